This design comes from an exercise in tuning for small area, a short achievable clock period and few clock cycles on the open sky130 flow, not from production work.
At most, simulation tests tie the RTL to the original design; equivalence was not proved.
The runs stand in the order in which they began. Some may have run side by side, so a run need not build on the results above it, and the first need not be the original design.
Some runs may be left out. An edit can pass the tests and still lose a function that they never use.
Function not checked in run 3: the RTL went through the layout flow alone.
No activity file was given, so power comes from the tool's default toggle rates.

[flow/design.v]
module rv32i_cpu(
    input clk,
    input reset,
    input  [31:0] program_data_bus,
    output [31:0] program_addr_bus,
    input  [31:0] mem_read_data_bus,
    output reg [31:0] mem_write_data_bus,
    output reg mem_write_signal,
    output reg [31:0] mem_addr_bus
);
    reg  [31:0] regs [31:1];
    reg  [31:0] pc;
    reg         load_wait;  
    assign program_addr_bus = pc;
    wire [31:0] instruction = program_data_bus;
    wire [6:0]  opcode = instruction[6:0];
    wire [4:0]  rd     = instruction[11:7];                            
    wire [2:0]  funct3 = instruction[14:12];                           
    wire [4:0]  rs1    = instruction[19:15];                           
    wire [4:0]  rs2    = instruction[24:20];                           
    wire [6:0]  funct7 = instruction[31:25];                           
    wire [31:0] i_imm  = $signed(instruction[31:20]);                  
    wire [31:0] u_imm  = {instruction[31:12], 12'b0};                  
    wire [31:0] j_imm  = $signed({instruction[31], instruction[19:12], instruction[20], instruction[30:21], 1'b0 });  
    wire [31:0] b_imm  = $signed({instruction[31], instruction[7],  instruction[30:25], instruction[11:8] , 1'b0 });  
    wire [31:0] s_imm  = $signed({instruction[31:25], instruction[11:7]});      
    logic [31:0] result;
    logic writeResult;
    logic [31:0] pcResult;
    wire [31:0] rs1Val = (rs1 == 5'd0) ? 32'd0 : regs[rs1];
    wire [31:0] rs2Val = (rs2 == 5'd0) ? 32'd0 : regs[rs2];
    function jumpCond();
        case (funct3)
            3'b000:  jumpCond = rs1Val == rs2Val;
            3'b001:  jumpCond = rs1Val != rs2Val;
            3'b100:  jumpCond = $signed(rs1Val) < $signed(rs2Val);
            3'b101:  jumpCond = $signed(rs1Val) >= $signed(rs2Val);
            3'b110: jumpCond = rs1Val < rs2Val;
            3'b111: jumpCond = rs1Val >= rs2Val;
            default:  jumpCond = 0;
        endcase
    endfunction
    function [31:0] immMath();
        case (funct3)
            3'b000:  immMath = rs1Val + i_imm;
            3'b010:  immMath = $signed(rs1Val) < $signed(i_imm);
            3'b011: immMath = rs1Val < i_imm;
            3'b100:  immMath = rs1Val ^ i_imm;
            3'b110:   immMath = rs1Val | i_imm;
            3'b111:  immMath = rs1Val & i_imm;
            3'b001:  immMath = rs1Val << i_imm[4:0];
            3'b101: begin
                if (i_imm[10]) immMath = $signed(rs1Val) >>> i_imm[4:0];
                else           immMath = rs1Val >> i_imm[4:0];
            end
            default: immMath = 0;
        endcase
    endfunction
    function [31:0] opMath();
        case({funct7, funct3})
            {7'b0000000, 3'b000}:  opMath = rs1Val + rs2Val;
            {7'b0000000, 3'b010}:  opMath = $signed(rs1Val) < $signed(rs2Val);
            {7'b0000000, 3'b011}: opMath = rs1Val < rs2Val;
            {7'b0000000, 3'b100}:  opMath = rs1Val ^ rs2Val;
            {7'b0000000, 3'b110}:   opMath = rs1Val | rs2Val;
            {7'b0000000, 3'b111}:  opMath = rs1Val & rs2Val;
            {7'b0000000, 3'b001}:  opMath = rs1Val << rs2Val[4:0];
            {7'b0000000, 3'b101}:  opMath = rs1Val >> rs2Val[4:0];
            {7'b0100000, 3'b000}:  opMath = $signed(rs1Val) - $signed(rs2Val);
            {7'b0100000, 3'b101}:  opMath = $signed(rs1Val) >>> rs2Val[4:0];
            default:              opMath = 0;
        endcase
    endfunction
    always @(posedge(clk)) begin
        if (reset == 0) begin
            pc <= 0;
            load_wait <= 0;
            mem_write_signal <= 0;
        end else begin
            result = 0;
            writeResult = 0;
            pcResult = pc + 4;
            mem_write_signal <= 0;
            case (opcode)
                7'b0000011: begin
                    mem_addr_bus <= rs1Val + i_imm;
                    if (load_wait) begin
                        result = funct3 == 3'b010 ? mem_read_data_bus : 0;
                        writeResult = 1;
                        load_wait <= 0;
                    end else begin
                        pcResult = pc;
                        load_wait <= 1;
                    end
                end
                7'b0100011: begin
                    mem_addr_bus <= rs1Val + $signed(s_imm);
                    mem_write_data_bus <= rs2Val;
                    if (funct3 == 3'b010) mem_write_signal <= 1;
                end
                7'b0010011: begin
                    result = immMath();
                    writeResult = 1;
                end  
                7'b0110111: begin
                    result = u_imm; 
                    writeResult = 1;
                end 
                7'b0010111: begin
                    result = u_imm + pc;
                    writeResult = 1;
                end
                7'b0110011: begin
                    result = opMath();
                    writeResult = 1;
                end
                7'b1101111: begin
                    result = pc + 4;
                    writeResult = 1;
                    pcResult = pc + j_imm;
                end
                7'b1100111: begin
                    result = pc + 4; 
                    writeResult = 1;
                    pcResult = (rs1Val + i_imm) & 32'b11111111111111111111111111111110;
                end
                7'b1100011: if(jumpCond()) pcResult = pc + b_imm;
            endcase
            pc <= pcResult;
            if (writeResult && rd != 5'd0) regs[rd] <= result; 
        end
    end
endmodule
[flow/constraint.sdc]
create_clock -name core_clock -period 9.0 [get_ports {clk}]
set_input_delay 1.8000 -clock core_clock [delete_from_list [all_inputs] [get_ports {clk}]]
set_output_delay 1.8000 -clock core_clock [all_outputs]
set_load 0.01 [all_outputs]
[flow/run.sh]
#!/bin/bash
# synth_recipe.tcl (not shown) runs the flow's synth.tcl, then flattens the netlist and writes it again
# the make line also repeats each setting of config.mk as NAME=value (left out here)
make -C /OpenROAD-flow-scripts/flow DESIGN_CONFIG=/design/flow/config.mk WORK_HOME=/design/flow/orfs CLKGATE_MAP_FILE= SYNTH_SCRIPT=/design/flow/synth_recipe.tcl finish
[flow/config.mk]
export PLATFORM = sky130hd
export DESIGN_NAME = rv32i_cpu
export DESIGN_NICKNAME = rv32i_cpu
export VERILOG_FILES = /design/flow/design.v
export SDC_FILE = /design/flow/constraint.sdc
export NUM_CORES = 4
export LEC_CHECK = 0
export CAP_MARGIN = 20
export CORE_MARGIN = 2
export CORE_UTILIZATION = 35
export PLACE_DENSITY = 0.55
export SLEW_MARGIN = 20
==> notes.md, run 1 <==
final cycle utilization of the critical path a little over nine tenths; max-cap viol count 0; pwr/cell area approximately 170 nW/um^2; Worst-Skew Late Latency between 0.7 and 0.8 ns; Core Area between 200,000 and 250,000 sq um; Max Buffers Root-to-Sink 3; gr usage total between 30% and 40%; Post-synth top cells edfxtp_1 (1,056), nand2_1 (471), mux4_2 (414); worst clock skew around 0.052 ns; I/O Buffers 161; CP max stage cell a211oi_2; hpwl dp 260,000 um; initial antenna violation count 21; achievable clock frequency 118 MHz; Rel. slew slack around 22%; Yosys cell types between 100 and 150; vias per inst about 6.7; Ys Warns 1; P&R area growth vs syn 15.1%; pin count of the biggest net entering global routing approximately 120; Pre-antenna DRT Iters 7; ANT nets after route 0; final hold viol count 0; root buffer cell clkbuf_16; post-synth top area share about 43%; num rows 168; Synth Flop Type edfxtp_1; #FFs+latches synth 1,089; RSZ-0062 raised after global routing false; setup repair bufs after CTS 0; Layout Nets roughly 6.8k; Worst-Margin Slew between 1 and 1.5 ns; Final Setup Violations 0; placed inst area about 80,000 sq um; most frequent CP cell buf_4; Design Area, Final around 84,000 sq um; worst endpoint required time 9.48 ns; first-pass GRT wire length 496,000 um; DRT iter0 DRCs about 9.7k; P_leak 30.7 nW; dominant cell type by area after synthesis edfxtp_1; Pins Over Slew Limit 0; Synth async-reset ratio 0%; Peak VDD IR approximately 0.00017 V; routed via count about 63k; share of cells above drive strength 1 between 20 and 25%; Setup CP Type in -> reg; top-count cell post-synth edfxtp_1; Clk pin slew, worst setup/hold paths approximately 0.06 ns; Hold/Removal Path Class reg -> reg; Tmin final 8.46 ns; Post-CTS Hold Buffers 0; Die Width roughly 460 um; DR WL/cell a little under 40 um; Num CTS Buffers 117; Post-Syn Area about 73,000 sq um; Starting Density between 30% and 40%; Fin Hold WS ~0.53 ns; EDFF count, synth approximately 1.1k; # IOs 163; worst path cell trace clkbuf_8 > buf_4 > nand3b_1 > o22a_1 > o2111ai_1 > o21ai_0 > nor2_2 > ha_1 > nor2b_1 > or3_1 > a31oi_1 > or3_1 > a2111oi_0 > buf_4 > o41ai_1 > buf_4 > o41ai_1 > a211oi_1 > xnor2_1 > a211oi_2 > buf_4 > o211ai_1 > buf_4; Post-Route WL roughly 360,000 um; CP arrival around 9.0 ns; sequential area share after synthesis 44.1%; H-tree depth 3; Synth Area per Inst between 10 and 15 sq um; CTS tree built; Worst Setup Start Kind primary input; Worst setup EP type flop; Die Area 213,000 sq um; vias in the first global route between 50k and 60k; CTS sink cnt around 1.1k; Post-Syn Instances approximately 6k; Die Y 462 um; Final GP Congestion 1.08; Post-CTS Resized 0; total gr overflow 0; top cells by area, synth edfxtp_1 (43%), mux4_2 (13%), ha_1 (4.3%); Crit Path Max Fanout 42; status finished clean; residual DRC count 0; worst stage delay on the critical path roughly 0.7 ns
==> final cells by class <==
type	instances	area (sq um)
diodes	12	30.0
clock buffers	135	3040
clock inverters	85	937
fillers	19800	124000
inverters	178	683
multi-input cells	4438	38400
flip-flops and latches	1089	32400
well taps	2805	3510
repair buffers	618	5490
==> sequential cells by signal, summed over array words and instances (netlist names) <==
signal and cells:
regs 992, mem_write_data_bus 32, mem_write_signal 1, pc 31, load_wait 1, mem_addr_bus 32
==> cell usage in the layout, fill, tap and decap left out, drive strengths merged, types with 55 or more instances in the layout <==
cell and count:
edfxtp 1056, buf 469, a211oi 91, mux2i 309
mux4 443, a21o 82, o22ai 55, inv 171
a22oi 63, clkinv 65, o21ai 334, o211ai 62
ha 254, nor2 413, a221oi 91, nand3 103
nand2 471, nor3 95, clkbuf 137, xnor2 124
mux2 159, clkdlybuf4s50 147, a21oi 411
==> report_power, final <==
part / internal [mW] / switching, mW
combinational: 1.17 / 2.43
clock: 2.90 / 2.16
sequential: 5.52 / 0.0267
==> cell families after synthesis <==
| logic type | synth area share, % |
|---|---|
| AO/OA/AOI/OAI | 16.0 |
| AND/OR/NAND/NOR | 8.74 |
| flip-flops | 44.1 |
| multiplexers | 20.4 |
| buffers and inverters | 4.32 |
| adder cells (fa/ha/maj) | 4.52 |
| XOR/XNOR | 1.87 |
| other | 0.00511 |
==> stage by stage <==
stage                     setup WS, ns  setup TNS (ns)  utilization, %  std cells  total power, mW
after floorplan                 0.0326               0               -       6178             7.58
after global placement          -0.488          -15.06            38.5       9124             9.12
after detailed placement        0.0191               0            38.5       9128             9.09
after CTS                        0.795               0            40.4       9348             14.1
after global routing             0.411               0            40.4       9350             14.5
final                            0.537               0            40.4       9360             14.2
==> worst max-delay path, delay by kind of cell <==
| family | cells | cell delay [ns] |
|---|---|---|
| AOI/OAI and AO/OA | 10 | 2.81 |
| xor gates and xnor gates | 1 | 0.20 |
| adders and majority gates | 1 | 0.31 |
| buffers and inverters | 6 | 1.88 |
| and+or+nand+nor | 5 | 1.80 |
==> metal layers <==
layer  vias to the layer above  track usage [%]  part of all wire [%]
met5                         -                0                 0.027
met4                        12             21.7                   7.9
met3                      1014             7.24                    11
met2                      4424             50.3                    43
met1                     32100             43.1                    38
li1                      25200                -                     -
==> worst paths after layout <==
path | endpoint | cells past startpoint | slack [ns] | from
hold reg to reg | load_wait | 2 | 0.53 | load_wait
setup reg to reg | regs[3][26] | 21 | 2.02 | regs[30][0]
setup / recovery | regs[3][26] | 23 | 0.54 | program_data_bus[16]
hold / removal | load_wait | 2 | 0.53 | load_wait
Testbench counts, summed over its fixed seeds: cycles 27,000.
==> inputs of run 2 (changes only) <==
==> flow/design.v (replaced) <==
module rv32i_cpu(
    input clk,
    input reset,
    input  [31:0] program_data_bus,
    output [31:0] program_addr_bus,
    input  [31:0] mem_read_data_bus,
    output reg [31:0] mem_write_data_bus,
    output reg mem_write_signal,
    output reg [31:0] mem_addr_bus
);
    localparam [6:0] OP_LOAD   = 7'b0000011,
                     OP_STORE  = 7'b0100011,
                     OP_IMM    = 7'b0010011,
                     OP_LUI    = 7'b0110111,
                     OP_AUIPC  = 7'b0010111,
                     OP_OP     = 7'b0110011,
                     OP_JAL    = 7'b1101111,
                     OP_JALR   = 7'b1100111,
                     OP_BRANCH = 7'b1100011;
    reg [31:0] regs [31:1];
    reg [31:2] pc;
    assign program_addr_bus = {pc, 2'b00};
    reg [31:0] ir;
    reg [31:2] pcD;
    reg        vD;
    reg        vE;
    reg [31:0] opA, opB, aux;
    reg [4:0]  rdE;
    reg        wE;           
    reg        ldE;          
    reg        lwE;          
    reg        stE;          
    reg        swE;          
    reg        stFwdE;       
    reg        brE;          
    reg        predE;        
    reg        jalrE;
    reg [2:0]  f3E;
    reg        subE;
    reg        sAdd, sSlt, sSltu, sXor, sOr, sAnd, sSll, sSrl, sSra, sAux;
    reg        wW;
    reg        lwW;
    reg [4:0]  rdW;
    reg [31:0] resW;
    wire [6:0] opcode = ir[6:0];
    wire [4:0] rd     = ir[11:7];
    wire [2:0] funct3 = ir[14:12];
    wire [4:0] rs1    = ir[19:15];
    wire [4:0] rs2    = ir[24:20];
    wire [6:0] funct7 = ir[31:25];
    wire [31:0] i_imm = {{20{ir[31]}}, ir[31:20]};
    wire [31:0] s_imm = {{20{ir[31]}}, ir[31:25], ir[11:7]};
    wire [31:0] u_imm = {ir[31:12], 12'b0};
    wire [31:0] b_imm = {{19{ir[31]}}, ir[31], ir[7], ir[30:25], ir[11:8], 1'b0};
    wire [31:0] j_imm = {{11{ir[31]}}, ir[31], ir[19:12], ir[20], ir[30:21], 1'b0};
    wire isLoad   = opcode == OP_LOAD;
    wire isStore  = opcode == OP_STORE;
    wire isImm    = opcode == OP_IMM;
    wire isLui    = opcode == OP_LUI;
    wire isAuipc  = opcode == OP_AUIPC;
    wire isOp     = opcode == OP_OP;
    wire isJal    = opcode == OP_JAL;
    wire isJalr   = opcode == OP_JALR;
    wire isBranch = opcode == OP_BRANCH;
    wire use1 = isOp | isBranch | isStore | isImm | isLoad | isJalr;
    wire use2 = isOp | isBranch;             
    wire writes = isLoad | isImm | isLui | isAuipc | isOp | isJal | isJalr;
    wire [31:0] exRes;
    wire [31:0] wbVal = lwW ? mem_read_data_bus : resW;
    wire fE1 = wE && rdE == rs1;
    wire fE2 = wE && rdE == rs2;
    wire fW1 = wW && rdW == rs1;
    wire fW2 = wW && rdW == rs2;
    wire [31:0] rf1 = (rs1 == 5'd0) ? 32'd0 : regs[rs1];
    wire [31:0] rf2 = (rs2 == 5'd0) ? 32'd0 : regs[rs2];
    wire [31:0] r1W = fW1 ? wbVal : rf1;
    wire [31:0] r2W = fW2 ? wbVal : rf2;
    wire [31:0] rs1Val = fE1 ? exRes : r1W;
    wire [31:0] rs2Val = fE2 ? exRes : r2W;
    wire ldHaz = vE && lwE && wE;
    wire stall = vD && ldHaz && ((use1 && fE1) || (use2 && fE2));
    wire stFwd = ldHaz && isStore && fE2;
    wire [31:2] tgt  = pcD + (isJal ? j_imm[31:2] : b_imm[31:2]);
    wire predT = isJal | (isBranch & ir[31]);
    wire exRedirect;
    wire [31:2] exTarget;
    wire idGo = vD && !stall && !exRedirect;      
    wire idRedirect = idGo && predT;
    wire [31:0] bOp  = subE ? ~opB : opB;
    wire [32:0] sum  = {1'b0, opA} + {1'b0, bOp} + {32'd0, subE};
    wire [31:0] add  = sum[31:0];
    wire ltu = ~sum[32];
    wire lt  = (opA[31] ^ opB[31]) ? opA[31] : add[31];
    wire eq  = opA == opB;
    wire [4:0]  sh = opB[4:0];
    reg  [31:0] shIn, shOut;
    integer k;
    always @* begin
        for (k = 0; k < 32; k = k + 1) shIn[k] = sSll ? opA[31 - k] : opA[k];
    end
    wire        shFill = sSra & opA[31];
    wire [63:0] shExt  = {{32{shFill}}, shIn} >> sh;
    always @* begin
        for (k = 0; k < 32; k = k + 1) shOut[k] = sSll ? shExt[31 - k] : shExt[k];
    end
    assign exRes = ({32{sAdd}} & add)
                 | {31'd0, (sSlt & lt) | (sSltu & ltu)}
                 | ({32{sXor}} & (opA ^ opB))
                 | ({32{sOr}}  & (opA | opB))
                 | ({32{sAnd}} & (opA & opB))
                 | ({32{sSll | sSrl | sSra}} & shOut)
                 | ({32{sAux}} & aux);
    reg taken;
    always @* begin
        case (f3E)
            3'b000: taken = eq;
            3'b001: taken = ~eq;
            3'b100: taken = lt;
            3'b101: taken = ~lt;
            3'b110: taken = ltu;
            3'b111: taken = ~ltu;
            default: taken = 1'b0;
        endcase
    end
    assign exRedirect = vE && (jalrE || (brE && (taken != predE)));
    assign exTarget   = jalrE ? add[31:2] : aux[31:2];
    always @(posedge clk) begin
        if (reset == 1'b0) begin
            pc <= 30'd0;
            vD <= 1'b0;
            vE <= 1'b0;
            wE <= 1'b0;
            ldE <= 1'b0;
            lwE <= 1'b0;
            stE <= 1'b0;
            swE <= 1'b0;
            brE <= 1'b0;
            jalrE <= 1'b0;
            wW <= 1'b0;
            lwW <= 1'b0;
            mem_write_signal <= 1'b0;
        end else begin
            if (exRedirect)      pc <= exTarget;
            else if (stall)      pc <= pc;
            else if (idRedirect) pc <= tgt;
            else                 pc <= pc + 30'd1;
            if (!stall || exRedirect) begin
                ir  <= program_data_bus;
                pcD <= pc;
                vD  <= !exRedirect && !idRedirect;
            end
            vE    <= idGo;
            wE    <= idGo && writes && rd != 5'd0;
            ldE   <= idGo && isLoad;
            lwE   <= idGo && isLoad && funct3 == 3'b010;
            stE   <= idGo && isStore;
            swE   <= idGo && isStore && funct3 == 3'b010;
            brE   <= idGo && isBranch;
            jalrE <= idGo && isJalr;
            predE <= predT;
            stFwdE <= stFwd;
            f3E   <= funct3;
            rdE   <= rd;
            opA <= isLui ? 32'd0 : isAuipc ? {pcD, 2'b00} : rs1Val;
            opB <= (isOp | isBranch) ? rs2Val :
                   isStore ? s_imm :
                   (isLui | isAuipc) ? u_imm : i_imm;
            aux <= isStore ? rs2Val :
                   (isBranch & ~ir[31]) ? {tgt, 2'b00} : {pc, 2'b00};
            subE <= isBranch | (isOp & funct7[5]) | ((isOp | isImm) & funct3[2:1] == 2'b01);
            sAdd <= isLui | isAuipc |
                    (isImm & funct3 == 3'b000) | (isOp & funct3 == 3'b000 & (funct7 == 7'b0000000 | funct7 == 7'b0100000));
            sSlt  <= (isImm & funct3 == 3'b010) | (isOp & funct3 == 3'b010 & funct7 == 7'b0000000);
            sSltu <= (isImm & funct3 == 3'b011) | (isOp & funct3 == 3'b011 & funct7 == 7'b0000000);
            sXor  <= (isImm & funct3 == 3'b100) | (isOp & funct3 == 3'b100 & funct7 == 7'b0000000);
            sOr   <= (isImm & funct3 == 3'b110) | (isOp & funct3 == 3'b110 & funct7 == 7'b0000000);
            sAnd  <= (isImm & funct3 == 3'b111) | (isOp & funct3 == 3'b111 & funct7 == 7'b0000000);
            sSll  <= (isImm & funct3 == 3'b001) | (isOp & funct3 == 3'b001 & funct7 == 7'b0000000);
            sSrl  <= (isImm & funct3 == 3'b101 & ~ir[30]) | (isOp & funct3 == 3'b101 & funct7 == 7'b0000000);
            sSra  <= (isImm & funct3 == 3'b101 &  ir[30]) | (isOp & funct3 == 3'b101 & funct7 == 7'b0100000);
            sAux  <= isJal | isJalr;
            if (ldE || stE) mem_addr_bus <= add;
            if (stE) mem_write_data_bus <= stFwdE ? mem_read_data_bus : aux;
            mem_write_signal <= vE && swE;
            wW   <= wE;
            lwW  <= lwE;
            rdW  <= rdE;
            resW <= exRes;
            if (wW) regs[rdW] <= wbVal;
        end
    end
endmodule
==> run 2 against run 1 <==
First-iteration DRC count shrank 37%. Sequential cell count grew 235. Die area shrank 5.3%. Worst setup slack gained 2.3 ns. Non-clock buffer count shrank 333. Hold slack lost 0.050 ns. Global-route usage shrank 8.5 points. Register-to-register slack gained 0.80 ns.
==> notes.md, run 2 <==
fin cells approximately 7.4k; Synth Area per Inst around 15 sq um; sequential area share after synthesis a little under three fifths; Power, Total approximately 16 mW; final worst slack 2.82 ns; achievable clock frequency ~160 MHz; worst stage delay on the critical path between 0.7 and 0.8 ns; hpwl dp approximately 170,000 um; CTS sink cnt 1,324; gr usage total between 20% and 30%; worst endpoint required time 9.51 ns; Post-Syn Instances roughly 4.6k; Worst setup EP type flop; critical path's top delay family compound AO/OA/AOI/OAI gates; post-synth top area share between 50% and 60%; DRT iter0 DRCs approximately 6.1k; Starting Density between 30% and 40%; Post-synth top cells edfxtp_1 (1,272), mux4_2 (575), clkbuf_1 (257); worst clock skew between 0.04 and 0.05 ns; top cells by area, synth edfxtp_1 (55%), mux4_2 (19%), mux2i_1 (2.8%); Worst-Margin Slew 1.14 ns; Layout Nets 4,871; reg2reg setup slack approximately 2.8 ns; Pins Over Slew Limit 0; Max Buffers Root-to-Sink 3; Crit Path Max Fanout 25; vias in the first global route 44.8k; hold path start swE; Rel. slew slack between 20% and 30%; I/O Buffers 160; Tmin final approximately 6 ns; first-pass GRT wire length about 360,000 um; DR WL/cell between 30 and 40 um; root buffer cell clkbuf_16; Synth Flop Type edfxtp_1; Post-CTS Hold Buffers 0; DP Cell Count ~7k; CP arrival around 6.7 ns; Bufs and invs on worst path 1; status finished clean; initial antenna violation count 22; max reg flops between 900 and 1k; r2r startpoint ir[5]; Worst-Skew Late Latency between 0.8 and 0.9 ns; Post-CTS Resized 0; setup repair bufs after CTS 0; pwr/cell area around 200 nW/um^2; # IOs approximately 160; Hold/Removal Path Class reg -> reg; Core Area 197,000 sq um; Final Setup Violations 0; dominant cell type by area after synthesis edfxtp_1; final hold viol count 0; RSZ-0062 raised after global routing false; Die Width between 400 and 500 um; Final GP Congestion approximately 1.0; Clk pin slew, worst setup/hold paths about 0.060 ns; Setup Slack @ Placement a little under 3 ns; H-tree depth 4; most common library cell in the layout ignoring fill and taps edfxtp_1; P&R area growth vs syn 13.8%; Num CTS Buffers 148; most frequent CP cell o21ai_0; #FFs+latches synth ~1.3k; share of cells above drive strength 1 between 20% and 30%; num rows about 160; Synth async-reset ratio 0%; Die Y about 450 um; ANT nets after route 0; Final Util between 40% and 50%; final cycle utilization of the critical path 68.6%; Setup CP Type reg -> reg; R2R Path End aux[22]; worst path cell trace nor2b_1 > nand3_1 > inv_1 > and2_1 > mux2_2 > ha_1 > fa_1 > a21o_1 > a21oi_1 > o21ai_0 > a311oi_1 > o21ai_0 > a211oi_1 > o21bai_1 > mux2i_1 > o21ai_0 > a22oi_1; Post-Syn Area 69,500 sq um; EDFF count, synth roughly 1.3k; top-count cell post-synth edfxtp_1; Ys Warns 1; Yosys cell types just under 90; Die Area between 200,000 and 250,000 sq um; Peak VDD IR around 0.00020 V; total gr overflow 0; max-cap viol count 0; residual DRC count 0; hold path cells 1; CTS tree built; vias per inst around 6; setup total negative slack 0 ns; P_leak roughly 26 nW; commonest non-fill, non-tap cells in the layout edfxtp_1 (1,272), mux4_2 (575), a21oi_1 (255), nand2_1 (223), nor2_1 (203); routed via count between 40k and 50k; Top reg by flops regs; reg2reg path depth 17; CP max stage cell edfxtp_1; pin count of the biggest net entering global routing around 110; Worst Setup Start Kind flop; Post-Route WL between 200,000 and 300,000 um; hold worst-path end mem_write_signal; Pre-antenna DRT Iters 6
-- run 2: how the worst max path moves through the flow --
stage / from / cells past startpoint / end / slack, ns
4_1_cts: ir[5] / 17 / aux[22] / 2.88
2_1_floorplan: ir[5] / 19 / aux[22] / 4.22
3_3_place_gp: ir[5] / 17 / aux[22] / 3.01
6_report: ir[5] / 17 / aux[22] / 2.82
5_1_grt: ir[5] / 17 / aux[22] / 2.33
3_5_place_dp: ir[5] / 17 / aux[22] / 2.95
-- run 2: final cells by class --
class | count | area, sq um
antenna | 8 | 20.0
clock buffer | 186 | 3970
clock inverter | 79 | 724
fill | 18000 | 118000
inverter | 119 | 447
multi-input combinational | 2800 | 28700
sequential | 1324 | 39300
tap | 2640 | 3300
timing repair buffer | 285 | 2640
-- run 2: power by group --
group          total [mW]  internal, mW  switching (mW)
sequential           7.26          7.01           0.250
clock                5.98          3.37            2.61
combinational        2.91          1.05            1.86
total                16.2          11.4            4.72
-- run 2: worst register-to-register path, stage by stage, from the launching register on --
cell and delay, ns:
edfxtp_1 0.76, nor2b_1 0.36, nand3_1 0.18, inv_1 0.13, and2_1 0.59, mux2_2 0.42
ha_1 0.22, fa_1 0.44, a21o_1 0.19, a21oi_1 0.29, o21ai_0 0.24, a311oi_1 0.73
o21ai_0 0.33, a211oi_1 0.45, o21bai_1 0.15, mux2i_1 0.13, o21ai_0 0.19, a22oi_1 0.09
-- run 2: kinds of logic after synthesis --
group                      after synthesis  synth area share, %
DFF                                   1324                 56.5
AOI/OAI and AO/OA                      961                 9.14
muxes                                  876                 23.2
and+or+nand+nor                        726                 4.89
buffers and inverters                  468                 2.65
adders and majority gates              127                 2.31
xor gates and xnor gates               108                 1.36
other                                    1              0.00540
-- run 2: per-layer routing --
layer  wire (um)  track usage [%]  share of wire [%]
met5          51                0              0.020
met4       13700             11.7                5.4
met3       22500             5.42                8.8
met2      118000             38.8                 46
met1      101000             32.7                 39
-- run 2: metrics by stage --
stage,area [sq um],hold WS [ns]
after floorplan,69500,0.424
after global placement,74300,0.454
after detailed placement,74300,0.459
after CTS,79000,0.472
after global routing,79100,0.489
final,79100,0.477
Testbench counts for the RTL of run 2, summed over its fixed seeds: cycles 29,722.
==> inputs of run 3 (changes only) <==
--- a/flow/design.v
+++ b/flow/design.v
@@ -4,7 +4,7 @@
     input  [31:0] program_data_bus,
     output [31:0] program_addr_bus,
     input  [31:0] mem_read_data_bus,
-    output reg [31:0] mem_write_data_bus,
+    output [31:0] mem_write_data_bus,
     output reg mem_write_signal,
     output reg [31:0] mem_addr_bus
 );
@@ -42,6 +42,7 @@
     reg        lwW;
     reg [4:0]  rdW;
     reg [31:0] resW;
+    assign mem_write_data_bus = resW;
     wire [6:0] opcode = ir[6:0];
     wire [4:0] rd     = ir[11:7];
     wire [2:0] funct3 = ir[14:12];
@@ -71,16 +72,22 @@
     wire fE2 = wE && rdE == rs2;
     wire fW1 = wW && rdW == rs1;
     wire fW2 = wW && rdW == rs2;
-    wire [31:0] rf1 = (rs1 == 5'd0) ? 32'd0 : regs[rs1];
-    wire [31:0] rf2 = (rs2 == 5'd0) ? 32'd0 : regs[rs2];
+    reg [31:0] rf1, rf2;
+    integer r;
+    always @* begin
+        rf1 = 32'd0;
+        rf2 = 32'd0;
+        for (r = 1; r < 32; r = r + 1) begin
+            rf1 = rf1 | ({32{rs1 == r}} & regs[r]);
+            rf2 = rf2 | ({32{rs2 == r}} & regs[r]);
+        end
+    end
     wire [31:0] r1W = fW1 ? wbVal : rf1;
     wire [31:0] r2W = fW2 ? wbVal : rf2;
-    wire [31:0] rs1Val = fE1 ? exRes : r1W;
-    wire [31:0] rs2Val = fE2 ? exRes : r2W;
     wire ldHaz = vE && lwE && wE;
     wire stall = vD && ldHaz && ((use1 && fE1) || (use2 && fE2));
     wire stFwd = ldHaz && isStore && fE2;
-    wire [31:2] tgt  = pcD + (isJal ? j_imm[31:2] : b_imm[31:2]);
+    wire [31:2] tgt  = pcD + (ir[3] ? j_imm[31:2] : b_imm[31:2]);
     wire predT = isJal | (isBranch & ir[31]);
     wire exRedirect;
     wire [31:2] exTarget;
@@ -141,14 +148,10 @@
             mem_write_signal <= 1'b0;
         end else begin
             if (exRedirect)      pc <= exTarget;
-            else if (stall)      pc <= pc;
+            else if (stall)      pc <= pcD;
             else if (idRedirect) pc <= tgt;
             else                 pc <= pc + 30'd1;
-            if (!stall || exRedirect) begin
-                ir  <= program_data_bus;
-                pcD <= pc;
-                vD  <= !exRedirect && !idRedirect;
-            end
+            vD <= !exRedirect && !idRedirect && !stall;
             vE    <= idGo;
             wE    <= idGo && writes && rd != 5'd0;
             ldE   <= idGo && isLoad;
@@ -157,36 +160,40 @@
             swE   <= idGo && isStore && funct3 == 3'b010;
             brE   <= idGo && isBranch;
             jalrE <= idGo && isJalr;
-            predE <= predT;
-            stFwdE <= stFwd;
-            f3E   <= funct3;
-            rdE   <= rd;
-            opA <= isLui ? 32'd0 : isAuipc ? {pcD, 2'b00} : rs1Val;
-            opB <= (isOp | isBranch) ? rs2Val :
-                   isStore ? s_imm :
-                   (isLui | isAuipc) ? u_imm : i_imm;
-            aux <= isStore ? rs2Val :
-                   (isBranch & ~ir[31]) ? {tgt, 2'b00} : {pc, 2'b00};
-            subE <= isBranch | (isOp & funct7[5]) | ((isOp | isImm) & funct3[2:1] == 2'b01);
-            sAdd <= isLui | isAuipc |
-                    (isImm & funct3 == 3'b000) | (isOp & funct3 == 3'b000 & (funct7 == 7'b0000000 | funct7 == 7'b0100000));
-            sSlt  <= (isImm & funct3 == 3'b010) | (isOp & funct3 == 3'b010 & funct7 == 7'b0000000);
-            sSltu <= (isImm & funct3 == 3'b011) | (isOp & funct3 == 3'b011 & funct7 == 7'b0000000);
-            sXor  <= (isImm & funct3 == 3'b100) | (isOp & funct3 == 3'b100 & funct7 == 7'b0000000);
-            sOr   <= (isImm & funct3 == 3'b110) | (isOp & funct3 == 3'b110 & funct7 == 7'b0000000);
-            sAnd  <= (isImm & funct3 == 3'b111) | (isOp & funct3 == 3'b111 & funct7 == 7'b0000000);
-            sSll  <= (isImm & funct3 == 3'b001) | (isOp & funct3 == 3'b001 & funct7 == 7'b0000000);
-            sSrl  <= (isImm & funct3 == 3'b101 & ~ir[30]) | (isOp & funct3 == 3'b101 & funct7 == 7'b0000000);
-            sSra  <= (isImm & funct3 == 3'b101 &  ir[30]) | (isOp & funct3 == 3'b101 & funct7 == 7'b0100000);
-            sAux  <= isJal | isJalr;
-            if (ldE || stE) mem_addr_bus <= add;
-            if (stE) mem_write_data_bus <= stFwdE ? mem_read_data_bus : aux;
             mem_write_signal <= vE && swE;
             wW   <= wE;
             lwW  <= lwE;
-            rdW  <= rdE;
-            resW <= exRes;
-            if (wW) regs[rdW] <= wbVal;
         end
+        ir  <= program_data_bus;
+        pcD <= pc;
+        predE  <= predT;
+        stFwdE <= stFwd;
+        f3E    <= funct3;
+        rdE    <= rd;
+        opA <= (fE1 & ~isLui & ~isAuipc) ? exRes :
+               isLui ? 32'd0 : isAuipc ? {pcD, 2'b00} : r1W;
+        opB <= (fE2 & (isOp | isBranch)) ? exRes :
+               (isOp | isBranch) ? r2W :
+               isStore ? s_imm :
+               (isLui | isAuipc) ? u_imm : i_imm;
+        aux <= (fE2 & isStore) ? exRes :
+               isStore ? r2W :
+               (isBranch & ~ir[31]) ? {tgt, 2'b00} : {pc, 2'b00};
+        subE  <= isBranch | (isOp & funct7[5]) | ((isOp | isImm) & funct3[2:1] == 2'b01);
+        sAdd  <= isLui | isAuipc |
+                 (isImm & funct3 == 3'b000) | (isOp & funct3 == 3'b000 & (funct7 == 7'b0000000 | funct7 == 7'b0100000));
+        sSlt  <= (isImm & funct3 == 3'b010) | (isOp & funct3 == 3'b010 & funct7 == 7'b0000000);
+        sSltu <= (isImm & funct3 == 3'b011) | (isOp & funct3 == 3'b011 & funct7 == 7'b0000000);
+        sXor  <= (isImm & funct3 == 3'b100) | (isOp & funct3 == 3'b100 & funct7 == 7'b0000000);
+        sOr   <= (isImm & funct3 == 3'b110) | (isOp & funct3 == 3'b110 & funct7 == 7'b0000000);
+        sAnd  <= (isImm & funct3 == 3'b111) | (isOp & funct3 == 3'b111 & funct7 == 7'b0000000);
+        sSll  <= (isImm & funct3 == 3'b001) | (isOp & funct3 == 3'b001 & funct7 == 7'b0000000);
+        sSrl  <= (isImm & funct3 == 3'b101 & ~ir[30]) | (isOp & funct3 == 3'b101 & funct7 == 7'b0000000);
+        sSra  <= (isImm & funct3 == 3'b101 &  ir[30]) | (isOp & funct3 == 3'b101 & funct7 == 7'b0100000);
+        sAux  <= isJal | isJalr | isStore;
+        mem_addr_bus       <= add;
+        rdW  <= rdE;
+        resW <= stFwdE ? mem_read_data_bus : exRes;
+        if (wW) regs[rdW] <= wbVal;
     end
 endmodule
--- a/flow/config.mk
+++ b/flow/config.mk
@@ -9,4 +9,5 @@
 export CORE_MARGIN = 2
 export CORE_UTILIZATION = 35
 export PLACE_DENSITY = 0.55
+export SETUP_SLACK_MARGIN = 5
 export SLEW_MARGIN = 20
==> run 3 against run 2 <==
Synthesized area is 13% lower. Still clean on timing, DRC and antenna. Critical path depth fell by 4. Combinational power decreased by 37%. Hold slack worse by 0.087 ns. Design area is 9.1% lower. Non-clock buffer count rose by 129. Clock skew increased by 0.010 ns.
==> notes.md, run 3 <==
sequential area share after synthesis between 50% and 60%; dominant cell type by area after synthesis edfxtp_1; Pins Over Slew Limit 0; Synth async-reset ratio 0%; Starting Density 35.3%; I/O Buffers between 150 and 200; Pre-antenna DRT Iters 17; Post-CTS Hold Buffers 0; ANT nets after route 0; CP arrival 4.66 ns; Final Setup Violations 0; Die Y between 400 and 500 um; top-count cell post-synth edfxtp_1; Hold/Removal Path Class reg -> reg; vias in the first global route 50.0k; Yosys cell types roughly 110; P_leak around 25 nW; Final Util between 40% and 50%; final cycle utilization of the critical path 46.4%; Tmin final 4.17 ns; DRT iter0 DRCs about 12k; P&R area growth vs syn 18.7%; Final GP Congestion 0.998; worst clock skew ~0.052 ns; share of cells above drive strength 1 approximately 16%; Ys Warns 1; Layout Nets roughly 5.4k; Synth Flop Type edfxtp_1; num rows 152; Clock Power Share between 40% and 50%; gr usage total between 30 and 40%; DR WL/cell between 40 and 50 um; vias per inst approximately 7.1; Pint just over 10 mW; Post-Syn Instances 4,978; Setup CP Type reg -> reg; Num CTS Buffers roughly 140; Rel. slew slack ~13%; hpwl dp between 150,000 and 200,000 um; H-tree depth 4; Worst-Skew Late Latency about 0.84 ns; Top reg by flops regs; max reg flops a little under 1k; residual DRC count 0; setup total negative slack 0 ns; final hold viol count 0; #FFs+latches synth 1,280; Crit Path Max Fanout 18; achievable clock frequency about 240 MHz; Post-Route WL 328,000 um; Worst setup EP type flop; pwr/cell area 198 nW/um^2; root buffer cell clkbuf_16; Worst-Margin Slew about 1.3 ns; first-pass GRT wire length 433,000 um; CTS sink cnt between 1k and 1.5k; Peak VDD IR approximately 0.0002 V; Max Buffers Root-to-Sink 3; CTS tree built; Clk pin slew, worst setup/hold paths about 0.060 ns; initial antenna violation count 26; sw power ~4 mW; post-synth top area share 49.2%; pin count of the biggest net entering global routing between 50 and 60; commonest non-fill, non-tap cells in the layout edfxtp_1 (992), a22oi_1 (598), nand2_1 (313), dfxtp_1 (264), buf_4 (226); final-layout fill cell count 15.9k; Core Area about 170,000 sq um; top cells by area, synth edfxtp_1 (49%), dfxtp_1 (9.5%), a22oi_1 (7.4%); Die Area 176,000 sq um; RSZ-0062 raised after global routing true; routed via count about 54k; EDFF count, synth 992; most common library cell in the layout ignoring fill and taps edfxtp_1; worst endpoint required time roughly 9.5 ns; Post-Syn Area between 60,000 and 70,000 sq um; Combinational Power Share ~13%; Synth Area per Inst ~12 sq um; Worst Setup Start Kind flop; Die Width about 420 um; total gr overflow 0; max-cap viol count 0; status finished clean; Reg power frac a little under half; Post-synth top cells edfxtp_1 (992), a22oi_1 (599), nand2_1 (317); # IOs between 150 and 200; switching share of power ~28%
run 3: per-layer routing:
metal  track usage [%]  wire [um]
met1              43.2     111000
met2              52.0     135000
met3              14.5      51400
met4              25.9      30600
met5             0.167        190
run 3: power groups by stage:
stage	registers [mW]	logic, mW	clock network (mW)
3_3_place_gp	6.72	1.62	0
5_1_grt	6.61	1.87	6.05
3_5_place_dp	6.72	1.62	0
4_1_cts	6.60	1.67	5.81
2_1_floorplan	6.65	0.819	0
6_report	6.61	1.82	5.81
run 3: per-stage QoR:
stage / total power [mW] / instance area [sq um] / cells / hold WS, ns / setup slack, ns
floorplan: 7.47 / 60600 / 4979 / 0.329 / 5.05
global placement: 8.34 / 65700 / 7261 / 0.383 / 3.71
detailed placement: 8.34 / 65700 / 7263 / 0.385 / 3.72
CTS: 14.1 / 71100 / 7557 / 0.391 / 4.97
global route: 14.5 / 71800 / 7592 / 0.404 / 4.85
finish: 14.2 / 71900 / 7606 / 0.389 / 4.83
run 3: worst paths after layout:
check	slack [ns]	end	startpoint	cells after the start
max	4.83	opA[4]	ir[17]	13
min	0.39	rdE[1]	ir[8]	0
max reg2reg	4.83	opA[4]	ir[17]	13
min reg2reg	0.39	rdE[1]	ir[8]	0
run 3: cell families (layout without fill, tap and decap cells):
logic type / Yosys count / in the layout / share of synthesized area [%]
AOI/OAI and AO/OA: 1648 / 1651 / 20.7
muxes: 194 / 194 / 4.06
buffers and inverters: 486 / 786 / 3.17
and+or+nand+nor: 1106 / 1106 / 8.67
xor gates and xnor gates: 136 / 136 / 2.00
other: 1 / 16 / 0.00619
DFF: 1280 / 1280 / 58.7
adders and majority gates: 127 / 127 / 2.65
run 3: what timing repair did:
action,CTS,global route
resized for setup,101,83
pin swaps,21,26
cloned,3,3
setup buffers,41,32
setup endpoints to repair,151,92
run 3: critical path, stage by stage, from the launching register on:
cell	delay, ns
dfxtp_2	0.59
nor2_1	0.09
nand2_1	0.31
nor2_4	0.05
buf_4	0.34
buf_4	0.40
a22o_1	0.24
a221oi_1	0.24
nand4_1	0.17
nor3_1	0.26
a221oi_1	0.11
buf_2	0.25
a21oi_1	0.30
o21ai_0	0.46
run 3: final cells by class:
type,instances,area [sq um],share of cell area (%)
clock buffers,166,3640,5.07
repair inverters,1,5.00,0.00696
repair buffers,414,3720,5.17
clock inverters,84,877,1.22
well taps,2310,2890,4.02
flip-flops and latches,1280,35600,49.5
multi-input cells,3216,24600,34.3
inverters,121,467,0.649
diodes,14,35.0,0.0487
==> inputs of run 4 (changes only) <==
--- a/flow/design.v
+++ b/flow/design.v
@@ -18,18 +18,13 @@
                      OP_JALR   = 7'b1100111,
                      OP_BRANCH = 7'b1100011;
     reg [31:0] regs [31:1];
-    reg [31:2] pc;
+    reg [31:2] pc;           
     assign program_addr_bus = {pc, 2'b00};
-    reg [31:0] ir;
-    reg [31:2] pcD;
-    reg        vD;
     reg        vE;
     reg [31:0] opA, opB, aux;
     reg [4:0]  rdE;
     reg        wE;           
-    reg        ldE;          
     reg        lwE;          
-    reg        stE;          
     reg        swE;          
     reg        stFwdE;       
     reg        brE;          
@@ -41,8 +36,9 @@
     reg        wW;
     reg        lwW;
     reg [4:0]  rdW;
-    reg [31:0] resW;
+    reg [31:0] resW;         
     assign mem_write_data_bus = resW;
+    wire [31:0] ir = program_data_bus;
     wire [6:0] opcode = ir[6:0];
     wire [4:0] rd     = ir[11:7];
     wire [2:0] funct3 = ir[14:12];
@@ -72,29 +68,32 @@
     wire fE2 = wE && rdE == rs2;
     wire fW1 = wW && rdW == rs1;
     wire fW2 = wW && rdW == rs2;
-    reg [31:0] rf1, rf2;
-    integer r;
-    always @* begin
-        rf1 = 32'd0;
-        rf2 = 32'd0;
-        for (r = 1; r < 32; r = r + 1) begin
-            rf1 = rf1 | ({32{rs1 == r}} & regs[r]);
-            rf2 = rf2 | ({32{rs2 == r}} & regs[r]);
+    wire [31:0] rf1, rf2;
+    wire [32*32-1:0] rfAll;
+    genvar gr;
+    assign rfAll[31:0] = 32'd0;
+    generate
+        for (gr = 1; gr < 32; gr = gr + 1) begin : g_rf
+            assign rfAll[gr*32 +: 32] = regs[gr];
         end
-    end
+    endgenerate
+    rv_rfread u_rf1 (.sel(rs1), .regs(rfAll), .q(rf1));
+    rv_rfread u_rf2 (.sel(rs2), .regs(rfAll), .q(rf2));
     wire [31:0] r1W = fW1 ? wbVal : rf1;
     wire [31:0] r2W = fW2 ? wbVal : rf2;
     wire ldHaz = vE && lwE && wE;
-    wire stall = vD && ldHaz && ((use1 && fE1) || (use2 && fE2));
+    wire stall = ldHaz && ((use1 && fE1) || (use2 && fE2));
     wire stFwd = ldHaz && isStore && fE2;
-    wire [31:2] tgt  = pcD + (ir[3] ? j_imm[31:2] : b_imm[31:2]);
+    wire [31:2] tgt;
+    rv_target u_tgt (.pc(pc), .ir(ir), .tgt(tgt));
+    wire [31:2] pc1 = pc + 30'd1;
     wire predT = isJal | (isBranch & ir[31]);
     wire exRedirect;
     wire [31:2] exTarget;
-    wire idGo = vD && !stall && !exRedirect;      
-    wire idRedirect = idGo && predT;
+    wire fGo = !stall && !exRedirect;        
     wire [31:0] bOp  = subE ? ~opB : opB;
-    wire [32:0] sum  = {1'b0, opA} + {1'b0, bOp} + {32'd0, subE};
+    wire [32:0] sum;
+    rv_add32 u_add (.a(opA), .b(bOp), .ci(subE), .s(sum[31:0]), .co(sum[32]));
     wire [31:0] add  = sum[31:0];
     wire ltu = ~sum[32];
     wire lt  = (opA[31] ^ opB[31]) ? opA[31] : add[31];
@@ -134,12 +133,9 @@
     always @(posedge clk) begin
         if (reset == 1'b0) begin
             pc <= 30'd0;
-            vD <= 1'b0;
             vE <= 1'b0;
             wE <= 1'b0;
-            ldE <= 1'b0;
             lwE <= 1'b0;
-            stE <= 1'b0;
             swE <= 1'b0;
             brE <= 1'b0;
             jalrE <= 1'b0;
@@ -147,38 +143,33 @@
             lwW <= 1'b0;
             mem_write_signal <= 1'b0;
         end else begin
-            if (exRedirect)      pc <= exTarget;
-            else if (stall)      pc <= pcD;
-            else if (idRedirect) pc <= tgt;
-            else                 pc <= pc + 30'd1;
-            vD <= !exRedirect && !idRedirect && !stall;
-            vE    <= idGo;
-            wE    <= idGo && writes && rd != 5'd0;
-            ldE   <= idGo && isLoad;
-            lwE   <= idGo && isLoad && funct3 == 3'b010;
-            stE   <= idGo && isStore;
-            swE   <= idGo && isStore && funct3 == 3'b010;
-            brE   <= idGo && isBranch;
-            jalrE <= idGo && isJalr;
+            if (exRedirect)  pc <= exTarget;
+            else if (stall)  pc <= pc;
+            else if (predT)  pc <= tgt;
+            else             pc <= pc1;
+            vE    <= fGo;
+            wE    <= fGo && writes && rd != 5'd0;
+            lwE   <= fGo && isLoad && funct3 == 3'b010;
+            swE   <= fGo && isStore && funct3 == 3'b010;
+            brE   <= fGo && isBranch;
+            jalrE <= fGo && isJalr;
             mem_write_signal <= vE && swE;
             wW   <= wE;
             lwW  <= lwE;
         end
-        ir  <= program_data_bus;
-        pcD <= pc;
         predE  <= predT;
         stFwdE <= stFwd;
         f3E    <= funct3;
         rdE    <= rd;
         opA <= (fE1 & ~isLui & ~isAuipc) ? exRes :
-               isLui ? 32'd0 : isAuipc ? {pcD, 2'b00} : r1W;
+               isLui ? 32'd0 : isAuipc ? {pc, 2'b00} : r1W;
         opB <= (fE2 & (isOp | isBranch)) ? exRes :
                (isOp | isBranch) ? r2W :
                isStore ? s_imm :
                (isLui | isAuipc) ? u_imm : i_imm;
         aux <= (fE2 & isStore) ? exRes :
                isStore ? r2W :
-               (isBranch & ~ir[31]) ? {tgt, 2'b00} : {pc, 2'b00};
+               (isBranch & ~ir[31]) ? {tgt, 2'b00} : {pc1, 2'b00};
         subE  <= isBranch | (isOp & funct7[5]) | ((isOp | isImm) & funct3[2:1] == 2'b01);
         sAdd  <= isLui | isAuipc |
                  (isImm & funct3 == 3'b000) | (isOp & funct3 == 3'b000 & (funct7 == 7'b0000000 | funct7 == 7'b0100000));
@@ -191,9 +182,67 @@
         sSrl  <= (isImm & funct3 == 3'b101 & ~ir[30]) | (isOp & funct3 == 3'b101 & funct7 == 7'b0000000);
         sSra  <= (isImm & funct3 == 3'b101 &  ir[30]) | (isOp & funct3 == 3'b101 & funct7 == 7'b0100000);
         sAux  <= isJal | isJalr | isStore;
-        mem_addr_bus       <= add;
+        mem_addr_bus <= add;
         rdW  <= rdE;
         resW <= stFwdE ? mem_read_data_bus : exRes;
         if (wW) regs[rdW] <= wbVal;
     end
 endmodule
+module rv_add32(
+    input  [31:0] a,
+    input  [31:0] b,
+    input         ci,
+    output [31:0] s,
+    output        co
+);
+    reg [31:0] g, p, G, P;
+    integer l, i, j;
+    always @* begin
+        g = a & b;
+        p = a ^ b;
+        G = g;
+        P = p;
+        G[0] = g[0] | (p[0] & ci);
+        for (l = 0; l < 5; l = l + 1)
+            for (i = 0; i < 32; i = i + 1)
+                if (((i >> l) & 1) == 1) begin
+                    j = ((i >> (l + 1)) << (l + 1)) + (1 << l) - 1;
+                    G[i] = G[i] | (P[i] & G[j]);
+                    P[i] = P[i] & P[j];
+                end
+    end
+    assign s  = p ^ {G[30:0], ci};
+    assign co = G[31];
+endmodule
+module rv_target(
+    input  [31:2] pc,
+    input  [31:0] ir,
+    output [31:2] tgt
+);
+    wire [20:2] jOff = {ir[31], ir[19:12], ir[20], ir[30:22]};
+    wire [20:2] bOff = {{8{ir[31]}}, ir[31], ir[7], ir[30:25], ir[11:9]};
+    wire [20:2] offLo = ir[3] ? jOff : bOff;
+    wire [31:0] sLo;
+    wire        cLo;
+    rv_add32 u_lo (.a({13'd0, pc[20:2]}), .b({13'd0, offLo}), .ci(1'b0), .s(sLo), .co(cLo));
+    wire c = sLo[19];
+    wire [31:21] pcHi1 = pc[31:21] + 11'd1;
+    wire [31:21] pcHiM = pc[31:21] - 11'd1;
+    wire hiSame = ir[31] == c;
+    wire hiInc  = c & ~ir[31];
+    wire hiDec  = ir[31] & ~c;
+    assign tgt = {({11{hiSame}} & pc[31:21]) | ({11{hiInc}} & pcHi1) | ({11{hiDec}} & pcHiM),
+                  sLo[18:0]};
+endmodule
+module rv_rfread(
+    input  [4:0]       sel,
+    input  [32*32-1:0] regs,
+    output reg [31:0]  q
+);
+    integer r;
+    always @* begin
+        q = 32'd0;
+        for (r = 1; r < 32; r = r + 1)
+            q = q | ({32{sel == r}} & regs[r*32 +: 32]);
+    end
+endmodule
==> run 4 against run 3 <==
Maximum frequency decreased by 8.9%. Power decreased by 3.0%. Routed wire length increased by 0.67%. Synthesized cell count decreased by 1.2%. Hold slack improved by 0.0056 ns.
==> notes.md, run 4 <==
status finished clean; Pint between 10 and 15 mW; Worst Setup Start Kind primary input; pwr/cell area ~190 nW/um^2; P&R area growth vs syn 23.3%; sequential area share after synthesis approximately three fifths; Clock Power Share 41.3%; Worst setup EP type flop; Starting Density 35.2%; Die Width roughly 410 um; Top reg by flops regs; switching share of power 27.1%; Combinational Power Share a little over an eighth; EDFF count, synth 992; Pins Over Slew Limit 0; Crit Path Max Fanout 7; Setup CP Type in -> reg; Die Y 414 um; Final GP Congestion approximately 0.98; vias in the first global route ~51k; achievable clock frequency approximately 220 MHz; r2r startpoint opB[0]; hold path start rdE[0]; Tmin final between 4 and 5 ns; first-pass GRT wire length ~440,000 um; Clk pin slew, worst setup/hold paths 0.06 ns; Ys Warns 3; Worst-Skew Late Latency roughly 0.82 ns; top-count cell post-synth edfxtp_1; CTS sink cnt 1,217; ANT nets after route 0; max-cap viol count 0; RSZ-0062 raised after global routing true; Hold/Removal Path Class reg -> reg; CP arrival between 5 and 6 ns; worst path cell trace buf_12 > buf_4 > mux2_2 > ha_1 > nand2_1 > o21ai_1 > a21oi_1 > o21ai_2 > a31o_2 > nand2_2 > a21oi_4 > a21o_1 > buf_4 > ha_4 > clkinv_4 > o22ai_2 > o21ai_1 > o21ai_1 > o22a_1 > o22ai_1 > nor3_1 > a31o_2; Setup Slack @ Placement approximately 2.3 ns; Synth async-reset ratio 0%; initial antenna violation count 26; worst stage delay on the critical path roughly 0.36 ns; Post-Syn Instances around 4.9k; share of cells above drive strength 1 about a fifth; most common library cell in the layout ignoring fill and taps edfxtp_1; Worst-Margin Slew 1.22 ns; Layout Nets 5,460; Yosys cell types 80; commonest non-fill, non-tap cells in the layout edfxtp_1 (992), a22oi_1 (627), nand2_1 (345), buf_4 (323), dfxtp_1 (196); routed via count 55.1k; root buffer cell clkbuf_16; hpwl dp about 190,000 um; H-tree depth 4; most frequent CP cell o21ai_1; total gr overflow 0; worst clock skew around 0.048 ns; Num CTS Buffers ~140; DR WL/cell between 40 and 50 um; final worst slack about 4.4 ns; critical path launch point program_data_bus[3]; Core Area 167,000 sq um; Max Buffers Root-to-Sink 3; Post-synth top cells edfxtp_1 (992), a22oi_1 (629), nand2_1 (352); P_leak 25.4 nW; setup total negative slack 0 ns; DRT iter0 DRCs about 13k; reg2reg setup slack approximately 4.8 ns; post-synth top area share 50.6%; Post-Route WL around 330,000 um; Rel. slew slack about 17%; final cycle utilization of the critical path roughly half; sw power 3.75 mW; Reg power frac a little under half; gr usage total 36.8%; final-layout fill cell count roughly 15k; Synth Area per Inst around 12 sq um; vias per inst around 7.2; I/O Buffers 160; dominant cell type by area after synthesis edfxtp_1; CP max stage cell ha_1; CTS tree built; Peak VDD IR roughly 0.00017 V; # IOs 163; residual DRC count 0; Die Area 172,000 sq um; Final Setup Violations 0; worst endpoint required time ~9.7 ns; num rows 150; Post-Syn Area slightly below 60,000 sq um; Pre-antenna DRT Iters 11; Synth Flop Type edfxtp_1; final hold viol count 0; top cells by area, synth edfxtp_1 (51%), a22oi_1 (8.0%), dfxtp_1 (7.6%); pin count of the biggest net entering global routing between 60 and 70; max reg flops ~990; #FFs+latches synth between 1k and 1.5k
run 4: changes by cell type in the layout (fill, tap and decap cells not counted), sizes merged, moves of 13 or more:
cell	previous run	this run
buf	252	430
dfxtp	288	225
a221oi	198	159
nand2	317	352
a22oi	599	629
clkdlybuf4s50	160	136
mux2i	88	64
xnor2	53	40
run 4: path summary, 6_finish.rpt:
| kind | endpoint | cells after the start |
|---|---|---|
| worst min-delay path | rdW[0] | 0 |
| worst min register to register | rdW[0] | 0 |
| worst max-delay path | pc[23] | 22 |
| worst max register to register | aux[12] | 13 |
run 4: stage by stage:
step	cell area, sq um	hold WS [ns]	power, mW	utilization [%]	std cells
final	72600	0.395	13.8	43.4	7601
after global routing	72600	0.407	14.0	43.4	7586
after CTS	71600	0.396	13.6	42.8	7537
after detailed placement	64000	0.387	7.91	38.3	7088
after global placement	64000	0.390	7.91	38.3	7087
after floorplan	59100	0.373	7.12	-	4920
run 4: logic make-up (layout without fill, tap and decap cells):
family | count (synthesis) | in the layout | share of synthesized area, %
AO/OA/AOI/OAI | 1624 | 1626 | 20.5
XOR/XNOR | 119 | 119 | 1.77
adder cells (fa/ha/maj) | 127 | 127 | 2.82
buffers and inverters | 516 | 971 | 3.37
flip-flops | 1217 | 1217 | 58.2
multiplexers | 192 | 192 | 4.41
other | 1 | 20 | 0.00637
AND/OR/NAND/NOR | 1123 | 1125 | 8.92
run 4: routing by layer:
metal	global-route usage [%]	routed length [um]	part of all wire [%]	vias up
met5	0.667	340	0.10	-
met3	16.5	54200	16	1936
li1	-	-	-	20500
met2	52.3	133000	40	6103
met1	42.9	108000	33	26600
met4	29.0	34600	10	34
run 4: area by class of cell:
class	instances	area, sq um	area share [%]
sequential	1217	34300	47.3
antenna	18	45.0	0.0620
timing repair buffer	584	5680	7.82
timing repair inverter	3	17.5	0.0241
tap	2204	2760	3.80
inverter	135	559	0.770
clock inverter	74	850	1.17
clock buffer	175	3620	4.99
multi-input combinational	3191	24800	34.1
run 4: critical path, delay by kind of cell:
kind            cells  cell delay, ns
compound gates     12            1.81
fa+ha+maj           2            0.54
buf+inv             4            0.47
mux                 1            0.35
simple gates        3            0.27
run 4: power by group through the flow:
stage | combinational, mW | sequential, mW | clock (mW)
floorplan | 0.765 | 6.35 | 0
global placement | 1.51 | 6.40 | 0
detailed placement | 1.51 | 6.40 | 0
CTS | 1.66 | 6.28 | 5.70
global route | 1.84 | 6.29 | 5.90
finish | 1.81 | 6.29 | 5.71
run 4: repair_timing:
action,4_1_cts,5_1_grt
hold endpoints to repair,0,0
cloned,10,3
resized for setup,363,151
setup endpoints to repair,163,121
hold buffers,0,0
buffers inserted,190,42
pin swaps,116,77
Testbench counts for the RTL of run 4, summed over its fixed seeds: cycles 26,504.
==> inputs of run 5 (changes only) <==
--- a/flow/design.v
+++ b/flow/design.v
@@ -21,6 +21,7 @@
     reg [31:2] pc;           
     assign program_addr_bus = {pc, 2'b00};
     reg        vE;
+    reg        killE;        
     reg [31:0] opA, opB, aux;
     reg [4:0]  rdE;
     reg        wE;           
@@ -31,7 +32,7 @@
     reg        predE;        
     reg        jalrE;
     reg [2:0]  f3E;
-    reg        subE;
+    reg        subE;         
     reg        sAdd, sSlt, sSltu, sXor, sOr, sAnd, sSll, sSrl, sSra, sAux;
     reg        wW;
     reg        lwW;
@@ -61,11 +62,14 @@
     wire isBranch = opcode == OP_BRANCH;
     wire use1 = isOp | isBranch | isStore | isImm | isLoad | isJalr;
     wire use2 = isOp | isBranch;             
+    wire subD = isBranch | (isOp & funct7[5] & funct3 == 3'b000) |
+                ((isOp | isImm) & funct3[2:1] == 2'b01);
     wire writes = isLoad | isImm | isLui | isAuipc | isOp | isJal | isJalr;
     wire [31:0] exRes;
     wire [31:0] wbVal = lwW ? mem_read_data_bus : resW;
-    wire fE1 = wE && rdE == rs1;
-    wire fE2 = wE && rdE == rs2;
+    wire wX  = wE && !killE;
+    wire fE1 = wX && rdE == rs1;
+    wire fE2 = wX && rdE == rs2;
     wire fW1 = wW && rdW == rs1;
     wire fW2 = wW && rdW == rs2;
     wire [31:0] rf1, rf2;
@@ -81,7 +85,7 @@
     rv_rfread u_rf2 (.sel(rs2), .regs(rfAll), .q(rf2));
     wire [31:0] r1W = fW1 ? wbVal : rf1;
     wire [31:0] r2W = fW2 ? wbVal : rf2;
-    wire ldHaz = vE && lwE && wE;
+    wire ldHaz = lwE && wE && !killE;
     wire stall = ldHaz && ((use1 && fE1) || (use2 && fE2));
     wire stFwd = ldHaz && isStore && fE2;
     wire [31:2] tgt;
@@ -90,14 +94,13 @@
     wire predT = isJal | (isBranch & ir[31]);
     wire exRedirect;
     wire [31:2] exTarget;
-    wire fGo = !stall && !exRedirect;        
-    wire [31:0] bOp  = subE ? ~opB : opB;
+    wire fGo = !stall;
     wire [32:0] sum;
-    rv_add32 u_add (.a(opA), .b(bOp), .ci(subE), .s(sum[31:0]), .co(sum[32]));
+    rv_add32 u_add (.a(opA), .b(opB), .ci(subE), .s(sum[31:0]), .co(sum[32]));
     wire [31:0] add  = sum[31:0];
     wire ltu = ~sum[32];
-    wire lt  = (opA[31] ^ opB[31]) ? opA[31] : add[31];
-    wire eq  = opA == opB;
+    wire lt  = (opA[31] == opB[31]) ? opA[31] : add[31];
+    wire eq  = &(opA ^ opB);
     wire [4:0]  sh = opB[4:0];
     reg  [31:0] shIn, shOut;
     integer k;
@@ -128,12 +131,13 @@
             default: taken = 1'b0;
         endcase
     end
-    assign exRedirect = vE && (jalrE || (brE && (taken != predE)));
+    assign exRedirect = vE && !killE && (jalrE || (brE && (taken != predE)));
     assign exTarget   = jalrE ? add[31:2] : aux[31:2];
     always @(posedge clk) begin
         if (reset == 1'b0) begin
             pc <= 30'd0;
             vE <= 1'b0;
+            killE <= 1'b0;
             wE <= 1'b0;
             lwE <= 1'b0;
             swE <= 1'b0;
@@ -148,14 +152,15 @@
             else if (predT)  pc <= tgt;
             else             pc <= pc1;
             vE    <= fGo;
+            killE <= exRedirect;
             wE    <= fGo && writes && rd != 5'd0;
             lwE   <= fGo && isLoad && funct3 == 3'b010;
             swE   <= fGo && isStore && funct3 == 3'b010;
             brE   <= fGo && isBranch;
             jalrE <= fGo && isJalr;
-            mem_write_signal <= vE && swE;
-            wW   <= wE;
-            lwW  <= lwE;
+            mem_write_signal <= swE && !killE;
+            wW   <= wX;
+            lwW  <= lwE && !killE;
         end
         predE  <= predT;
         stFwdE <= stFwd;
@@ -163,14 +168,14 @@
         rdE    <= rd;
         opA <= (fE1 & ~isLui & ~isAuipc) ? exRes :
                isLui ? 32'd0 : isAuipc ? {pc, 2'b00} : r1W;
-        opB <= (fE2 & (isOp | isBranch)) ? exRes :
+        opB <= {32{subD}} ^ ((fE2 & (isOp | isBranch)) ? exRes :
                (isOp | isBranch) ? r2W :
                isStore ? s_imm :
-               (isLui | isAuipc) ? u_imm : i_imm;
+               (isLui | isAuipc) ? u_imm : i_imm);
         aux <= (fE2 & isStore) ? exRes :
                isStore ? r2W :
                (isBranch & ~ir[31]) ? {tgt, 2'b00} : {pc1, 2'b00};
-        subE  <= isBranch | (isOp & funct7[5]) | ((isOp | isImm) & funct3[2:1] == 2'b01);
+        subE  <= subD;
         sAdd  <= isLui | isAuipc |
                  (isImm & funct3 == 3'b000) | (isOp & funct3 == 3'b000 & (funct7 == 7'b0000000 | funct7 == 7'b0100000));
         sSlt  <= (isImm & funct3 == 3'b010) | (isOp & funct3 == 3'b010 & funct7 == 7'b0000000);
--- a/flow/config.mk
+++ b/flow/config.mk
@@ -6,8 +6,10 @@
 export NUM_CORES = 4
 export LEC_CHECK = 0
 export CAP_MARGIN = 20
+export CELL_PAD_IN_SITES_DETAIL_PLACEMENT = 1
+export CELL_PAD_IN_SITES_GLOBAL_PLACEMENT = 1
 export CORE_MARGIN = 2
-export CORE_UTILIZATION = 35
+export CORE_UTILIZATION = 30
 export PLACE_DENSITY = 0.55
 export SETUP_SLACK_MARGIN = 5
 export SLEW_MARGIN = 20
==> run 5 against run 4 <==
Global-route usage down 1.0 points. Synthesized cell count grew 6.2%. Sequential cell count grew 1. Sequential power about the same. Register-to-register slack got worse by 0.17 ns. Die area increased by 19%. Non-clock buffer count grew 73. Critical path type unchanged.
==> notes.md, run 5 <==
Starting Density 30.2%; Worst-Margin Slew ~1.2 ns; CTS sink cnt about 1.2k; Pins Over Slew Limit 0; Num CTS Buffers around 140; Power, Total about 14 mW; Post-Route WL 380,000 um; worst endpoint required time around 9.7 ns; Synth Flop Type edfxtp_1; Clock Power Share 41.3%; pin count of the biggest net entering global routing 56; final-layout fill cell count approximately 21k; Worst-Skew Late Latency between 0.8 and 0.9 ns; #FFs+latches synth approximately 1.2k; Pint 10.2 mW; most common library cell in the layout ignoring fill and taps edfxtp_1; pwr/cell area 185 nW/um^2; RSZ-0062 raised after global routing true; Die Area roughly 200,000 sq um; hpwl dp ~230,000 um; share of cells above drive strength 1 roughly 24%; commonest non-fill, non-tap cells in the layout edfxtp_1 (992), a22oi_1 (749), nand2_1 (401), buf_4 (328), nand3_1 (236); Post-Syn Area around 60,000 sq um; Synth Area per Inst about 12 sq um; Crit Path Max Fanout 4; met1 usage between 40% and 50%; vias in the first global route between 50k and 60k; I/O Buffers 160; Die Y between 400 and 500 um; gr usage total 35.7%; Post-Syn Instances approximately 5.2k; ANT nets after route 0; total gr overflow 0; dominant cell type by area after synthesis edfxtp_1; switching share of power 28.6%; Pre-antenna DRT Iters 9; setup total negative slack 0 ns; Reg power frac 44.3%; Clk pin slew, worst setup/hold paths about 0.060 ns; DR WL/cell approximately 45 um; P_leak 27.5 nW; Top reg by flops regs; Design Area, Final 76,900 sq um; placed inst area between 60,000 and 70,000 sq um; Final Setup Violations 0; met3 global-route usage about an eighth; Worst setup EP type flop; DRT iter0 DRCs 10.8k; post-synth top area share approximately half; # IOs between 150 and 200; initial antenna violation count 24; H-tree depth 4; residual DRC count 0; first-pass GRT wire length 500,000 um; Synth async-reset ratio 0%; EDFF count, synth slightly below 1k; max reg flops between 900 and 1k; Hold/Removal Path Class reg -> reg; Peak VDD IR about 0.00021 V; top cells by area, synth edfxtp_1 (49%), a22oi_1 (9.6%), dfxtp_1 (7.5%); CP arrival ~5.5 ns; Max Buffers Root-to-Sink 3; Die Width 452 um; Core Area roughly 200,000 sq um; status finished clean; P&R area growth vs syn 27.6%; sequential area share after synthesis a little under three fifths; Layout Nets between 5k and 6k; max-cap viol count 0; top-count cell post-synth edfxtp_1; achievable clock frequency slightly above 200 MHz; Combinational Power Share between 10% and 20%; Setup CP Type in -> reg; final cycle utilization of the critical path a little over half; final hold viol count 0; Final GP Congestion 0.955; Worst Setup Start Kind primary input; vias per inst approximately 7; Ys Warns 3; CTS tree built; root buffer cell clkbuf_16; Rel. slew slack roughly 15%; Tmin final around 4.8 ns; num rows ~160; sw power 4.06 mW; M2 GR Usage between 50% and 60%; Post-synth top cells edfxtp_1 (992), a22oi_1 (768), nand2_1 (408); worst clock skew between 0.04 and 0.05 ns; routed via count between 50k and 60k; global route hottest layer met2; Yosys cell types 90
## run 5: cell types whose count changed after synthesis, sizes merged, moves of 52 or more
cell and delta:
a221oi -105, a22o -101, a22oi +139, and3 +78, nand2 +56, nand3 +131, o21ai -52
## run 5: per-stage QoR
step / util [%] / setup WS, ns / std cells / hold slack [ns]
after floorplan: - / 3.69 / 5223 / 0.373
after global routing: 38.5 / 4.08 / 8390 / 0.427
after global placement: 33.0 / 2.07 / 7841 / 0.396
final: 38.5 / 4.16 / 8402 / 0.414
after detailed placement: 33.1 / 1.99 / 7842 / 0.397
after CTS: 37.5 / 4.35 / 8312 / 0.407
## run 5: metal layers
layer	routed length, um	vias up
met4	34600	16
met5	127	-
met1	132000	29400
met3	50900	1577
li1	-	21500
met2	162000	5363
## run 5: kinds of logic after synthesis
group                    synth area share, %
AO/OA/AOI/OAI                           19.2
AND/OR/NAND/NOR                         11.9
flip-flops                              56.9
buffers and inverters                   3.59
multiplexers                            4.63
XOR/XNOR                                1.54
adder cells (fa/ha/maj)                 2.21
other                                0.00622
## run 5: final timing paths
path / slack [ns] / depth (start not counted) / start / to
setup / recovery: 4.16 / 20 / program_data_bus[22] / aux[19]
hold / removal: 0.41 / 0 / rdE[2] / rdW[2]
setup reg to reg: 4.66 / 22 / opB[4] / pc[15]
hold reg to reg: 0.41 / 0 / rdE[2] / rdW[2]
## run 5: layout make-up
cell class,instances,area (sq um),share of cell area (%)
well taps,2656,3320,4.32
repair inverters,3,15.0,0.0195
multi-input cells,3459,26900,35.0
flip-flops and latches,1218,34400,44.8
clock inverters,88,797,1.04
inverters,134,549,0.715
clock buffers,174,3820,4.96
diodes,13,32.5,0.0423
repair buffers,657,7010,9.12
## run 5: timing repair
action | in CTS | in global routing
hold buffers | 0 | 0
endpoints found under the setup margin | 171 | 146
gates resized for setup | 605 | 264
setup buffers | 186 | 70
gates cloned | 22 | 6
pin swaps | 130 | 130
## run 5: critical path, stage by stage
cell      delay [ns]
buf_8           0.10
buf_12          0.13
mux2_4          0.27
ha_4            0.16
inv_2           0.05
fa_2            0.20
nor2b_2         0.06
o31ai_4         0.28
a21oi_2         0.10
a221o_1         0.38
a221oi_2        0.31
buf_4           0.16
buf_4           0.09
buf_4           0.09
buf_4           0.08
inv_1           0.04
fa_2            0.37
xor2_4          0.18
a211oi_4        0.52
a31oi_1         0.09
## run 5: power groups by stage
stage / clock (mW) / sequential [mW] / combinational (mW)
6_report: 5.87 / 6.29 / 2.06
5_1_grt: 6.08 / 6.29 / 2.11
4_1_cts: 5.87 / 6.28 / 1.87
3_5_place_dp: 0 / 6.41 / 1.65
3_3_place_gp: 0 / 6.41 / 1.64
2_1_floorplan: 0 / 6.35 / 0.830
Testbench counts for the RTL of run 5, summed over its fixed seeds: cycles 26,504.
==> inputs of run 6 (changes only) <==
--- a/flow/design.v
+++ b/flow/design.v
@@ -31,9 +31,11 @@
     reg        brE;          
     reg        predE;        
     reg        jalrE;
+    reg        jalE;
+    reg [20:2] offE;         
     reg [2:0]  f3E;
     reg        subE;         
-    reg        sAdd, sSlt, sSltu, sXor, sOr, sAnd, sSll, sSrl, sSra, sAux;
+    reg        sAdd, sSlt, sSltu, sXor, sOr, sAnd, sSll, sSrl, sSra, sAux, sLink;
     reg        wW;
     reg        lwW;
     reg [4:0]  rdW;
@@ -72,26 +74,29 @@
     wire fE2 = wX && rdE == rs2;
     wire fW1 = wW && rdW == rs1;
     wire fW2 = wW && rdW == rs2;
-    wire [31:0] rf1, rf2;
-    wire [32*32-1:0] rfAll;
-    genvar gr;
-    assign rfAll[31:0] = 32'd0;
-    generate
-        for (gr = 1; gr < 32; gr = gr + 1) begin : g_rf
-            assign rfAll[gr*32 +: 32] = regs[gr];
+    reg [31:0] rf1, rf2;
+    integer r;
+    always @* begin
+        rf1 = 32'd0;
+        rf2 = 32'd0;
+        for (r = 1; r < 32; r = r + 1) begin
+            rf1 = rf1 | ({32{rs1 == r}} & regs[r]);
+            rf2 = rf2 | ({32{rs2 == r}} & regs[r]);
         end
-    endgenerate
-    rv_rfread u_rf1 (.sel(rs1), .regs(rfAll), .q(rf1));
-    rv_rfread u_rf2 (.sel(rs2), .regs(rfAll), .q(rf2));
+    end
     wire [31:0] r1W = fW1 ? wbVal : rf1;
     wire [31:0] r2W = fW2 ? wbVal : rf2;
     wire ldHaz = lwE && wE && !killE;
     wire stall = ldHaz && ((use1 && fE1) || (use2 && fE2));
     wire stFwd = ldHaz && isStore && fE2;
-    wire [31:2] tgt;
-    rv_target u_tgt (.pc(pc), .ir(ir), .tgt(tgt));
-    wire [31:2] pc1 = pc + 30'd1;
-    wire predT = isJal | (isBranch & ir[31]);
+    wire [12:2]  bOffLo = {ir[31], ir[7], ir[30:25], ir[11:9]};
+    wire [11:0]  sLo    = {1'b0, pc[12:2]} + {1'b0, bOffLo};
+    wire [31:13] pcHiM  = pc[31:13] - 19'd1;
+    wire [31:2]  tgt    = {({19{sLo[11]}} & pc[31:13]) | ({19{~sLo[11]}} & pcHiM), sLo[10:0]};
+    wire [31:2]  pc1    = pc + 30'd1;
+    wire predT = isBranch & ir[31];
+    wire [20:2]  jOff   = {ir[31], ir[19:12], ir[20], ir[30:22]};
+    wire [20:2]  bOff   = {{8{ir[31]}}, ir[31], ir[7], ir[30:25], ir[11:9]};
     wire exRedirect;
     wire [31:2] exTarget;
     wire fGo = !stall;
@@ -118,7 +123,8 @@
                  | ({32{sOr}}  & (opA | opB))
                  | ({32{sAnd}} & (opA & opB))
                  | ({32{sSll | sSrl | sSra}} & shOut)
-                 | ({32{sAux}} & aux);
+                 | ({32{sAux}} & aux)
+                 | ({32{sLink}} & {tgtE, 2'b00});
     reg taken;
     always @* begin
         case (f3E)
@@ -131,8 +137,9 @@
             default: taken = 1'b0;
         endcase
     end
-    assign exRedirect = vE && !killE && (jalrE || (brE && (taken != predE)));
-    assign exTarget   = jalrE ? add[31:2] : aux[31:2];
+    wire [31:2] tgtE = aux[31:2] + {{11{offE[20]}}, offE};
+    assign exRedirect = vE && !killE && (jalrE || jalE || (brE && (taken != predE)));
+    assign exTarget   = jalrE ? add[31:2] : tgtE;
     always @(posedge clk) begin
         if (reset == 1'b0) begin
             pc <= 30'd0;
@@ -143,6 +150,7 @@
             swE <= 1'b0;
             brE <= 1'b0;
             jalrE <= 1'b0;
+            jalE <= 1'b0;
             wW <= 1'b0;
             lwW <= 1'b0;
             mem_write_signal <= 1'b0;
@@ -158,6 +166,7 @@
             swE   <= fGo && isStore && funct3 == 3'b010;
             brE   <= fGo && isBranch;
             jalrE <= fGo && isJalr;
+            jalE  <= fGo && isJal;
             mem_write_signal <= swE && !killE;
             wW   <= wX;
             lwW  <= lwE && !killE;
@@ -166,17 +175,17 @@
         stFwdE <= stFwd;
         f3E    <= funct3;
         rdE    <= rd;
-        opA <= (fE1 & ~isLui & ~isAuipc) ? exRes :
-               isLui ? 32'd0 : isAuipc ? {pc, 2'b00} : r1W;
+        opA <= (fE1 & ~isLui & ~isAuipc & ~isJal) ? exRes :
+               isLui ? 32'd0 : (isAuipc | isJal) ? {pc, 2'b00} : r1W;
         opB <= {32{subD}} ^ ((fE2 & (isOp | isBranch)) ? exRes :
                (isOp | isBranch) ? r2W :
                isStore ? s_imm :
-               (isLui | isAuipc) ? u_imm : i_imm);
+               (isLui | isAuipc) ? u_imm : isJal ? 32'd4 : i_imm);
         aux <= (fE2 & isStore) ? exRes :
-               isStore ? r2W :
-               (isBranch & ~ir[31]) ? {tgt, 2'b00} : {pc1, 2'b00};
+               isStore ? r2W : {pc, 2'b00};
+        offE <= isJal ? jOff : (isBranch & ~ir[31]) ? bOff : 19'd1;
         subE  <= subD;
-        sAdd  <= isLui | isAuipc |
+        sAdd  <= isLui | isAuipc | isJal |
                  (isImm & funct3 == 3'b000) | (isOp & funct3 == 3'b000 & (funct7 == 7'b0000000 | funct7 == 7'b0100000));
         sSlt  <= (isImm & funct3 == 3'b010) | (isOp & funct3 == 3'b010 & funct7 == 7'b0000000);
         sSltu <= (isImm & funct3 == 3'b011) | (isOp & funct3 == 3'b011 & funct7 == 7'b0000000);
@@ -186,7 +195,8 @@
         sSll  <= (isImm & funct3 == 3'b001) | (isOp & funct3 == 3'b001 & funct7 == 7'b0000000);
         sSrl  <= (isImm & funct3 == 3'b101 & ~ir[30]) | (isOp & funct3 == 3'b101 & funct7 == 7'b0000000);
         sSra  <= (isImm & funct3 == 3'b101 &  ir[30]) | (isOp & funct3 == 3'b101 & funct7 == 7'b0100000);
-        sAux  <= isJal | isJalr | isStore;
+        sAux  <= isStore;
+        sLink <= isJalr;
         mem_addr_bus <= add;
         rdW  <= rdE;
         resW <= stFwdE ? mem_read_data_bus : exRes;
@@ -219,35 +229,3 @@
     assign s  = p ^ {G[30:0], ci};
     assign co = G[31];
 endmodule
-module rv_target(
-    input  [31:2] pc,
-    input  [31:0] ir,
-    output [31:2] tgt
-);
-    wire [20:2] jOff = {ir[31], ir[19:12], ir[20], ir[30:22]};
-    wire [20:2] bOff = {{8{ir[31]}}, ir[31], ir[7], ir[30:25], ir[11:9]};
-    wire [20:2] offLo = ir[3] ? jOff : bOff;
-    wire [31:0] sLo;
-    wire        cLo;
-    rv_add32 u_lo (.a({13'd0, pc[20:2]}), .b({13'd0, offLo}), .ci(1'b0), .s(sLo), .co(cLo));
-    wire c = sLo[19];
-    wire [31:21] pcHi1 = pc[31:21] + 11'd1;
-    wire [31:21] pcHiM = pc[31:21] - 11'd1;
-    wire hiSame = ir[31] == c;
-    wire hiInc  = c & ~ir[31];
-    wire hiDec  = ir[31] & ~c;
-    assign tgt = {({11{hiSame}} & pc[31:21]) | ({11{hiInc}} & pcHi1) | ({11{hiDec}} & pcHiM),
-                  sLo[18:0]};
-endmodule
-module rv_rfread(
-    input  [4:0]       sel,
-    input  [32*32-1:0] regs,
-    output reg [31:0]  q
-);
-    integer r;
-    always @* begin
-        q = 32'd0;
-        for (r = 1; r < 32; r = r + 1)
-            q = q | ({32{sel == r}} & regs[r*32 +: 32]);
-    end
-endmodule
==> flow/config.mk (replaced) <==
export PLATFORM = sky130hd
export DESIGN_NAME = rv32i_cpu
export DESIGN_NICKNAME = rv32i_cpu
export VERILOG_FILES = /design/flow/design.v
export SDC_FILE = /design/flow/constraint.sdc
export NUM_CORES = 4
export LEC_CHECK = 0
export CAP_MARGIN = 20
export CORE_MARGIN = 2
export CORE_UTILIZATION = 35
export PLACE_DENSITY = 0.55
export SETUP_SLACK_MARGIN = 5
export SLEW_MARGIN = 20
export TNS_END_PERCENT = 0
==> run 6 against run 5 <==
Synthesized cell count fell by 0.59%. Sequential cell count rose by 21. Sequential power rose by 2%. Combinational power decreased by 15%. Global-route usage grew 0.15 points. Clock skew up 0.0065 ns. Synthesized area is essentially flat. Routed wire length decreased by 14%. Worst setup slack worse by 0.046 ns. Critical endpoint is now opB[15].
==> notes.md, run 6 <==
top-count cell post-synth edfxtp_1; Synth Flop Type edfxtp_1; H-tree depth 4; Ys Warns 2; share of cells above drive strength 1 ~16%; Worst Setup Start Kind primary input; main combinational cell family by area after synthesis compound AO/OA/AOI/OAI gates; pwr/cell area slightly below 200 nW/um^2; P&R area growth vs syn 19.4%; dominant cell type by area after synthesis edfxtp_1; Final Util 42.0%; gr usage total around 36%; Pre-antenna DRT Iters 17; routed via count 55.1k; Post-Synth XOR/XNOR Area around 1.7%; final worst slack between 4 and 5 ns; Peak VDD IR around 0.00018 V; Max Buffers Root-to-Sink 3; met3 global-route usage ~14%; #FFs+latches synth ~1.2k; CP arrival about 5.6 ns; global route hottest layer met2; vias in the first global route ~52k; Final Setup Violations 0; Synth Area in Adders ~2.5%; M2 GR Usage between 50% and 60%; final-layout fill cell count approximately 16k; final hold viol count 0; post-synthesis simple-gate area fraction a little over a tenth; r2r startpoint sSll; DRT iter0 DRCs between 10k and 15k; worst clock skew between 0.05 and 0.06 ns; sequential area share after synthesis ~58%; placed inst area 65,700 sq um; met1 usage a little over two fifths; Rel. slew slack a little under a quarter; Num CTS Buffers around 140; Die Y between 400 and 500 um; P_leak 25.1 nW; hold path start rdE[0]; Final GP Congestion 1.02; Worst-Skew Late Latency between 0.8 and 0.9 ns; Top reg by flops regs; area of the multi-input gates 24,800 sq um; Die Width between 400 and 500 um; Layout Nets 5,613; ANT nets after route 0; post-synth top area share between 40% and 50%; Core Area between 150,000 and 200,000 sq um; pin count of the biggest net entering global routing 45; total gr overflow 0; Crit Path Max Fanout 24; root buffer cell clkbuf_16; Clk pin slew, worst setup/hold paths roughly 0.070 ns; first-pass GRT wire length ~430,000 um; Hold/Removal Path Class reg -> reg; # IOs 163; DR WL/cell between 40 and 50 um; Setup Slack @ Placement about 2.2 ns; commonest non-fill, non-tap cells in the layout edfxtp_1 (992), a22oi_1 (902), nand2_1 (451), buf_4 (279), nor2_1 (220); Post-Syn Area 60,300 sq um; Pins Over Slew Limit 0; Register Area approximately 35,000 sq um; fin cells 7,861; I/O Buffers 160; final cycle utilization of the critical path between 50% and 60%; Tmin final ~5 ns; vias per inst about 7; CTS sink cnt roughly 1.2k; Post-Route WL about 320,000 um; Starting Density 35.2%; Synth async-reset ratio 0%; initial antenna violation count 21; post-synthesis compound-gate area fraction between 20% and 30%; most common library cell in the layout ignoring fill and taps edfxtp_1; Design Area, Final between 70,000 and 80,000 sq um; worst endpoint required time ~9.7 ns; Worst-Margin Slew ~1.2 ns; Worst setup EP type flop; Post-CTS Hold Buffers 0; Post-synth top cells edfxtp_1 (992), a22oi_1 (902), nand2_1 (455); DP Cell Count roughly 7.5k; Setup CP Type in -> reg; top cells by area, synth edfxtp_1 (49%), a22oi_1 (11%), dfxtp_1 (8.2%); Synth Area per Inst approximately 12 sq um; num rows around 150; fraction of synthesized area in multiplexers 4.25%; max-cap viol count 0; CTS tree built; max reg flops 992; hpwl dp 203,000 um; Die Area approximately 180,000 sq um; EDFF count, synth between 900 and 1k; residual DRC count 0; setup total negative slack 0 ns; Fin Hold WS about 0.39 ns; RSZ-0062 raised after global routing true; status finished clean; Post-Syn Instances slightly above 5k; critical path launch point program_data_bus[21]; Yosys cell types 94; Power, Total about 14 mW; achievable clock frequency slightly above 200 MHz
## run 6: kinds of logic (layout without fill, tap and decap cells)
kind of cell               Yosys count  in the layout
AOI/OAI and AO/OA                 1667           1668
and+or+nand+nor                   1349           1349
DFF                               1239           1239
buffers and inverters              516            859
muxes                              187            187
adders and majority gates          116            116
xor gates and xnor gates           116            116
other                                1             17
## run 6: layout make-up
cell class,count,area share (%)
well taps,2310,4.02
clock buffers,159,4.91
inverters,136,0.769
flip-flops and latches,1239,48.4
repair buffers,479,6.10
diodes,15,0.0522
multi-input cells,3438,34.4
clock inverters,85,1.32
## run 6: routing by layer
metal / up-vias / share of wire, %
li1: 21100 / -
met1: 26700 / 34
met2: 5655 / 41
met3: 1736 / 15
met4: 14 / 10
met5: - / 0.030
## run 6: worst paths after layout
| path | endpoint | slack (ns) | cells past startpoint |
|---|---|---|---|
| max | opB[15] | 4.11 | 11 |
| min | rdW[0] | 0.39 | 0 |
| max reg2reg | opB[29] | 4.35 | 12 |
| min reg2reg | rdW[0] | 0.39 | 0 |
## run 6: worst max-delay path: stages
cell           delay (ns)
dlygate4sd2_1        0.66
or3b_2               0.64
nor2_4               0.46
buf_6                0.48
a22oi_1              0.16
nand3_1              0.12
nor3_1               0.05
nand3_1              0.26
o211ai_1             0.44
a31oi_1              0.33
xor2_1               0.08
## run 6: power by group
| group | total (mW) | internal (mW) | switching (mW) | leakage, nW |
|---|---|---|---|---|
| logic | 1.76 | 0.642 | 1.12 | 11.8 |
| registers | 6.39 | 6.25 | 0.136 | 11.1 |
| clock network | 5.71 | 3.18 | 2.53 | 2.17 |
| total | 13.9 | 10.1 | 3.79 | 25.1 |
## run 6: what timing repair did
item,in CTS,in global routing
setup endpoints to repair,180,177
resized for setup,146,16
buffers inserted,109,5
gates cloned,5,1
pin swaps,61,5
Testbench counts for the RTL of run 6, summed over its fixed seeds: cycles 26,881.
==> inputs of run 7 (changes only) <==
==> flow/design.v: back to that of run 4 <==
==> run 7 against run 6 <==
First-iteration DRC count shrank 4.9%. Critical path depth up 2. Design area down 3.0%. Via count down 3.6%. Synthesized area fell by 2.2%. Clock power about the same. Non-clock buffer count decreased by 61. Global-route usage is 0.43 points lower. Hold slack got worse by 0.010 ns. Combinational power shrank 6%. Clock-buffer cell count grew 9. Die area shrank 2.2%. Critical path type unchanged.
==> notes.md, run 7 <==
status finished clean; Post-CTS Hold Buffers 0; P_leak 24.2 nW; vias per inst roughly 7.2; Synth Flop Type edfxtp_1; num rows 150; first-pass GRT wire length 421,000 um; hold path cells 0; # IOs between 150 and 200; setup total negative slack 0 ns; initial antenna violation count 18; fin cells about 7.4k; Num CTS Buffers around 130; most common library cell in the layout ignoring fill and taps edfxtp_1; Die Y 414 um; Post-synth top cells edfxtp_1 (992), a22oi_1 (629), nand2_1 (352); post-synth top area share between 50% and 60%; worst clock skew between 0.03 and 0.04 ns; r2r startpoint subE; Worst Setup Start Kind primary input; #FFs+latches synth 1,217; H-tree depth 4; sequential area share after synthesis 58.2%; vias in the first global route 49.2k; CTS tree built; Synth Area per Inst ~12 sq um; Rel. slew slack ~22%; Post-Syn Instances approximately 4.9k; DP Cell Count between 7k and 8k; Worst-Margin Slew between 1 and 1.5 ns; top cells by area, synth edfxtp_1 (51%), a22oi_1 (8.0%), dfxtp_1 (7.6%); Setup CP Type in -> reg; Pre-antenna DRT Iters 12; Hold/Removal Path Class reg -> reg; DR WL/cell around 43 um; critical path launch point program_data_bus[15]; pin count of the biggest net entering global routing 66; Tmin final roughly 4.7 ns; Die Width roughly 410 um; Power, Total approximately 14 mW; Layout Nets ~5.3k; Post-Syn Area a little under 60,000 sq um; Starting Density 35.2%; P&R area growth vs syn 18.5%; total gr overflow 0; EDFF count, synth 992; ANT nets after route 0; RSZ-0062 raised after global routing true; Crit Path Max Fanout 13; max-cap viol count 0; share of cells above drive strength 1 between 10% and 20%; final hold viol count 0; Final Util between 40% and 50%; Design Area, Final 69,800 sq um; pwr/cell area 196 nW/um^2; reg2reg path depth 13; residual DRC count 0; I/O Buffers 160; Final Setup Violations 0; worst endpoint required time 9.66 ns; Post-Route WL 317,000 um; dominant cell type by area after synthesis edfxtp_1; routed via count ~53k; CP arrival 5.32 ns; Pins Over Slew Limit 0; hpwl dp ~190,000 um; Max Buffers Root-to-Sink 3; Ys Warns 3; commonest non-fill, non-tap cells in the layout edfxtp_1 (992), a22oi_1 (629), nand2_1 (349), buf_4 (223), dfxtp_1 (218); Clk pin slew, worst setup/hold paths 0.06 ns; root buffer cell clkbuf_16; Fin Hold WS 0.381 ns; final cycle utilization of the critical path roughly half; Top reg by flops regs; Worst setup EP type flop; placed inst area about 64,000 sq um; Core Area between 150,000 and 200,000 sq um; Setup Slack @ Placement 2.13 ns; max reg flops 992; Die Area about 170,000 sq um; Worst-Skew Late Latency roughly 0.82 ns; Yosys cell types 80; achievable clock frequency 214 MHz; Peak VDD IR roughly 0.00021 V; Synth async-reset ratio 0%; final worst slack between 4 and 5 ns; CTS sink cnt between 1k and 1.5k; hold path start rdE[4]; gr usage total between 30 and 40%; Final GP Congestion 0.983; DRT iter0 DRCs around 11k; top-count cell post-synth edfxtp_1
[run 7: cells by family (layout without fill, tap and decap cells)]
| kind of cell | Yosys count | after routing | share of synthesized area [%] |
|---|---|---|---|
| fa+ha+maj | 127 | 127 | 2.82 |
| flops | 1217 | 1217 | 58.2 |
| mux | 192 | 192 | 4.41 |
| simple gates | 1123 | 1123 | 8.92 |
| other cells | 1 | 11 | 0.00637 |
| xor+xnor | 119 | 119 | 1.77 |
| compound gates | 1624 | 1624 | 20.5 |
| buf+inv | 516 | 798 | 3.37 |
[run 7: worst paths after layout]
kind	to	slack [ns]
worst min register to register	rdW[4]	0.38
worst max-delay path	opA[11]	4.34
worst min-delay path	rdW[4]	0.38
worst max register to register	opB[29]	4.45
[run 7: routing by layer]
layer	global-route usage [%]	vias up	wire [um]
met3	14.5	1633	48000
met4	26.2	18	29700
li1	-	20100	-
met2	52.3	5630	134000
met5	0.611	-	286
met1	41.3	25800	105000
[run 7: power by group]
group          internal [mW]  switching (mW)
Combinational          0.594            1.07
Clock                   3.30            2.44
Sequential              6.14           0.152
[run 7: layout make-up]
| cell class | count | area, sq um |
|---|---|---|
| fill | 15400 | 97400 |
| sequential | 1217 | 34300 |
| multi-input combinational | 3187 | 23800 |
| timing repair buffer | 418 | 3840 |
| clock buffer | 168 | 3590 |
| tap | 2204 | 2760 |
| clock inverter | 76 | 908 |
| inverter | 135 | 539 |
| antenna | 9 | 22.5 |
| timing repair inverter | 1 | 5.00 |
[run 7: repair_timing]
| item | CTS | global route |
|---|---|---|
| gates cloned | 3 | 0 |
| pin swaps | 43 | 5 |
| setup buffers | 68 | 0 |
| gates resized for setup | 189 | 1 |
| setup endpoints to repair | 170 | 153 |
[run 7: critical path, cell delays in order]
cell           delay [ns]
dlygate4sd2_1        0.25
buf_12               0.18
buf_4                0.23
nand3b_1             0.38
nor2_4               0.24
buf_4                0.32
a22o_1               0.26
a221oi_1             0.30
nand4_1              0.20
nor3_4               0.39
a21oi_1              0.15
a22oi_1              0.43
o21ai_0              0.15
Testbench counts for the RTL of run 7, summed over its fixed seeds: cycles 26,504.

==> afterwards: timing with drivers on the ports <==
The results above use ideal ports. As a check the final layouts listed here were re-extracted and re-timed, cells and wires unchanged. Step 1: set_driving_cell puts a clkbuf_16 on clk and a buf_2 on each other input, an assumption about the parent block. Step 2 also shifts input and output timing later by t, the mid clock arrival at the registers, as if the neighbouring blocks saw the same clock. Slacks: no drivers / after step 1 / after step 2; pairs: no drivers / after step 1.
run	shift t [ns]	setup WS [ns]	hold slack, ns	worst slew at a driven data input, ns	pins driven straight from the clock port
run 1	0.859	0.537 / 0.564 / -0.295	0.527 / 0.527 / 0.527	0.22	1
run 2	0.874	2.823 / 2.823 / 2.823	0.477 / 0.477 / 0.477	0.07	1
run 3	0.893	4.826 / 4.826 / 4.198	0.389 / 0.389 / 0.389	0.10	1
run 4	0.887	4.417 / 4.406 / 3.520	0.395 / 0.395 / 0.395	0.15	1
run 5	0.907	4.158 / 4.200 / 3.292	0.414 / 0.414 / 0.414	0.17	1
run 6	0.888	4.113 / 3.971 / 3.083	0.391 / 0.391 / 0.391	0.31	1
run 7	0.891	4.335 / 4.219 / 3.328	0.381 / 0.381 / 0.381	0.23	1
Met with ideal ports but missed after step 2: setup timing in run 1. The setup slack of run 6, which loses most, moves by -0.142 ns with the drivers and by -1.030 ns with both steps.
